Context: an optimization exercise on an open-source flow, tuned for small area. The choices shown serve that exercise and are no tape-out recipe.
RTL that was checked went through simulation tests only; none was proved equivalent to the original.
The runs stand in the order in which they began. Some may have run side by side, so a run need not build on the results above it, and the first need not be the original design.
Some runs may be left out. An edit can pass the tests and still lose a function that they never use.
Function not checked in runs 3 and 6 to 9: the RTL went through the layout flow alone.
In runs 8 to 14 the design's own scripts or RTL, not TritonCTS, make the clock network.
The clock input has no modelled driver; a real chip could not lean on it and would need a root buffer or a full tree.
Power figures rest on the tool's default switching activity, not on a simulated workload.

## flow/config.mk

```make
export PLATFORM = sky130hd
export DESIGN_NAME = top
export DESIGN_NICKNAME = top
export VERILOG_FILES = /design/flow/design.v
export SDC_FILE = /design/flow/constraint.sdc
export NUM_CORES = 4
export LEC_CHECK = 0
export CAP_MARGIN = 20
export CORE_MARGIN = 2
export CORE_UTILIZATION = 40
export SLEW_MARGIN = 20
```

## flow/constraint.sdc

```tcl
create_clock -name core_clock -period 10.0 [get_ports {clk}]
set_input_delay 2.0000 -clock core_clock [delete_from_list [all_inputs] [get_ports {clk}]]
set_output_delay 2.0000 -clock core_clock [all_outputs]
set_load 0.01 [all_outputs]
```

## flow/design.v

```verilog
module decoder ( input wire [4:0] x, output reg [6:0] y );
    always @(*) begin
        case(x)
            'd0:     y = 'b1000000;         
            'd1:     y = 'b1111001;         
            'd2:     y = 'b0100100;         
            'd3:     y = 'b0110000;         
            'd4:     y = 'b0011001;         
            'd5:     y = 'b0010010;         
            'd6:     y = 'b0000010;         
            'd7:     y = 'b1111000;         
            'd8:     y = 'b0000000;         
            'd9:     y = 'b0010000;         
            'd10:    y = 'b0001000;         
            'd11:    y = 'b0000011;         
            'd12:    y = 'b1000110;         
            'd13:    y = 'b0100001;         
            'd14:    y = 'b0000110;         
            'd15:    y = 'b0001110;         
            'd16:    y = 'b0101111;         
            default: y = 'b1111111;
        endcase
    end
endmodule
`timescale 1ns / 1ps
module top
#(
    parameter speed = 1,
    parameter newclkc = 15,
    parameter std_score = 5,
    parameter error_str_count = 10000000
)
(
    input                   clk,
    input                   resetn,
    input       [15:0]      SW,
    input       [4:0]       BTN,
    output      [15:0]      LED,
    output                  DP,
    output      [7:0]       AN,
    output      [6:0]       C
    );
    localparam STATE_START_MENU = 'd0;
    localparam STATE_GAME = 'd1;
    localparam STATE_ERROR = 'd2;
    reg         [7:0]       cnt1;
    reg         [7:0]       cnt2;
    reg         [7:0]       score;
    reg                     isearlier;
    reg                     realisearlier;
    reg                     side;
    reg         [15:0]      tempLED;
    reg         [7:0]       tempAN;
    reg         [1:0]       switch_delay_btn1;
    reg         [1:0]       switch_delay_btn2;
    reg         [1:0]       delay_isearlier;
    reg         [1:0]       state;
    reg         [1:0]       nextstate;
    reg         [1:0]       flag_left;
    reg         [1:0]       flag_right;
    reg         [15:0]      flag_counter;
    reg         [15:0]      flag_counter1;
    reg [4:0] x;
    assign DP = 'b1;
    wire newClk;
    wire switch_start_press_btn1;
    wire switch_start_press_btn2;
    wire isearlier_w;
    assign isearlier_w = delay_isearlier[1] & !delay_isearlier[0];
    assign switch_start_press_btn1 = switch_delay_btn1[1] & !switch_delay_btn1[0];
    assign switch_start_press_btn2 = switch_delay_btn2[1] & !switch_delay_btn2[0];
    always @(posedge clk) begin
        if(!resetn) switch_delay_btn1 <= 'b0;
        else begin
            switch_delay_btn1[1] <= BTN[2];
            switch_delay_btn1[0] <= switch_delay_btn1[1];
        end
    end
    always @(posedge clk) begin
        if(!resetn) switch_delay_btn2 <= 'b0;
        else begin
            switch_delay_btn2[1] <= BTN[3];
            switch_delay_btn2[0] <= switch_delay_btn2[1];
        end
    end
    always @(posedge clk) begin
        if(!resetn) delay_isearlier <= 'b0;
        else begin
            delay_isearlier[1] <= isearlier;
            delay_isearlier[0] <= delay_isearlier[1];
        end
    end
    always @(posedge clk) begin
        state <= nextstate;
    end
    always @(posedge clk) begin
        if(!resetn) score <= std_score;
        else if(BTN[2] && state == STATE_START_MENU && switch_start_press_btn1 && score < 20) begin
            score <= score + 1;
        end
        else if(BTN[3] && score > 0 && state == STATE_START_MENU && switch_start_press_btn2) score <= score - 1;
        else if(BTN[4] && state == STATE_ERROR) score <= std_score;
    end
    always @(*) begin
        case(state)
            STATE_START_MENU: begin
                if(!resetn) nextstate = STATE_START_MENU;
                else if(BTN[1]) begin
                    if(score == 0) nextstate = STATE_ERROR;
                    else nextstate = STATE_GAME;
                end
                else nextstate = STATE_START_MENU;
            end
            STATE_GAME: begin
                if(!resetn) nextstate = STATE_START_MENU;
                else if(cnt1 == score || cnt2 == score) nextstate = STATE_START_MENU;
                else nextstate = STATE_GAME;
            end
            STATE_ERROR: begin
                if(!resetn) nextstate = STATE_START_MENU;
                else if(BTN[4]) begin
                    nextstate = STATE_START_MENU;
                end
                else nextstate = STATE_ERROR;
            end
            default: nextstate = STATE_START_MENU;
        endcase
    end
    reg [7:0] cnt1_n;
    reg [7:0] cnt2_n;
    always @(*) begin
        cnt1_n = cnt1;
        cnt2_n = cnt2;
        if(cnt1 == score || cnt2 == score) begin
            cnt1_n = 8'd0;
            cnt2_n = 8'd0;
        end
        if(state == STATE_GAME) begin
            if(tempLED == {1'b1, 15'b0} || flag_left == 1) cnt1_n = cnt1_n + 1'b1;
            if(tempLED == {15'b0, 1'b1} || flag_right == 1) cnt2_n = cnt2_n + 1'b1;
        end
    end
    always @(posedge clk) begin
        if(~resetn) begin
            cnt1 <= 8'd0;
            cnt2 <= 8'd0;
            flag_left <= 2'd0;
            flag_right <= 2'd0;
            flag_counter <= 16'd0;
            flag_counter1 <= 16'd0;
        end
        else if(newClk) begin
            cnt1 <= cnt1_n;
            cnt2 <= cnt2_n;
            if(state == STATE_GAME) begin
                if (SW[0]) flag_counter <= flag_counter +1'd1;
                if (flag_counter > 'd20) flag_right <=  1'd1;
                if (SW[0] == 0) begin
                    flag_right <= 0;
                    flag_counter <= 0;
                end
                if (SW[15]) flag_counter1 <= flag_counter1 +1'd1;
                if (flag_counter1 > 'd20) flag_left <=  1'd1;
                if (SW[15] == 0) begin
                    flag_left <= 0;
                    flag_counter1 <= 0;
                end
            end
        end
    end
    always @(posedge clk) begin
        if(!resetn) realisearlier <= 'b0;
        else begin
            if(isearlier_w) realisearlier <= 'b1;
            else if(tempLED == {1'b1, 15'b0} || tempLED == {15'b0, 1'b1}) realisearlier <= 'b0;
        end
    end
    always @(posedge clk) begin
        if(~resetn) isearlier <= 1'b0;
        else begin
            if(state == STATE_GAME) begin
                if((SW[0] && tempLED != 16'd2) || (SW[15] && tempLED != {1'b0, 1'b1, 14'b0})) isearlier <= 1'b1;
                if(tempLED == {1'b1, 15'b0} || tempLED == {15'b0, 1'b1}) isearlier <= 1'b0;
            end
        end
    end
    reg side_n;
    always @(*) begin
        side_n = side;
        if(tempLED == {14'b0, 1'b1, 1'b0} && SW[0] && !realisearlier) side_n = ~side_n;
        if(tempLED == {1'b0, 1'b1, 14'b0} && SW[15] && !realisearlier) side_n = ~side_n;
        if(tempLED == {15'b0, 1'b1} || tempLED == {1'b1, 15'b0}) side_n = ~side_n;
    end
    always @(posedge clk) begin
        if(~resetn) begin
            tempLED <= 'd32;
            side <= 'b0;
        end
        else if(newClk) begin
            if(state == STATE_GAME) begin
                side <= side_n;
                if(tempLED == {15'b0, 1'b1} || tempLED == {1'b1, 15'b0}) begin
                    tempLED <= {8'b0, 1'b1, 7'b0};
                end
                else begin
                    case(side_n)
                        'b0: tempLED <= {tempLED[14:0], tempLED[15]};  
                        'b1: tempLED <= {tempLED[0], tempLED[15:1]};
                    endcase
                end
            end
        end
    end
    reg [28:0] prescale_an;
    always @(posedge clk) begin
        if (~resetn) begin
            prescale_an <= 29'b0;
        end
        else if (prescale_an >= error_str_count) begin
            prescale_an <= 29'b0;
        end
        else prescale_an <= prescale_an + 1'b1;
    end
    reg [28:0] prescale;
    always @(posedge clk) begin
        if (~resetn) begin
            prescale <= 29'b0;
        end
        else if (prescale >= newclkc) begin
            prescale <= 29'b0;
        end
        else prescale <= prescale + speed;
    end
    reg [9:0] tic_an;
    always @(posedge clk) begin
        if(!resetn) begin
            tempAN <= 'b11111101;
            tic_an <= 10'd0;
        end
        else if(tic_an == 10'd1000) begin
            if(state == STATE_GAME) begin
                if(tempAN == 'b11111101) tempAN <= 8'b10111111;
                else tempAN <= {tempAN[6:0], tempAN[7]};  
                tic_an <= 10'd0;
            end
            else if(state == STATE_START_MENU) begin
                if(tempAN == 'b11111101) tempAN <= 8'b11110111;
                else tempAN <= {tempAN[6:0], tempAN[7]};
                tic_an <= 10'd0;
            end
            else if(state == STATE_ERROR) begin
                if(tempAN == 'b01111111) tempAN <= 8'b11110111;
                else tempAN <= {tempAN[6:0], tempAN[7]};
                tic_an <= 10'd0;
            end
        end
        else tic_an <= tic_an + 1'b1;
    end
    always @(posedge clk) begin
        if(state == STATE_GAME) begin
            case(tempAN)
                'b11111110: x <= cnt1 % 10;
                'b11111101: x <= cnt1 / 10;
                'b01111111: x <= cnt2 / 10;
                'b10111111: x <= cnt2 % 10;
            endcase
        end
        else if(state == STATE_START_MENU) begin
            case(tempAN)
                'b01111111: x <= 5'd5;   
                'b10111111: x <= 5'd12;  
                'b11011111: x <= 5'd0;  
                'b11101111: x <= 5'd16;  
                'b11110111: x <= 5'd14;  
                'b11111110: x <= score % 10;
                'b11111101: x <= score / 10;
            endcase
        end
        else if(state == STATE_ERROR) begin
            case(tempAN)
                'b01111111: x <= 5'd14;   
                'b10111111: x <= 5'd16;  
                'b11011111: x <= 5'd16;  
                'b11101111: x <= 5'd0;  
                'b11110111: x <= 5'd16;  
            endcase
        end
    end
    wire [4:0] wire_x = x;
    decoder dc(.x(wire_x), .y(C));
    assign AN = tempAN;
    assign newClk = (prescale >= newclkc);
    assign LED[15:0] = tempLED[15:0];
endmodule
```

## flow/run.sh

```bash
#!/bin/bash
# synth_recipe.tcl (not shown) runs the flow's synth.tcl, then flattens the netlist and writes it again
# the make line also repeats each setting of config.mk as NAME=value (left out here)
make -C /OpenROAD-flow-scripts/flow DESIGN_CONFIG=/design/flow/config.mk WORK_HOME=/design/flow/orfs CLKGATE_MAP_FILE= SYNTH_SCRIPT=/design/flow/synth_recipe.tcl finish
```

==> out/metrics.cfg, run 1 <==
[yosys]
synth_area_um2=9270
ys.flop_type=dfxtp_1
yosysWarnings=2
netlist_instances=1169
synth-simple-area-share_pct=27.5
synthTopCellsByArea=dfxtp_1, nand2_1, xor2_1
yosys.area.top_type=dfxtp_1
synthMuxAreaShare_pct=4.35
syn_avg_cell_area_um2=7.93
synth_top_family_by_area=simple AND/OR/NAND/NOR gates
ys_seq_area_share_pct=31.6
synth_edf_count=5
synthAdderAreaFrac_pct=3.38
synth_xor_xnor_area_share_pct=6.80
synth_compound_area_share_pct=21.4
synth_seq_cells=144
synth_top_area_share_pct=30.0
async_flop_share_pct=0
synth.distinct_cells=88

[place]
dpl.hpwl_um=15600
gp_congestion=0.845
portBuffers=38
place_inst=1452

[layout]
mostFrequentLayoutCell=dfxtp_1
post-route-util_pct=46.0
n_antenna_cell=0
layout.nets=1234
stdcell_count=1484
areaGrowthSynthToFinish_pct=12.7
drive_above_1_share_pct=7.17
final_cell_mix=dfxtp_1, nand2_1, nor2_1, o21ai_0, a21oi_1

[pwr]
ir_drop_uv=89.6
powerDensity_nw_per_um2=127
p_leak_nw=3.89

[status]
status=complete, no violations

[worst_setup_path]
path_delay_family=simple AND/OR/NAND/NOR gates
rr_worst_depth=24
rrSetupSlack_ps=2980
cp.required_ps=10330
timing.rr.start=tempAN[5]
cpMostUsedCell=ha_1
cp_slowest_cell=dfxtp_1
critPathKind=reg -> reg
worstPathMaxFanout=13
start_kind=flop
cp_cell_sequence=and4_1 -> and2_1 -> mux2_2 -> ha_1 -> or2_2 -> a221oi_1 -> nand3_1 -> and2_1 -> o21ai_0 -> a21boi_0 -> ha_1 -> and3_1 -> a311oi_1 -> o221ai_1 -> a2111oi_0 -> a311oi_1 -> nand3_1 -> o211ai_1 -> or2_2 -> o21ai_1 -> inv_1 -> ha_1 -> or4_1 -> o211a_1
r2r_end=C[6]
critical_path.endpoint_type=flop
cp_num_buf_inv=1
slowest_delay_ps=600
critical_path_arrival_ps=7350

[cts]
clock_path_buffers=2
clkTransAtPathRegs_ps=70
cts.htree.levels=4
numCtsBuffers=17
clock_latency_ps=440
hold_buffers=0
cts_num_sinks=144
cts_tree=done
cts_setup_buffers=0
cts-root-buf=clkbuf_16
ctsResizeCount=0

[floorplanning]
die_y_um=156
core_um2=22700
die-area_um2=24400
pin_count=55
row_count=55
initial_core_util_pct=40.8
die_w_um=156

[global_route]
grt_pass1_vias=7724
grt_use_total_pct=18.9
gr-total-overflow=0
grt_pass1_wl_um=38100
antenna_found_initial=0
grt_max_degree=67

[timing]
fmax_mhz=142
post-route-period-util_pct=70.2
setup-violations-final=0
maxSlewHeadroom_pct=28.5
slew_viol_final=0
finalSetupTns_ps=0
fin_worst_skew_ps=17.9
grt_setup_unrepaired=no
hold_viol=0
tightest_slew_ps=1060
min_period_ps=7020

[routing]
post_drt_wl_per_cell_um=15.0
drt_iter0_markers=521
antenna_left=0
avgViaCountPerCell=5.57
drt_wl_total_um=22200
vias=8262
first_pass_iters=5
drc=0

[worst_hold_path]
hp-start=delay_isearlier[1]
min_path_type=reg -> reg
min_to=delay_isearlier[0]
whs_path_depth=1

[run]
cap_violations=0

[cell usage after synthesis (12+ instances only)]
library cell,instances
o21ai_0,59
and3_1,14
nor4_1,23
a211oi_1,12
nor2_1,104
inv_1,33
or3_1,12
a21oi_1,56
clkbuf_1,56
nor2b_1,29
o211ai_1,16
nand4_1,29
dfxtp_1,139
ha_1,25
a31oi_1,13
nand2b_1,14
nor3_1,18
nand3_1,42
mux2i_1,31
xor2_1,52
nand2_1,127
xnor2_1,20
and2_1,42
[area by class of cell]
cell class                      count  area, µm²
Inverter                           35        131
Sequential cell                   144       2930
Clock inverter                     15        175
Clock buffer                       17        425
Multi-Input combinational cell    941       5990
Tap cell                          285        357
Timing Repair Buffer               47        440
Fill cell                        2205      12300
[layer usage]
metal | global-route usage [%] | wire length (µm) | up-vias
met3 | 3.49 | 877 | 22
met5 | 0 | 0 | -
met2 | 30.7 | 10400 | 147
met1 | 25.6 | 10700 | 3838
li1 | - | - | 4255
met4 | 5.85 | 279 | 0
[cells by family (layout without fill, tap and decap cells)]
kind of cell,count (synthesis),after routing
compound gates,281,281
xor+xnor,72,72
fa+ha+maj,25,25
buf+inv,108,114
flops,144,144
mux,39,39
other cells,2,26
simple gates,498,498
[how the worst max path moves through the flow]
stage	from	end	slack, ps	depth (start not counted)
after floorplan	tempAN[6]	C[6]	3640	29
after global placement	tempAN[5]	C[6]	3110	24
after detailed placement	tempAN[5]	C[6]	3020	24
after CTS	tempAN[5]	C[6]	2990	24
after global routing	tempAN[5]	C[6]	2430	24
final	tempAN[5]	C[6]	2980	24
[stage by stage]
stage                     setup WS, ps  power (mW)  hold WS, ps  cell area (µm²)
after floorplan                   3640       0.664          427             9360
final                             2980        1.33          450            10400
after detailed placement          3020       0.694          442             9850
after global placement            3110       0.692          434             9840
after global routing              2430        1.38          495            10400
after CTS                         2990        1.34          457            10400
[worst register-to-register path, cell delays in order (launching register included)]
cell       delay [ps]
dfxtp_1           600
and4_1            360
and2_1            360
mux2_2            400
ha_1              420
or2_2             320
a221oi_1          310
nand3_1           180
and2_1            280
o21ai_0           180
a21boi_0          150
ha_1              290
and3_1            170
a311oi_1          250
o221ai_1          160
a2111oi_0         590
a311oi_1          100
nand3_1           120
o211ai_1           90
or2_2             320
o21ai_1           230
inv_1             150
ha_1              250
or4_1             520
o211a_1           140
[state kept, by name, indices dropped and copies added (netlist names), 5 cells and up]
name and count:
C 7, cnt1 8, cnt2 8, flag_counter 16, flag_counter1 16, prescale 29
score 8, tempAN 8, tempLED 16, tic_an 10, x 5
[where the power goes]
part / switching, mW / internal, mW / total, mW
clock network: 0.305 / 0.340 / 0.645
registers: 0.0113 / 0.593 / 0.604
logic: 0.0436 / 0.0325 / 0.0762
total: 0.360 / 0.965 / 1.33
==> inputs of run 2 (changes only) <==
==> flow/design.v (replaced) <==
module decoder ( input wire [4:0] x, output wire [6:0] y );
    localparam [31:0] SEG0 = 32'hffff2812;
    localparam [31:0] SEG1 = 32'hffffd860;
    localparam [31:0] SEG2 = 32'hffffd004;
    localparam [31:0] SEG3 = 32'hffff8492;
    localparam [31:0] SEG4 = 32'hfffe02ba;
    localparam [31:0] SEG5 = 32'hffff208e;
    localparam [31:0] SEG6 = 32'hfffe1083;
    assign y = {SEG6[x], SEG5[x], SEG4[x], SEG3[x], SEG2[x], SEG1[x], SEG0[x]};
endmodule
`timescale 1ns / 1ps
module top
(
    input                   clk,
    input                   resetn,
    input       [15:0]      SW,
    input       [4:0]       BTN,
    output      [15:0]      LED,
    output                  DP,
    output      [7:0]       AN,
    output      [6:0]       C
    );
    reg         [1:0]       state;
    wire menu = ~state[0] & ~state[1];
    wire game = state[0];
    wire err  = state[1];
    reg         [1:0]       st;      
    reg         [3:0]       so;      
    reg         [4:0]       t1, t2;  
    reg         [3:0]       o1, o2;  
    reg                     isearlier;
    reg                     realisearlier;
    reg                     side;
    reg         [3:0]       pos;     
    reg         [2:0]       dig;     
    reg         [1:0]       sd1, sd2, dly;
    reg         [4:0]       fcr, fcl;    
    reg         [3:0]       prescale;
    reg         [9:0]       tic;
    reg         [4:0]       x;
    assign DP = 1'b1;
    wire newClk = &prescale;
    wire press1 = sd1[1] & ~sd1[0];
    wire press2 = sd2[1] & ~sd2[0];
    wire isearlier_w = dly[1] & ~dly[0];
    wire at0  = pos == 4'd0;
    wire at1  = pos == 4'd1;
    wire at14 = pos == 4'd14;
    wire at15 = pos == 4'd15;
    wire atend = at0 | at15;
    wire flag_right = fcr == 5'd22;
    wire flag_left  = fcl == 5'd22;
    wire eq1 = (t1 == {3'b0, st}) & (o1 == so);
    wire eq2 = (t2 == {3'b0, st}) & (o2 == so);
    wire eq  = eq1 | eq2;
    always @(posedge clk) begin
        if (!resetn) begin
            sd1 <= 2'b0; sd2 <= 2'b0; dly <= 2'b0;
        end else begin
            sd1 <= {BTN[2], sd1[1]};
            sd2 <= {BTN[3], sd2[1]};
            dly <= {isearlier, dly[1]};
        end
    end
    always @(posedge clk) begin
        if (!resetn) state <= 2'b00;
        else if (menu) begin
            if (BTN[1]) state <= (st == 2'd0 && so == 4'd0) ? 2'b10 : 2'b01;
        end
        else if (game) begin
            if (eq) state <= 2'b00;
        end
        else if (err) begin
            if (BTN[4]) state <= 2'b00;
        end
        else state <= 2'b00;
    end
    always @(posedge clk) begin
        if (!resetn) begin
            st <= 2'd0; so <= 4'd5;
        end
        else if (BTN[2] && menu && press1 && st != 2'd2) begin
            if (so == 4'd9) begin so <= 4'd0; st <= st + 1'b1; end
            else so <= so + 1'b1;
        end
        else if (BTN[3] && !(st == 2'd0 && so == 4'd0) && menu && press2) begin
            if (so == 4'd0) begin so <= 4'd9; st <= st - 1'b1; end
            else so <= so - 1'b1;
        end
        else if (BTN[4] && err) begin
            st <= 2'd0; so <= 4'd5;
        end
    end
    wire inc1 = game & (at15 | flag_left);
    wire inc2 = game & (at0 | flag_right);
    wire [4:0] bt1 = eq ? 5'd0 : t1;
    wire [3:0] bo1 = eq ? 4'd0 : o1;
    wire [4:0] bt2 = eq ? 5'd0 : t2;
    wire [3:0] bo2 = eq ? 4'd0 : o2;
    always @(posedge clk) begin
        if (!resetn) begin
            t1 <= 5'd0; o1 <= 4'd0; t2 <= 5'd0; o2 <= 4'd0;
            fcr <= 5'd0; fcl <= 5'd0;
        end
        else if (newClk) begin
            if (inc1) begin
                if (bt1 == 5'd25 && bo1 == 4'd5) begin t1 <= 5'd0; o1 <= 4'd0; end
                else if (bo1 == 4'd9) begin t1 <= bt1 + 1'b1; o1 <= 4'd0; end
                else begin t1 <= bt1; o1 <= bo1 + 1'b1; end
            end
            else begin t1 <= bt1; o1 <= bo1; end
            if (inc2) begin
                if (bt2 == 5'd25 && bo2 == 4'd5) begin t2 <= 5'd0; o2 <= 4'd0; end
                else if (bo2 == 4'd9) begin t2 <= bt2 + 1'b1; o2 <= 4'd0; end
                else begin t2 <= bt2; o2 <= bo2 + 1'b1; end
            end
            else begin t2 <= bt2; o2 <= bo2; end
            if (game) begin
                if (!SW[0]) fcr <= 5'd0;
                else if (!flag_right) fcr <= fcr + 1'b1;
                if (!SW[15]) fcl <= 5'd0;
                else if (!flag_left) fcl <= fcl + 1'b1;
            end
        end
    end
    always @(posedge clk) begin
        if (!resetn) realisearlier <= 1'b0;
        else if (isearlier_w) realisearlier <= 1'b1;
        else if (atend) realisearlier <= 1'b0;
    end
    always @(posedge clk) begin
        if (!resetn) isearlier <= 1'b0;
        else if (game) begin
            if (atend) isearlier <= 1'b0;
            else if ((SW[0] && !at1) || (SW[15] && !at14)) isearlier <= 1'b1;
        end
    end
    wire side_n = side ^ (atend | (!realisearlier & ((at1 & SW[0]) | (at14 & SW[15]))));
    always @(posedge clk) begin
        if (!resetn) begin
            pos <= 4'd5; side <= 1'b0;
        end
        else if (newClk && game) begin
            side <= side_n;
            if (atend) pos <= 4'd7;
            else if (side_n) pos <= pos - 1'b1;
            else pos <= pos + 1'b1;
        end
    end
    always @(posedge clk) begin
        if (!resetn) prescale <= 4'd0;
        else prescale <= prescale + 1'b1;
    end
    always @(posedge clk) begin
        if (!resetn) begin
            dig <= 3'd1; tic <= 10'd0;
        end
        else if (tic == 10'd1000) begin
            tic <= 10'd0;
            if (game & dig == 3'd1) dig <= 3'd6;
            else if (menu & dig == 3'd1) dig <= 3'd3;
            else if (err & dig == 3'd7) dig <= 3'd3;
            else dig <= dig + 1'b1;
        end
        else tic <= tic + 1'b1;
    end
    always @(posedge clk) begin
        if (game) begin
            case (dig)
                3'd0: x <= {1'b0, o1};
                3'd1: x <= t1;
                3'd7: x <= t2;
                3'd6: x <= {1'b0, o2};
                default: ;
            endcase
        end
        else if (menu) begin
            case (dig)
                3'd7: x <= 5'd5;
                3'd6: x <= 5'd12;
                3'd5: x <= 5'd0;
                3'd4: x <= 5'd16;
                3'd3: x <= 5'd14;
                3'd0: x <= {1'b0, so};
                3'd1: x <= {3'b0, st};
                default: ;
            endcase
        end
        else if (err) begin
            case (dig)
                3'd7: x <= 5'd14;
                3'd6: x <= 5'd16;
                3'd5: x <= 5'd16;
                3'd4: x <= 5'd0;
                3'd3: x <= 5'd16;
                default: ;
            endcase
        end
    end
    decoder dc(.x(x), .y(C));
    genvar i;
    generate
        for (i = 0; i < 16; i = i + 1) begin : g_led
            assign LED[i] = pos == i;
        end
        for (i = 0; i < 8; i = i + 1) begin : g_an
            assign AN[i] = dig != i;
        end
    endgenerate
endmodule
==> run 2 against run 1 <==
Final area shrank 46%; total power down 47%; die area is 46% lower; area after synthesis is 47% lower; critical path type is now reg -> out; largest cell class unchanged; largest power group unchanged.
==> out/metrics.cfg, run 2 <==
[worst_setup_path]
cpMostUsedCell=inv_1
cp_cell_sequence=inv_1 -> ha_1 -> nor2b_1 -> inv_1 -> clkdlybuf4s50_1
timing.rr.start=so[0]
critPathKind=reg -> out
path_delay_family=buffers and inverters
rrSetupSlack_ps=6820
critical_path_arrival_ps=2350
worstPathMaxFanout=9
cp.required_ps=8000
cp_num_buf_inv=3
r2r_end=t2[0]
cp.depth=5
endpoint=AN[1]
start_kind=flop
critical_path.endpoint_type=primary output
cp_slowest_cell=nor2b_1
rr_worst_depth=11
slowest_delay_ps=550
setup.worst_path.start=dig[1]

[floorplanning]
initial_core_util_pct=40.9
core_um2=12000
die_w_um=115
pin_count=55
die_y_um=115
row_count=40
die-area_um2=13200

[yosys]
synthTopCellsByArea=dfxtp_1, ha_1, nand2_1
synthMuxAreaShare_pct=1.94
synth_top_family_by_area=simple AND/OR/NAND/NOR gates
ys_seq_area_share_pct=30.0
yosysWarnings=1
syn_avg_cell_area_um2=8.01
netlist_instances=613
ys.flop_type=dfxtp_1
synth-simple-area-share_pct=28.0
synth_top_area_share_pct=26.9
synth_edf_count=5
synth_xor_xnor_area_share_pct=5.71
synth_compound_area_share_pct=19.5
synth_seq_cells=71
synth_top_cells_by_count=dfxtp_1, nand2_1, nor2_1, a21oi_1
yosys.area.top_type=dfxtp_1
async_flop_share_pct=0
synthAdderAreaFrac_pct=7.90
synth_most_common_cell=dfxtp_1
synth_area_um2=4910
synth.distinct_cells=81

[cts]
ctsResizeCount=0
cts_tree=done
cts_num_sinks=71
hold_buffers=0
clkTransAtPathRegs_ps=60
cts_setup_buffers=0
numCtsBuffers=9
clock_path_buffers=2
cts.htree.levels=3
clock_latency_ps=340
cts-root-buf=clkbuf_16

[global_route]
gr-total-overflow=0
grt_use_met2_pct=32.3
grt-busiest-layer=met2
grt_util_met3_pct=4.32
grt_max_degree=35
grtUsageMet1_pct=24.8
grt_pass1_wl_um=20600
antenna_found_initial=0
grt_pass1_vias=4327
grt_use_total_pct=19.5

[place]
placed_area_um2=5290
gp_congestion=0.863
portBuffers=38
dpl.hpwl_um=8640

[layout]
design_area_um2=5610
mostFrequentLayoutCell=dfxtp_1
post-route-util_pct=46.7
areaGrowthSynthToFinish_pct=14.4
drive_above_1_share_pct=5.91
final_cell_mix=dfxtp_1, nand2_1, nor2_1, clkdlybuf4s50_1, a21oi_1
largest-register=tic
largest_reg_flops=10
n_antenna_cell=0
layout.nets=675

[timing]
whs_ps=450
tightest_slew_ps=919
setup-violations-final=0
post-route-period-util_pct=43.5
finalSetupTns_ps=0
slew_viol_final=0
maxSlewHeadroom_pct=38.6
grt_setup_unrepaired=no
min_period_ps=4350
fmax_mhz=230
fin_worst_skew_ps=5.68
hold_viol=0

[worst_hold_path]
min_path_type=reg -> reg

[routing]
first_pass_iters=6
drt_wl_total_um=12200
antenna_left=0
avgViaCountPerCell=5.78
drt_iter0_markers=321
drc=0
post_drt_wl_per_cell_um=15.8
vias=4471

[pwr]
p_leak_nw=2.04
ir_drop_uv=57.3
powerDensity_nw_per_um2=126

[run]
cap_violations=0

[status]
status=complete, no violations

## run 2: layout make-up
cell class | count | area, µm²
fill | 1170 | 6400
multi-input combinational | 464 | 3100
sequential | 71 | 1470
timing repair buffer | 42 | 430
clock buffer | 13 | 262
tap | 147 | 184
inverter | 33 | 129
clock inverter | 3 | 40.0
## run 2: per-stage QoR
step	setup slack (ps)	instances	total power, mW
final	5650	773	0.706
after global routing	5500	773	0.737
after CTS	5670	772	0.715
after detailed placement	5490	756	0.382
after global placement	5560	756	0.380
after floorplan	6590	613	0.357
## run 2: kinds of logic (layout without fill, tap and decap cells)
family / after synthesis / after routing
AND/OR/NAND/NOR: 256 / 256
XOR/XNOR: 32 / 32
multiplexers: 9 / 9
other: 1 / 1
adder cells (fa/ha/maj): 31 / 31
buffers and inverters: 78 / 91
AO/OA/AOI/OAI: 135 / 135
flip-flops: 71 / 71
## run 2: how the worst min path moves through the flow
stage | slack (ps) | depth (start not counted) | from | end
CTS | 450 | 1 | prescale[0] | prescale[0]
global placement | 430 | 1 | prescale[0] | prescale[0]
detailed placement | 440 | 1 | dly[1] | dly[0]
floorplan | 420 | 1 | prescale[0] | prescale[0]
finish | 450 | 1 | prescale[0] | prescale[0]
global route | 490 | 1 | isearlier | dly[1]
## run 2: worst reg2reg max path: stages, from the launching register on
cell and delay [ps]:
dfxtp_1 700, xnor2_1 140, nand3_1 170, o22a_1 160, buf_4 310, and2_1 220, ha_1 140, nor4bb_1 230
and4b_1 270, o21ai_0 230, o211a_1 290, a31o_1 210
## run 2: metal layers
metal / routed length (µm) / vias up
li1: - / 2202
met1: 5560 / 2123
met2: 5740 / 127
met3: 643 / 19
met4: 231 / 0
met5: 0 / -
## run 2: where the power goes
group	internal (mW)	switching, mW
clock	0.208	0.121
sequential	0.294	0.0134
combinational	0.0332	0.0359
==> inputs of run 3 (changes only) <==
--- a/flow/design.v
+++ b/flow/design.v
@@ -50,4 +50,6 @@
     wire atend = at0 | at15;
-    wire flag_right = fcr == 5'd22;
-    wire flag_left  = fcl == 5'd22;
+    wire flag_right = fcr[4] & fcr[3] & fcr[1];
+    wire flag_left  = fcl[4] & fcl[3] & fcl[1];
+    wire [4:0] fcr_step = {fcr[3:0], ~(fcr[4] ^ fcr[1])};
+    wire [4:0] fcl_step = {fcl[3:0], ~(fcl[4] ^ fcl[1])};
     wire eq1 = (t1 == {3'b0, st}) & (o1 == so);
@@ -102,3 +104,3 @@
             t1 <= 5'd0; o1 <= 4'd0; t2 <= 5'd0; o2 <= 4'd0;
-            fcr <= 5'd0; fcl <= 5'd0;
+            fcr <= 5'd8; fcl <= 5'd8;
         end
@@ -118,6 +120,6 @@
             if (game) begin
-                if (!SW[0]) fcr <= 5'd0;
-                else if (!flag_right) fcr <= fcr + 1'b1;
-                if (!SW[15]) fcl <= 5'd0;
-                else if (!flag_left) fcl <= fcl + 1'b1;
+                if (!SW[0]) fcr <= 5'd8;
+                else if (!flag_right) fcr <= fcr_step;
+                if (!SW[15]) fcl <= 5'd8;
+                else if (!flag_left) fcl <= fcl_step;
             end
@@ -153,8 +155,10 @@
     end
-    always @(posedge clk) begin
-        if (!resetn) begin
-            dig <= 3'd1; tic <= 10'd0;
-        end
-        else if (tic == 10'd1000) begin
-            tic <= 10'd0;
+    localparam [9:0] TIC0 = 10'd178;
+    wire tic_end = tic[9] & tic[8] & tic[7] & tic[6] & tic[4] & tic[3] & tic[1] & tic[0];
+    always @(posedge clk) begin
+        if (!resetn) begin
+            dig <= 3'd1; tic <= TIC0;
+        end
+        else if (tic_end) begin
+            tic <= TIC0;
             if (game & dig == 3'd1) dig <= 3'd6;
@@ -164,3 +168,3 @@
         end
-        else tic <= tic + 1'b1;
+        else tic <= {tic[8:0], ~(tic[9] ^ tic[2])};
     end
==> run 3 against run 2 <==
Maximum frequency decreased by 2.9%; die area shrank 6.6%; setup slack got worse by 130 ps; critical endpoint is now C[3]; largest cell class unchanged; largest power group unchanged.
==> out/metrics.cfg, run 3 <==
[status]
status=complete, no violations

[cts]
ctsResizeCount=0
cts_tree=done
clock_latency_ps=340
cts_num_sinks=71
cts.htree.levels=3
numCtsBuffers=9
cts_setup_buffers=0
cts-root-buf=clkbuf_16
clock_path_buffers=2
hold_buffers=0
clkTransAtPathRegs_ps=60

[layout]
multi_input_area_um2=2790
n_antenna_cell=0
layout.nets=626
post-route-util_pct=47.0
mostFrequentLayoutCell=dfxtp_1
seq_area_um2=1470
largest_reg_flops=10
final_cell_mix=dfxtp_1, nand2_1, nor2_1, clkdlybuf4s50_1, inv_1
drive_above_1_share_pct=6.20
areaGrowthSynthToFinish_pct=15.9
fillerInstances=1094
largest-register=tic

[global_route]
grt_pass1_vias=3850
grt-busiest-layer=met2
grt_pass1_wl_um=19300
grtUsageMet1_pct=25.7
grt_use_met2_pct=30.0
gr-total-overflow=0
antenna_found_initial=0
grt_use_total_pct=19.2
grt_max_degree=44
grt_util_met3_pct=4.59

[yosys]
yosysWarnings=1
ys_seq_area_share_pct=32.2
ys.flop_type=dfxtp_1
synth_top_cells_by_count=dfxtp_1, nand2_1, nor2_1, clkbuf_1, inv_1
synth_area_um2=4570
synth_seq_cells=71
syn_avg_cell_area_um2=8.11
synth_most_common_cell=dfxtp_1
synthTopCellsByArea=dfxtp_1, ha_1, nand2_1
yosys.area.top_type=dfxtp_1
synth_top_area_share_pct=28.9
async_flop_share_pct=0
netlist_instances=564
synth.distinct_cells=69
synth_edf_count=5

[pwr]
clkPwrFrac_pct=50.2
p_seq_share_pct=43.7
ir_drop_uv=145
swShare_pct=23.5
p_leak_nw=1.98
powerDensity_nw_per_um2=132
power.internal_uw=534
switching_power_uw=164
combPwrFrac_pct=6.2
p_total_uw=698

[floorplanning]
core_um2=11300
die_w_um=111
die_y_um=111
die-area_um2=12300
pin_count=55
initial_core_util_pct=40.6
row_count=39

[worst_setup_path]
worstPathMaxFanout=6
start_kind=flop
critical_path.endpoint_type=primary output
cp.required_ps=8000
critPathKind=reg -> out
critical_path_arrival_ps=2480

[routing]
drc=0
drt_wl_total_um=11500
vias=4098
antenna_left=0
first_pass_iters=5
drt_iter0_markers=341
avgViaCountPerCell=5.66
post_drt_wl_per_cell_um=15.9

[timing]
finalSetupTns_ps=0
tightest_slew_ps=779
setup-violations-final=0
min_period_ps=4480
maxSlewHeadroom_pct=47.7
slew_viol_final=0
fmax_mhz=223
fin_worst_skew_ps=9.75
post-route-period-util_pct=44.8
grt_setup_unrepaired=no
hold_viol=0

[place]
gp_congestion=0.891
portBuffers=38
dpl.hpwl_um=8090

[run]
cap_violations=0

[worst_hold_path]
min_path_type=reg -> reg

## run 3: layer usage
layer / wire, µm / vias to the layer above
li1: - / 2051
met1: 5510 / 1921
met2: 5180 / 108
met3: 600 / 18
met4: 218 / 0
met5: 0 / -
## run 3: final timing paths
path / start / end / slack [ps] / cells past startpoint
setup / recovery: x[1] / C[3] / 5520 / 6
hold / removal: tic[6] / tic[7] / 440 / 1
setup reg to reg: so[2] / t2[1] / 6440 / 12
hold reg to reg: tic[6] / tic[7] / 440 / 1
## run 3: area by class of cell
| cell class | count | share of cell area (%) |
|---|---|---|
| tap | 143 | 3.38 |
| clock buffer | 10 | 4.32 |
| clock inverter | 6 | 1.75 |
| inverter | 33 | 2.43 |
| sequential | 71 | 27.8 |
| timing repair buffer | 42 | 7.74 |
| multi-input combinational | 419 | 52.6 |
## run 3: metrics by stage
stage                     std cells  hold WS, ps  setup WS, ps  cell area [µm²]
after CTS                       724          442          5510             5300
final                           724          438          5520             5300
after detailed placement        708          435          5860             4980
after floorplan                 564          411          6460             4570
after global routing            724          467          5410             5300
after global placement          708          428          5920             4980
## run 3: kinds of logic (layout without fill, tap and decap cells)
family	after synthesis	in the layout	share of synthesized area, %
AO/OA/AOI/OAI	129	129	19.9
XOR/XNOR	20	20	3.83
adder cells (fa/ha/maj)	27	27	7.39
buffers and inverters	74	91	6.87
flip-flops	71	71	32.2
multiplexers	14	14	3.34
other	1	1	0.0820
AND/OR/NAND/NOR	228	228	26.4
## run 3: power groups by stage
stage / Sequential, mW / Clock [mW] / Combinational, mW
floorplan: 0.303 / 0 / 0.0332
global placement: 0.310 / 0 / 0.0423
detailed placement: 0.311 / 0 / 0.0429
CTS: 0.304 / 0.358 / 0.0431
global route: 0.306 / 0.369 / 0.0477
finish: 0.305 / 0.350 / 0.0429
## run 3: worst max-delay path, stage by stage, from the launching register on
cell	delay (ps)
edfxtp_1	470
inv_1	120
ha_1	310
inv_1	50
mux4_2	440
or2_2	280
clkdlybuf4s50_1	480
==> inputs of run 4 (changes only) <==
==> flow/design.v (replaced) <==
module decoder ( input wire [4:0] x, output wire [6:0] y );
    assign y[0] = ((~x[0] & ~x[1] & x[2] & ~x[3]) | (x[4]) | (x[0] & x[1] & ~x[2] & x[3]) | (x[0] & ~x[1] & ~x[2] & ~x[3]) | (x[0] & ~x[1] & x[2] & x[3]));
    assign y[1] = ((x[0] & ~x[1] & x[2] & ~x[3]) | (x[0] & x[1] & x[3]) | (x[4]) | (~x[0] & x[1] & x[2]) | (~x[0] & x[2] & x[3]));
    assign y[2] = ((~x[0] & x[2] & x[3]) | (x[4]) | (~x[0] & x[1] & ~x[2] & ~x[3]) | (x[1] & x[2] & x[3]));
    assign y[3] = ((~x[0] & ~x[1] & x[2] & ~x[3]) | (~x[0] & x[1] & ~x[2] & x[3]) | (x[4]) | (x[0] & ~x[1] & ~x[2] & ~x[3]) | (x[0] & x[1] & x[2]));
    assign y[4] = ((x[3] & x[4]) | (x[0] & ~x[1] & ~x[2]) | (~x[1] & x[2] & ~x[3]) | (x[0] & ~x[3]) | (x[1] & x[4]));
    assign y[5] = ((x[0] & ~x[2] & ~x[3]) | (x[4]) | (x[1] & ~x[2] & ~x[3]) | (x[0] & x[1] & ~x[3]) | (x[0] & ~x[1] & x[2] & x[3]));
    assign y[6] = ((~x[1] & ~x[2] & ~x[3] & ~x[4]) | (x[2] & x[4]) | (x[3] & x[4]) | (~x[0] & ~x[1] & x[2] & x[3]) | (x[0] & x[1] & x[2] & ~x[3]) | (x[1] & x[4]) | (x[0] & x[4]));
endmodule
`timescale 1ns / 1ps
module top
(
    input                   clk,
    input                   resetn,
    input       [15:0]      SW,
    input       [4:0]       BTN,
    output      [15:0]      LED,
    output                  DP,
    output      [7:0]       AN,
    output      [6:0]       C
    );
    wire rst = ~resetn;
    reg                     game, err;
    wire menu = ~game & ~err;
    reg         [1:0]       st;
    reg         [3:0]       so;
    reg         [4:0]       t1, t2;
    reg         [3:0]       o1, o2;
    reg                     isearlier, realisearlier, side;
    reg         [3:0]       pos;     
    reg         [2:0]       dig;     
    reg         [1:0]       sd1, sd2, dly;
    reg         [4:0]       fcr, fcl;
    reg         [3:0]       prescale;
    reg         [9:0]       tic;
    reg         [4:0]       x;
    assign DP = 1'b1;
    wire newClk = &prescale;
    always @(posedge clk) begin
        prescale[0] <= ~rst & ~prescale[0];
        prescale[1] <= ~rst & (prescale[1] ^ prescale[0]);
        prescale[2] <= ~rst & (prescale[2] ^ (prescale[1] & prescale[0]));
        prescale[3] <= ~rst & (prescale[3] ^ (prescale[2] & prescale[1] & prescale[0]));
    end
    wire press1 = sd1[1] & ~sd1[0];
    wire press2 = sd2[1] & ~sd2[0];
    always @(posedge clk) begin
        sd1[1] <= ~rst & BTN[2];
        sd1[0] <= sd1[1];
        sd2[1] <= ~rst & BTN[3];
        sd2[0] <= sd2[1];
    end
    wire s20 = st[1];                        
    wire s0  = ~st[1] & ~st[0] & ~so[3] & ~so[2] & ~so[1] & ~so[0];
    wire up  = BTN[2] & menu & press1 & ~s20;
    wire dn  = ~up & BTN[3] & menu & press2 & ~s0;
    wire ld5 = rst | (~up & ~dn & BTN[4] & err);
    wire so9 = so[3] & so[0];
    wire soz = ~so[3] & ~so[2] & ~so[1] & ~so[0];
    wire [3:0] so_up = so9 ? 4'd0 : {so[3] ^ (so[2] & so[1] & so[0]), so[2] ^ (so[1] & so[0]), so[1] ^ so[0], ~so[0]};
    wire [3:0] so_dn = soz ? 4'd9 : {so[3] & (so[2] | so[1] | so[0]), so[2] ^ (~so[1] & ~so[0]), so[1] ^ ~so[0], ~so[0]};
    always @(posedge clk) begin
        if (ld5) begin
            st <= 2'd0; so <= 4'd5;
        end else begin
            if (up) begin
                so <= so_up;
                if (so9) st <= {st[0], ~st[0]};
            end else if (dn) begin
                so <= so_dn;
                if (soz) st <= {1'b0, st[1]};
            end
        end
    end
    wire eq1 = ~t1[4] & ~t1[3] & ~t1[2] & (t1[1:0] == st) & (o1 == so);
    wire eq2 = ~t2[4] & ~t2[3] & ~t2[2] & (t2[1:0] == st) & (o2 == so);
    wire eq  = eq1 | eq2;
    always @(posedge clk) begin
        game <= ~rst & ((menu & BTN[1] & ~s0) | (game & ~eq));
        err  <= ~rst & ((menu & BTN[1] & s0) | (err & ~BTN[4]));
    end
    wire at0  = pos == 4'd0;
    wire at1  = pos == 4'd1;
    wire at14 = pos == 4'd14;
    wire at15 = pos == 4'd15;
    wire atend = at0 | at15;
    wire step = newClk & game;
    wire side_n = side ^ (atend | (~realisearlier & ((at1 & SW[0]) | (at14 & SW[15]))));
    wire [3:0] g = pos ^ {4{side_n}};
    wire [3:0] pos_mv = {pos[3] ^ (g[2] & g[1] & g[0]), pos[2] ^ (g[1] & g[0]), pos[1] ^ g[0], ~pos[0]};
    always @(posedge clk) begin
        if (rst) begin
            pos <= 4'd5; side <= 1'b0;
        end else if (step) begin
            side <= side_n;
            pos <= atend ? 4'd7 : pos_mv;
        end
    end
    wire isearlier_w = dly[1] & ~dly[0];
    always @(posedge clk) begin
        dly[1] <= ~rst & isearlier;
        dly[0] <= dly[1];
        realisearlier <= ~rst & (isearlier_w | (realisearlier & ~atend));
        isearlier <= ~rst & (game ? ~atend & (isearlier | (SW[0] & ~at1) | (SW[15] & ~at14)) : isearlier);
    end
    wire flag_right = fcr[4] & fcr[3] & fcr[1];
    wire flag_left  = fcl[4] & fcl[3] & fcl[1];
    always @(posedge clk) begin
        if (rst | (step & ~SW[0])) fcr <= 5'd8;
        else if (step & ~flag_right) fcr <= {fcr[3:0], ~(fcr[4] ^ fcr[1])};
        if (rst | (step & ~SW[15])) fcl <= 5'd8;
        else if (step & ~flag_left) fcl <= {fcl[3:0], ~(fcl[4] ^ fcl[1])};
    end
    wire inc1 = step & (at15 | flag_left);
    wire inc2 = step & (at0 | flag_right);
    wire eqE = newClk & eq;
    wire c1 = inc1 & o1[0];
    wire w1 = inc1 & t1[4] & t1[3] & t1[0] & o1[2] & ~o1[1] & o1[0];    
    wire clr1 = rst | eqE | w1;
    wire ti1 = inc1 & o1[3] & o1[0];
    always @(posedge clk) begin
        o1[0] <= ~rst & (eqE ? inc1 : (o1[0] ^ inc1) & ~w1);
        o1[1] <= ~clr1 & (o1[1] ^ (c1 & ~o1[3]));
        o1[2] <= ~clr1 & (o1[2] ^ (c1 & o1[1]));
        o1[3] <= ~clr1 & (o1[3] ? ~c1 : (c1 & o1[1] & o1[2]));
        t1[0] <= ~clr1 & (t1[0] ^ ti1);
        t1[1] <= ~clr1 & (t1[1] ^ (ti1 & t1[0]));
        t1[2] <= ~clr1 & (t1[2] ^ (ti1 & t1[0] & t1[1]));
        t1[3] <= ~clr1 & (t1[3] ^ (ti1 & t1[0] & t1[1] & t1[2]));
        t1[4] <= ~clr1 & (t1[4] ^ (ti1 & t1[0] & t1[1] & t1[2] & t1[3]));
    end
    wire c2 = inc2 & o2[0];
    wire w2 = inc2 & t2[4] & t2[3] & t2[0] & o2[2] & ~o2[1] & o2[0];
    wire clr2 = rst | eqE | w2;
    wire ti2 = inc2 & o2[3] & o2[0];
    always @(posedge clk) begin
        o2[0] <= ~rst & (eqE ? inc2 : (o2[0] ^ inc2) & ~w2);
        o2[1] <= ~clr2 & (o2[1] ^ (c2 & ~o2[3]));
        o2[2] <= ~clr2 & (o2[2] ^ (c2 & o2[1]));
        o2[3] <= ~clr2 & (o2[3] ? ~c2 : (c2 & o2[1] & o2[2]));
        t2[0] <= ~clr2 & (t2[0] ^ ti2);
        t2[1] <= ~clr2 & (t2[1] ^ (ti2 & t2[0]));
        t2[2] <= ~clr2 & (t2[2] ^ (ti2 & t2[0] & t2[1]));
        t2[3] <= ~clr2 & (t2[3] ^ (ti2 & t2[0] & t2[1] & t2[2]));
        t2[4] <= ~clr2 & (t2[4] ^ (ti2 & t2[0] & t2[1] & t2[2] & t2[3]));
    end
    wire tic_end = tic[9] & tic[8] & tic[7] & tic[6] & tic[4] & tic[3] & tic[1] & tic[0];
    always @(posedge clk) begin
        if (rst | tic_end) tic <= 10'd178;
        else tic <= {tic[8:0], ~(tic[9] ^ tic[2])};
    end
    wire d1 = dig == 3'd1;
    wire d7 = dig == 3'd7;
    wire [2:0] dig_inc = {dig[2] ^ (dig[1] & dig[0]), dig[1] ^ dig[0], ~dig[0]};
    always @(posedge clk) begin
        if (rst) dig <= 3'd1;
        else if (tic_end) begin
            if (game & d1) dig <= 3'd6;
            else if ((menu & d1) | (err & d7)) dig <= 3'd3;
            else dig <= dig_inc;
        end
    end
    wire sd0 = dig == 3'd0;
    wire sd6 = dig == 3'd6;
    wire [4:0] dval = ({5{game & sd0}} & {1'b0, o1}) |
                      ({5{game & d1}}  & t1) |
                      ({5{game & d7}}  & t2) |
                      ({5{game & sd6}} & {1'b0, o2}) |
                      ({5{menu & sd0}} & {1'b0, so}) |
                      ({5{menu & d1}}  & {3'b0, st});
    wire [4:0] lval = err ? (d7 ? 5'd14 : (dig == 3'd4) ? 5'd0 : 5'd16) :
                      d7 ? 5'd5 : sd6 ? 5'd12 : (dig == 3'd5) ? 5'd0 : (dig == 3'd4) ? 5'd16 : 5'd14;
    wire hold = game ? ~(sd0 | d1 | d7 | sd6) :
                menu ? (dig == 3'd2) :
                       (dig == 3'd0) | d1 | (dig == 3'd2);
    wire letter = ~game & (dig[2] | (dig[1] & dig[0]));
    always @(posedge clk) begin
        if (!hold) x <= letter ? lval : dval;
    end
    decoder dc(.x(x), .y(C));
    genvar i;
    generate
        for (i = 0; i < 16; i = i + 1) begin : g_led
            assign LED[i] = pos == i;
        end
        for (i = 0; i < 8; i = i + 1) begin : g_an
            assign AN[i] = dig != i;
        end
    endgenerate
endmodule
==> flow/flow/run.sh (new file) <==
#!/bin/bash
# Standard ORFS layout with smaller port buffers and a lighter clock tree:
# ports get sky130_fd_sc_hd__buf_1 buffers, the clock tree is built from
# clkbuf_4/clkbuf_8 cells without dummy loads. Tool output goes to
# standard.log and to ORFS's own logs under orfs/logs.
export BUFFER_PORTS_ARGS="-buffer_cell sky130_fd_sc_hd__buf_1"
export CTS_ARGS="-sink_clustering_enable -repair_clock_nets -buf_list {sky130_fd_sc_hd__clkbuf_4 sky130_fd_sc_hd__clkbuf_8} -dont_use_dummy_load"
bash standard.sh > standard.log 2>&1
==> flow/standard.sh (new file) <==
#!/bin/bash
# synth_recipe.tcl (not shown) runs the flow's synth.tcl, then flattens the netlist and writes it again
# the make line also repeats each setting of config.mk as NAME=value (left out here)
make -C /OpenROAD-flow-scripts/flow DESIGN_CONFIG=/design/flow/config.mk WORK_HOME=/design/flow/orfs CLKGATE_MAP_FILE= SYNTH_SCRIPT=/design/flow/synth_recipe.tcl "${@:-finish}"
removed: flow/run.sh
==> run 4 against run 3 <==
First-iteration DRC count decreased by 33%; still clean; highest routed layer unchanged; critical path type unchanged; combinational power increased by 15%; die area decreased by 12%; total power decreased by 24%; non-clock buffer count decreased by 3; global-route usage decreased by 2.1 points; utilization decreased by 3.1 points; maximum frequency increased by 10%; largest cell class unchanged.
==> out/metrics.cfg, run 4 <==
[layout]
largest-register=tic
n_antenna_cell=0
drive_above_1_share_pct=4.02
layout.nets=545
multi_input_area_um2=2290
post-route-util_pct=43.9
seq_area_um2=1470
mostFrequentLayoutCell=dfxtp_1
final_cell_mix=dfxtp_1, nor2_1, buf_1, nand2_1
fillerInstances=1007
design_area_um2=4290
stdcell_count=631
largest_reg_flops=10
areaGrowthSynthToFinish_pct=6.86

[worst_setup_path]
critical_path_arrival_ps=2060
rr_worst_depth=11
rrSetupSlack_ps=6830
start_kind=flop
r2r_end=t1[4]
critical_path.endpoint_type=primary output
critPathKind=reg -> out
timing.rr.start=game
worstPathMaxFanout=11
setup.worst_path.start=dig[0]
cp.required_ps=8000

[pwr]
powerDensity_nw_per_um2=124
p_total_uw=532
ir_drop_uv=74.0
p_leak_nw=1.62

[routing]
drc=0
first_pass_iters=6
drt_wl_total_um=9020
drt_iter0_markers=227
vias=3449
avgViaCountPerCell=5.47
post_drt_wl_per_cell_um=14.3
antenna_left=0

[floorplanning]
die-area_um2=10800
core_um2=9770
row_count=36
die_w_um=104
initial_core_util_pct=41.1
die_y_um=104
pin_count=55

[yosys]
netlist_instances=483
synth_top_area_share_pct=32.9
synth.distinct_cells=63
ys_seq_area_share_pct=36.7
synthTopCellsByArea=dfxtp_1, ha_1, xnor2_1
synth_edf_count=5
synth_most_common_cell=dfxtp_1
async_flop_share_pct=0
synth_top_cells_by_count=dfxtp_1, nor2_1, nand2_1, and2_1, xnor2_1
yosys.area.top_type=dfxtp_1
synth_seq_cells=71
ys.flop_type=dfxtp_1
synth_area_um2=4010
yosysWarnings=1
syn_avg_cell_area_um2=8.31

[timing]
grt_setup_unrepaired=no
fmax_mhz=246
post-route-period-util_pct=40.6
hold_viol=0
finalSetupTns_ps=0
maxSlewHeadroom_pct=43.3
whs_ps=349
fin_worst_skew_ps=31.0
worst_slack_ps=5940
min_period_ps=4060
tightest_slew_ps=849
setup-violations-final=0
slew_viol_final=0

[global_route]
gr-total-overflow=0
grt_pass1_vias=3202
grt_max_degree=36
grt_pass1_wl_um=15300
grt_use_total_pct=17.2
antenna_found_initial=0

[cts]
clock_latency_ps=350
cts_num_sinks=71
clkTransAtPathRegs_ps=70
cts.htree.levels=3
cts_setup_buffers=0
cts_tree=done
ctsResizeCount=0
numCtsBuffers=9
clock_path_buffers=2
hold_buffers=0
cts-root-buf=clkbuf_8

[worst_hold_path]
whs_path_depth=0
min_path_type=reg -> reg
min_to=sd1[0]
hp-start=sd1[1]

[place]
placed_area_um2=4160
place_inst=622
dpl.hpwl_um=6420
gp_congestion=0.927
dpl_worst_slack_ps=6340
portBuffers=38

[run]
cap_violations=0

[status]
status=complete, no violations

==> run 4: worst max path at each step <==
stage,endpoint,depth (start not counted)
after floorplan,pos[3],6
after global placement,AN[1],4
after detailed placement,AN[1],4
after CTS,AN[1],4
after global routing,AN[1],4
final,AN[1],4
==> run 4: worst max-delay path, cell delays in order, from the launching register on <==
cell     delay, ps
dfxtp_1        410
ha_1           340
nor2b_1        730
inv_1           80
buf_1          160
==> run 4: cell families after synthesis <==
group	count (synthesis)	synth area share, %
and+or+nand+nor	203	26.3
AOI/OAI and AO/OA	100	17.1
DFF	71	36.7
buffers and inverters	56	6.27
xor gates and xnor gates	26	5.68
adders and majority gates	22	6.86
muxes	4	0.998
other	1	0.0935
==> run 4: report_power, final <==
part	internal, mW	switching (mW)
combinational	0.0204	0.0291
sequential	0.296	0.0127
clock	0.0803	0.0941
==> run 4: cell type report <==
class	count	area share, %
inverter	23	2.01
tap	133	3.88
sequential	71	34.3
timing repair buffer	39	3.50
multi-input combinational	356	53.4
clock buffer	9	2.89
==> run 4: routing by layer <==
layer,vias to the layer above,track usage (%),part of all wire [%],wire length (µm)
met2,103,28.6,47,4230
met1,1607,22.2,46,4170
met5,-,0,0,0
li1,1717,-,-,-
met4,0,7.05,2.3,203
met3,22,2.69,4.5,410
==> inputs of run 5 (changes only) <==
==> flow/flow/run.sh (replaced) <==
#!/bin/bash
# Own layout flow: the standard ORFS flow (standard.sh) with three changes.
#  1. Synthesis is synth_recipe.tcl unchanged except that Yosys's abc pass maps
#     the combinational logic with flow/abc_area.script (area-oriented) instead
#     of ORFS's delay-oriented script. Registers are not touched by abc.
#  2. Port buffers are sky130_fd_sc_hd__buf_1.
#  3. The clock tree uses clkbuf_4/clkbuf_8 cells and no dummy loads.
# make's output goes to standard.log; ORFS keeps each step's log under orfs/logs.
set -euo pipefail
HERE=$(pwd)
cat > "$HERE/area_synth.tcl" <<EOS
proc abc {args} {
  set i [lsearch -exact \$args -script]
  if {\$i >= 0} { lset args [expr {\$i + 1}] $HERE/flow/abc_area.script }
  set j [lsearch -exact \$args -D]
  if {\$j >= 0} { set args [lreplace \$args \$j [expr {\$j + 1}]] }
  yosys abc {*}\$args
}
source $HERE/synth_recipe.tcl
EOS
export BUFFER_PORTS_ARGS="-buffer_cell sky130_fd_sc_hd__buf_1"
export CTS_ARGS="-sink_clustering_enable -repair_clock_nets -buf_list {sky130_fd_sc_hd__clkbuf_4 sky130_fd_sc_hd__clkbuf_8} -dont_use_dummy_load"
bash standard.sh SYNTH_SCRIPT="$HERE/area_synth.tcl" finish > standard.log 2>&1
==> flow/flow/abc_area.script (new file) <==
strash
balance -l
resub -K 6 -l
rewrite -l
resub -K 6 -N 2 -l
refactor -l
resub -K 8 -l
balance -l
resub -K 8 -N 2 -l
rewrite -l
resub -K 10 -l
rewrite -z -l
resub -K 10 -N 2 -l
balance -l
resub -K 12 -l
refactor -z -l
resub -K 12 -N 2 -l
rewrite -z -l
balance -l
balance -l
resub -K 6 -l
rewrite -l
resub -K 6 -N 2 -l
refactor -l
resub -K 8 -l
balance -l
resub -K 8 -N 2 -l
rewrite -l
resub -K 10 -l
rewrite -z -l
resub -K 10 -N 2 -l
balance -l
resub -K 12 -l
refactor -z -l
resub -K 12 -N 2 -l
rewrite -z -l
balance -l
dch -f
amap
topo
==> run 5 against run 4 <==
Total power decreased by 6.7%; flip-flop and latch count stayed put; non-clock buffer count is 1 higher; synthesized cell count is 4.3% lower; clock skew fell by 0.83 ps; clock power about the same; first-iteration DRC count decreased by 55%; register-to-register slack better by 120 ps; combinational power down 46%; maximum frequency grew 5.7%; critical path depth up 1; critical endpoint is now C[6].
==> out/metrics.cfg, run 5 <==
[floorplanning]
die_w_um=99.1
die-area_um2=9820
core_um2=8760
pin_count=55
initial_core_util_pct=41.3
row_count=34
die_y_um=99.1

[timing]
tightest_slew_ps=688
fin_worst_skew_ps=30.2
grt_setup_unrepaired=no
setup-violations-final=0
min_period_ps=3840
slew_viol_final=0
fmax_mhz=260
maxSlewHeadroom_pct=53.5
worst_slack_ps=6160
post-route-period-util_pct=38.4
hold_viol=0
whs_ps=355
finalSetupTns_ps=0

[worst_hold_path]
min_path_type=reg -> reg
whs_path_depth=0

[place]
gp_congestion=0.867
dpl_worst_slack_ps=6060
portBuffers=38
place_inst=605
dpl.hpwl_um=6200
placed_area_um2=3870

[yosys]
ys.flop_type=dfxtp_1
synthTopCellsByArea=dfxtp_1, nor2_1, ha_1
synth_edf_count=5
yosysWarnings=1
syn_avg_cell_area_um2=7.83
yosys.area.top_type=dfxtp_1
synth_most_common_cell=nor2_1
ys_seq_area_share_pct=40.7
synth_seq_cells=71
synth.distinct_cells=39
async_flop_share_pct=0
synth_area_um2=3620
synth_top_area_share_pct=36.5
netlist_instances=462
synth_top_cells_by_count=nor2_1, clkinv_1, dfxtp_1, nand2_1, o21ai_0

[status]
status=complete, no violations

[global_route]
grt_pass1_vias=3047
grtUsageMet1_pct=21.7
gr-total-overflow=0
grt_use_total_pct=17.3
grt_pass1_wl_um=13800
grt_use_met2_pct=28.7
grt_util_met3_pct=4.99
grt_max_degree=19
antenna_found_initial=0
grt-busiest-layer=met2

[worst_setup_path]
critical_path_arrival_ps=1840
worstPathMaxFanout=9
cp_num_buf_inv=2
endpoint=C[6]
cp_cell_sequence=clkinv_1 -> o22ai_1 -> o21ai_0 -> a221o_1 -> buf_1
critPathKind=reg -> out
timing.rr.start=prescale[0]
r2r_end=t2[4]
rrSetupSlack_ps=6950
rr_worst_depth=11
path_delay_family=compound AO/OA/AOI/OAI gates
cp.required_ps=8000
start_kind=flop
slowest_delay_ps=500
critical_path.endpoint_type=primary output
setup.worst_path.start=x[2]
cp_slowest_cell=edfxtp_1
cp.depth=5

[routing]
antenna_left=0
first_pass_iters=5
post_drt_wl_per_cell_um=13.4
avgViaCountPerCell=5.40
drt_iter0_markers=102
drt_wl_total_um=8220
vias=3313
drc=0

[cts]
cts_setup_buffers=0
numCtsBuffers=9
clock_path_buffers=2
hold_buffers=0
cts_tree=done
cts_num_sinks=71
clock_latency_ps=350
cts-root-buf=clkbuf_8
clkTransAtPathRegs_ps=60
ctsResizeCount=0
cts.htree.levels=3

[pwr]
ir_drop_uv=75.4
p_leak_nw=1.52
powerDensity_nw_per_um2=124
p_total_uw=497

[layout]
largest-register=tic
areaGrowthSynthToFinish_pct=10.5
layout.nets=553
final_cell_mix=nor2_1, clkinv_1, dfxtp_1, buf_1, nand2_1
fillerInstances=886
post-route-util_pct=45.6
stdcell_count=614
mostFrequentLayoutCell=nor2_1
largest_reg_flops=10
n_antenna_cell=0
drive_above_1_share_pct=2.17
design_area_um2=4000

[run]
cap_violations=0

[run 5: cell families (layout without fill, tap and decap cells)]
family,after synthesis,after routing,share of synthesized area (%)
DFF,71,71,40.7
adders and majority gates,22,22,7.61
buffers and inverters,73,117,8.09
other,1,1,0.104
AOI/OAI and AO/OA,103,103,19.5
and+or+nand+nor,192,192,24.0
[run 5: report_power, final]
group	leakage [nW]	total [mW]	switching, mW	internal [mW]
clock network	0.0647	0.172	0.0914	0.0802
registers	0.600	0.298	0.00568	0.293
logic	0.855	0.0266	0.0166	0.0101
total	1.52	0.497	0.114	0.383
[run 5: layout make-up]
| type | count | area, µm² | area share, % |
|---|---|---|---|
| Timing Repair Buffer | 40 | 158 | 3.94 |
| Clock buffer | 9 | 124 | 3.10 |
| Multi-Input combinational cell | 318 | 1850 | 46.4 |
| Tap cell | 108 | 135 | 3.38 |
| Inverter | 68 | 255 | 6.39 |
| Sequential cell | 71 | 1470 | 36.8 |
[run 5: worst min-delay path by stage]
| stage | end | from | slack [ps] |
|---|---|---|---|
| 2_1_floorplan | sd1[0] | sd1[1] | 330 |
| 3_3_place_gp | sd1[0] | sd1[1] | 340 |
| 3_5_place_dp | dly[0] | dly[1] | 340 |
| 4_1_cts | dly[0] | dly[1] | 360 |
| 5_1_grt | sd2[0] | sd2[1] | 370 |
| 6_report | sd1[0] | sd1[1] | 350 |
[run 5: routing by layer]
layer / vias up / wire (µm)
li1: 1702 / -
met1: 1517 / 3840
met2: 86 / 3810
met3: 8 / 461
met4: 0 / 102
met5: - / 0
[run 5: worst register-to-register path, cell delays in order, from the launching register on]
cell      delay (ps)
dfxtp_1          330
ha_1             200
and2_0           190
nand3_1          350
clkinv_1         430
o21ai_0          350
nor3_1           110
ha_1             200
ha_1             190
ha_1             180
ha_1             180
a211oi_1         230
==> inputs of run 6 (changes only) <==
--- a/flow/design.v
+++ b/flow/design.v
@@ -24,4 +24,3 @@
     wire menu = ~game & ~err;
-    reg         [1:0]       st;
-    reg         [3:0]       so;
+    reg         [4:0]       score;
     reg         [4:0]       t1, t2;
@@ -52,4 +51,4 @@
     end
-    wire s20 = st[1];                        
-    wire s0  = ~st[1] & ~st[0] & ~so[3] & ~so[2] & ~so[1] & ~so[0];
+    wire s20 = score[4] & score[2];          
+    wire s0  = ~|score;
     wire up  = BTN[2] & menu & press1 & ~s20;
@@ -57,19 +56,17 @@
     wire ld5 = rst | (~up & ~dn & BTN[4] & err);
-    wire so9 = so[3] & so[0];
-    wire soz = ~so[3] & ~so[2] & ~so[1] & ~so[0];
-    wire [3:0] so_up = so9 ? 4'd0 : {so[3] ^ (so[2] & so[1] & so[0]), so[2] ^ (so[1] & so[0]), so[1] ^ so[0], ~so[0]};
-    wire [3:0] so_dn = soz ? 4'd9 : {so[3] & (so[2] | so[1] | so[0]), so[2] ^ (~so[1] & ~so[0]), so[1] ^ ~so[0], ~so[0]};
+    wire [4:0] sg = score ^ {5{dn}};
+    wire       mv = up | dn;
+    wire [4:0] sc_t = {mv & sg[3] & sg[2] & sg[1] & sg[0], mv & sg[2] & sg[1] & sg[0],
+                       mv & sg[1] & sg[0], mv & sg[0], mv};
     always @(posedge clk) begin
-        if (ld5) begin
-            st <= 2'd0; so <= 4'd5;
-        end else begin
-            if (up) begin
-                so <= so_up;
-                if (so9) st <= {st[0], ~st[0]};
-            end else if (dn) begin
-                so <= so_dn;
-                if (soz) st <= {1'b0, st[1]};
-            end
-        end
+        score[0] <= ld5 | (score[0] ^ sc_t[0]);
+        score[1] <= ~ld5 & (score[1] ^ sc_t[1]);
+        score[2] <= ld5 | (score[2] ^ sc_t[2]);
+        score[3] <= ~ld5 & (score[3] ^ sc_t[3]);
+        score[4] <= ~ld5 & (score[4] ^ sc_t[4]);
     end
+    wire ge10 = score[4] | (score[3] & (score[2] | score[1]));
+    wire [1:0] st = {s20, ge10 & ~s20};
+    localparam [47:0] HALF_MOD5 = 48'h000023444688;
+    wire [3:0] so = {HALF_MOD5[score[4:1] * 3 +: 3], score[0]};
     wire eq1 = ~t1[4] & ~t1[3] & ~t1[2] & (t1[1:0] == st) & (o1 == so);
@@ -81,6 +78,6 @@
     end
-    wire at0  = pos == 4'd0;
-    wire at1  = pos == 4'd1;
-    wire at14 = pos == 4'd14;
-    wire at15 = pos == 4'd15;
+    wire at0  = LED[0];
+    wire at1  = LED[1];
+    wire at14 = LED[14];
+    wire at15 = LED[15];
     wire atend = at0 | at15;
--- a/flow/flow/run.sh
+++ b/flow/flow/run.sh
@@ -1,3 +1,3 @@
 #!/bin/bash
-# Own layout flow: the standard ORFS flow (standard.sh) with three changes.
+# Own layout flow: the standard ORFS flow (standard.sh) with four changes.
 #  1. Synthesis is synth_recipe.tcl unchanged except that Yosys's abc pass maps
@@ -6,3 +6,4 @@
 #  2. Port buffers are sky130_fd_sc_hd__buf_1.
-#  3. The clock tree uses clkbuf_4/clkbuf_8 cells and no dummy loads.
+#  3. TritonCTS runs as usual, then flow/clock_tree.tcl (POST_CTS hook)
+#     replaces its tree with four clkbuf_8 buffers fed by the clock port.
 # make's output goes to standard.log; ORFS keeps each step's log under orfs/logs.
@@ -22,2 +23,5 @@
 export CTS_ARGS="-sink_clustering_enable -repair_clock_nets -buf_list {sky130_fd_sc_hd__clkbuf_4 sky130_fd_sc_hd__clkbuf_8} -dont_use_dummy_load"
+export POST_CTS_TCL="$HERE/flow/clock_tree.tcl"
+export FLAT_CTS_BUF=sky130_fd_sc_hd__clkbuf_8
+export FLAT_CTS_NET=clk
 bash standard.sh SYNTH_SCRIPT="$HERE/area_synth.tcl" finish > standard.log 2>&1
==> flow/flow/clock_tree.tcl (new file) <==
# POST_CTS hook: replace the clock tree TritonCTS built with a flat one.
# The flip-flops are split into four groups of neighbours (two columns by
# x, then two rows by y within each column); each group is driven by one
# clock buffer placed at the group's centre, and the clock port drives the
# four buffers. Every register's clock passes through exactly one buffer.
set block [ord::get_db_block]
set db [ord::get_db]
set buf_master [$db findMaster $::env(FLAT_CTS_BUF)]
set clk_net [$block findNet $::env(FLAT_CTS_NET)]

# walk the tree TritonCTS made: collect its buffers and the clock sinks
set tree_bufs {}
set sinks {}
proc walk {net} {
  global tree_bufs sinks
  foreach it [$net getITerms] {
    if {[$it isOutputSignal]} { continue }
    set inst [$it getInst]
    set mname [[$inst getMaster] getName]
    if {[string match "*clkbuf*" $mname]} {
      lappend tree_bufs $inst
      foreach o [$inst getITerms] {
        if {[$o isOutputSignal] && [$o getNet] ne "NULL"} { walk [$o getNet] }
      }
    } else {
      lappend sinks $it
    }
  }
}
walk $clk_net
puts "flat clock tree: removing [llength $tree_bufs] TritonCTS buffers, [llength $sinks] sinks"
foreach inst $tree_bufs {
  set onet "NULL"
  foreach o [$inst getITerms] {
    if {[$o isOutputSignal]} { set onet [$o getNet] }
    $o disconnect
  }
  odb::dbInst_destroy $inst
  if {$onet ne "NULL" && $onet ne $clk_net} { odb::dbNet_destroy $onet }
}

proc by_x {a b} {
  set ax [lindex [[$a getInst] getLocation] 0]; set bx [lindex [[$b getInst] getLocation] 0]
  expr {$ax < $bx ? -1 : ($ax > $bx ? 1 : 0)}
}
proc by_y {a b} {
  set ay [lindex [[$a getInst] getLocation] 1]; set by [lindex [[$b getInst] getLocation] 1]
  expr {$ay < $by ? -1 : ($ay > $by ? 1 : 0)}
}
set sorted [lsort -command by_x $sinks]
set n [llength $sorted]
set half [expr {($n + 1) / 2}]
set groups {}
foreach col [list [lrange $sorted 0 [expr {$half - 1}]] [lrange $sorted $half end]] {
  set col [lsort -command by_y $col]
  set m [llength $col]
  set h [expr {($m + 1) / 2}]
  lappend groups [lrange $col 0 [expr {$h - 1}]] [lrange $col $h end]
}
set g 0
foreach grp $groups {
  if {[llength $grp] == 0} { continue }
  set inst [odb::dbInst_create $block $buf_master "flat_clkbuf_$g"]
  set net [odb::dbNet_create $block "flat_clknet_$g"]
  $net setSigType CLOCK
  set sx 0; set sy 0
  foreach it $grp {
    $it disconnect
    $it connect $net
    set loc [[$it getInst] getLocation]
    incr sx [lindex $loc 0]; incr sy [lindex $loc 1]
  }
  $inst setLocation [expr {$sx / [llength $grp]}] [expr {$sy / [llength $grp]}]
  $inst setPlacementStatus PLACED
  foreach it [$inst getITerms] {
    if {[$it isInputSignal]} { $it connect $clk_net }
    if {[$it isOutputSignal]} { $it connect $net }
  }
  puts "flat clock tree: flat_clkbuf_$g drives [llength $grp] sinks"
  incr g
}
detailed_placement
check_placement -verbose
estimate_parasitics -placement
report_clock_skew
==> run 6 against run 5 <==
Area after synthesis shrank 0.97%; final area shrank 1.1%; utilization shrank 0.27 points; total power is 3.5% higher; critical path type unchanged; largest cell class unchanged; largest power group unchanged; highest routed layer unchanged.
==> out/metrics.cfg, run 6 <==
[status]
status=complete, no violations

[timing]
slew_viol_final=0
fin_worst_skew_ps=28.7
worst_slack_ps=6140
whs_ps=332
min_period_ps=3860
maxSlewHeadroom_pct=52.0
finalSetupTns_ps=0
fmax_mhz=259
hold_viol=0
tightest_slew_ps=702
post-route-period-util_pct=38.6
setup-violations-final=0
grt_setup_unrepaired=no

[run]
cap_violations=0

[floorplanning]
initial_core_util_pct=41.1
core_um2=8720
die_y_um=98.6
row_count=34
die-area_um2=9730
die_w_um=98.6
pin_count=55

[pwr]
powerDensity_nw_per_um2=130
p_leak_nw=1.48
ir_drop_uv=57.9

[layout]
multi_input_area_um2=1830
fillerInstances=882
layout.nets=552
drive_above_1_share_pct=1.97
areaGrowthSynthToFinish_pct=10.4
largest-register=tic
seq_area_um2=1450
mostFrequentLayoutCell=nor2_1
final_cell_mix=nor2_1, clkinv_1, dfxtp_1, buf_1, o21ai_0
stdcell_count=615
largest_reg_flops=10
n_antenna_cell=0

[worst_setup_path]
critical_path_arrival_ps=1860
slowest_delay_ps=510
path_delay_family=compound AO/OA/AOI/OAI gates
cp_num_buf_inv=2
rr_worst_depth=12
r2r_end=t2[0]
timing.rr.start=score[1]
critical_path.endpoint_type=primary output
start_kind=flop
critPathKind=reg -> out
rrSetupSlack_ps=6870
cp_slowest_cell=edfxtp_1
cp_cell_sequence=clkinv_1 -> o22ai_1 -> o21ai_0 -> a221o_1 -> buf_1
cp.required_ps=8000
worstPathMaxFanout=9

[routing]
avgViaCountPerCell=5.33
drt_wl_total_um=8080
post_drt_wl_per_cell_um=13.1
antenna_left=0
drc=0
drt_iter0_markers=240
first_pass_iters=4
vias=3276

[cts]
cts_tree=done
cts_num_sinks=70
clock_latency_ps=350
clkTransAtPathRegs_ps=80

[place]
gp_congestion=0.959
place_inst=606
portBuffers=38
dpl_worst_slack_ps=6000
dpl.hpwl_um=6190

[yosys]
syn_avg_cell_area_um2=7.72
synth.distinct_cells=38
ys_seq_area_share_pct=40.5
synthTopCellsByArea=dfxtp_1, nor2_1, clkinv_1
synth_most_common_cell=nor2_1
async_flop_share_pct=0
yosysWarnings=1
synth_area_um2=3580
yosys.area.top_type=dfxtp_1
synth_edf_count=5
synth_seq_cells=70
synth_top_cells_by_count=nor2_1, clkinv_1, dfxtp_1, o21ai_0, nand2_1
synth_top_area_share_pct=36.3
ys.flop_type=dfxtp_1
netlist_instances=464

[worst_hold_path]
min_path_type=reg -> reg
hp-start=sd2[1]
whs_path_depth=0
min_to=sd2[0]

[global_route]
grt_pass1_wl_um=13500
gr-total-overflow=0
antenna_found_initial=0
grt_max_degree=19
grt_use_total_pct=17.2
grt_pass1_vias=2947

## run 6: cell types whose count changed in the layout (fill, tap and decap cells not counted), sizes merged, moves of 2 or more
cell	delta
a21oi	+7
a221oi	-5
a311oi	+2
clkinv	+3
ha	-2
nand3	-2
nor2	+2
nor3	-2
o21ai	+7
o221a	+2
o22ai	-6
## run 6: routing by layer
metal	wire [µm]	track usage [%]	up-vias
met4	188	8.96	0
met3	356	3.19	17
li1	-	-	1710
met5	0	0	-
met2	3540	26.5	68
met1	3990	23.0	1481
## run 6: logic make-up after synthesis
family                     Yosys count  synth area share, %
AOI/OAI and AO/OA                  108                 20.3
adders and majority gates           20                 6.99
other                                1                0.105
buffers and inverters               76                 8.49
and+or+nand+nor                    189                 23.6
DFF                                 70                 40.5
## run 6: layout make-up, clock buffers not listed
cell class / instances / share of cell area, %
Multi-Input combinational cell: 318 / 46.2
Timing Repair Buffer: 39 / 3.80
Inverter: 71 / 6.74
Tap cell: 108 / 3.42
Sequential cell: 70 / 36.7
## run 6: through the flow
stage / instance area [µm²] / util, % / total power, mW
after global routing: 3950 / 45.3 / 0.538
after detailed placement: 3830 / 43.9 / 0.349
after floorplan: 3580 / - / 0.336
after global placement: 3830 / 43.9 / 0.349
final: 3950 / 45.3 / 0.514
## run 6: where the power goes
part	internal [mW]	total, mW	switching [mW]
Sequential	0.291	0.297	0.00634
Combinational	0.0166	0.0464	0.0298
Clock	0.0801	0.171	0.0908
## run 6: how the worst max path moves through the flow
stage / slack (ps) / cells past startpoint / end / start
after global routing: 5930 / 5 / C[6] / x[2]
final: 6140 / 5 / C[6] / x[2]
after global placement: 6020 / 13 / score[4] / BTN[2]
after floorplan: 6360 / 12 / score[4] / BTN[2]
after detailed placement: 6000 / 4 / tic[0] / resetn
## run 6: worst reg2reg max path, delay by kind of cell, from the launching register on
kind / cells / cell delay, ps
buffers and inverters: 2 / 320
AND/OR/NAND/NOR: 4 / 1020
AO/OA/AOI/OAI: 6 / 1280
flip-flops: 1 / 350
==> inputs of run 7 (changes only) <==
--- a/flow/flow/run.sh
+++ b/flow/flow/run.sh
@@ -7,3 +7,3 @@
 #  3. TritonCTS runs as usual, then flow/clock_tree.tcl (POST_CTS hook)
-#     replaces its tree with four clkbuf_8 buffers fed by the clock port.
+#     replaces its tree with four clkbuf_16 buffers fed by the clock port.
 # make's output goes to standard.log; ORFS keeps each step's log under orfs/logs.
@@ -24,3 +24,3 @@
 export POST_CTS_TCL="$HERE/flow/clock_tree.tcl"
-export FLAT_CTS_BUF=sky130_fd_sc_hd__clkbuf_8
+export FLAT_CTS_BUF=sky130_fd_sc_hd__clkbuf_16
 export FLAT_CTS_NET=clk
==> run 7 against run 6 <==
Critical path depth stayed put; utilization stayed put; sequential share of layout area stayed put; highest routed layer unchanged; via count stayed put; cell count stayed put; register-to-register slack hardly changed; critical endpoint unchanged; combinational power hardly changed; wire length stayed put; clock skew stayed put; synthesized cell count stayed put.
==> out/metrics.cfg, run 7 <==
[status]
status=complete, no violations

[timing]
finalSetupTns_ps=0
fin_worst_skew_ps=28.7
maxSlewHeadroom_pct=52.0
fmax_mhz=259
post-route-period-util_pct=38.6
whs_ps=332
hold_viol=0
tightest_slew_ps=702
slew_viol_final=0
worst_slack_ps=6140
grt_setup_unrepaired=no
setup-violations-final=0
min_period_ps=3860

[yosys]
synth_compound_area_share_pct=20.3
synth.distinct_cells=38
synthMuxAreaShare_pct=0
netlist_instances=464
syn_avg_cell_area_um2=7.72
synth_most_common_cell=nor2_1
ys.flop_type=dfxtp_1
synth_seq_cells=70
synth_top_area_share_pct=36.3
synth_xor_xnor_area_share_pct=0
synth-simple-area-share_pct=23.6
yosysWarnings=1
ys_seq_area_share_pct=40.5
synthAdderAreaFrac_pct=6.99
synthTopCellsByArea=dfxtp_1, nor2_1, clkinv_1
synth_edf_count=5
async_flop_share_pct=0
synth_top_family_by_area=simple AND/OR/NAND/NOR gates
yosys.area.top_type=dfxtp_1
synth_area_um2=3580
synth_top_cells_by_count=nor2_1, clkinv_1, dfxtp_1, o21ai_0, nand2_1

[routing]
avgViaCountPerCell=5.33
antenna_left=0
post_drt_wl_per_cell_um=13.1
drt_wl_total_um=8080
drc=0
vias=3276
drt_iter0_markers=240
first_pass_iters=4

[pwr]
p_leak_nw=1.48
powerDensity_nw_per_um2=130
ir_drop_uv=57.9
p_total_uw=514

[place]
portBuffers=38
gp_congestion=0.959
dpl.hpwl_um=6190
dpl_worst_slack_ps=6000

[global_route]
grt_pass1_vias=2947
gr-total-overflow=0
antenna_found_initial=0
grt_pass1_wl_um=13500
grt_max_degree=19
grt_use_total_pct=17.2

[floorplanning]
die-area_um2=9730
core_um2=8720
die_y_um=98.6
row_count=34
die_w_um=98.6
initial_core_util_pct=41.1
pin_count=55

[layout]
largest_reg_flops=10
final_cell_mix=nor2_1, clkinv_1, dfxtp_1, buf_1, o21ai_0
largest-register=tic
areaGrowthSynthToFinish_pct=10.4
drive_above_1_share_pct=1.97
mostFrequentLayoutCell=nor2_1
n_antenna_cell=0
layout.nets=552

[cts]
clock_latency_ps=350
clkTransAtPathRegs_ps=80
cts_tree=done
cts_num_sinks=70

[worst_setup_path]
critical_path_arrival_ps=1860
cp_cell_sequence=clkinv_1 -> o22ai_1 -> o21ai_0 -> a221o_1 -> buf_1
slowest_delay_ps=510
setup.worst_path.start=x[2]
critPathKind=reg -> out
critical_path.endpoint_type=primary output
cp.required_ps=8000
timing.rr.start=score[1]
start_kind=flop
worstPathMaxFanout=9
cp_slowest_cell=edfxtp_1
path_delay_family=compound AO/OA/AOI/OAI gates
cp_num_buf_inv=2

[worst_hold_path]
hp-start=sd2[1]
min_path_type=reg -> reg

[run]
cap_violations=0

## run 7: worst reg2reg max path, stage by stage (launching register included)
cell	delay (ps)
dfxtp_1	350
nor3_1	300
clkinv_1	130
o22ai_1	210
clkinv_1	190
a211oi_1	280
o221ai_1	140
a2111oi_0	280
o221ai_1	170
o21ai_0	200
nand3_1	280
nand3_1	350
nor2b_1	90
## run 7: path summary, 6_finish.rpt
check	to	slack (ps)	depth (start not counted)
worst max-delay path	C[6]	6140	5
worst min-delay path	sd2[0]	330	0
worst max register to register	t2[0]	6870	12
worst min register to register	sd2[0]	330	0
## run 7: power breakdown
| group | leakage [nW] | internal (mW) | switching (mW) | total (mW) |
|---|---|---|---|---|
| Clock | 0.0647 | 0.0801 | 0.0908 | 0.171 |
| Combinational | 0.829 | 0.0166 | 0.0298 | 0.0464 |
| Sequential | 0.591 | 0.291 | 0.00634 | 0.297 |
| Total | 1.48 | 0.387 | 0.127 | 0.514 |
## run 7: layer usage
| layer | wire length, µm | part of all wire (%) | global-route usage (%) |
|---|---|---|---|
| met1 | 3990 | 49 | 23.0 |
| met2 | 3540 | 44 | 26.5 |
| met3 | 356 | 4.4 | 3.19 |
| met4 | 188 | 2.3 | 8.96 |
| met5 | 0 | 0 | 0 |
## run 7: area by class of cell, clock buffers not listed
type / instances / area [µm²]
Fill cell: 882 / 4770
Tap cell: 108 / 135
Inverter: 71 / 267
Timing Repair Buffer: 39 / 150
Multi-Input combinational cell: 318 / 1830
Sequential cell: 70 / 1450
## run 7: cell families after synthesis
family                   Yosys count
flip-flops                        70
other                              1
buffers and inverters             76
AO/OA/AOI/OAI                    108
AND/OR/NAND/NOR                  189
adder cells (fa/ha/maj)           20
## run 7: through the flow
stage               util [%]  std cells  area [µm²]
floorplan                  -        464        3580
global placement        43.9        606        3830
detailed placement      43.9        606        3830
global route            45.3        615        3950
finish                  45.3        615        3950
==> inputs of run 8 (changes only) <==
--- a/flow/flow/run.sh
+++ b/flow/flow/run.sh
@@ -7,3 +7,3 @@
 #  3. TritonCTS runs as usual, then flow/clock_tree.tcl (POST_CTS hook)
-#     replaces its tree with four clkbuf_16 buffers fed by the clock port.
+#     replaces its tree with four clkbuf_8 buffers fed by the clock port.
 # make's output goes to standard.log; ORFS keeps each step's log under orfs/logs.
@@ -24,3 +24,3 @@
 export POST_CTS_TCL="$HERE/flow/clock_tree.tcl"
-export FLAT_CTS_BUF=sky130_fd_sc_hd__clkbuf_16
+export FLAT_CTS_BUF=sky130_fd_sc_hd__clkbuf_8
 export FLAT_CTS_NET=clk
--- a/flow/flow/clock_tree.tcl
+++ b/flow/flow/clock_tree.tcl
@@ -11,6 +11,5 @@
 # walk the tree TritonCTS made: collect its buffers and the clock sinks
-set tree_bufs {}
-set sinks {}
-proc walk {net} {
-  global tree_bufs sinks
+set ::flat_tree_bufs {}
+set ::flat_sinks {}
+proc flat_walk {net} {
   foreach it [$net getITerms] {
@@ -20,8 +19,8 @@
     if {[string match "*clkbuf*" $mname]} {
-      lappend tree_bufs $inst
+      lappend ::flat_tree_bufs $inst
       foreach o [$inst getITerms] {
-        if {[$o isOutputSignal] && [$o getNet] ne "NULL"} { walk [$o getNet] }
+        if {[$o isOutputSignal] && [$o getNet] ne "NULL"} { flat_walk [$o getNet] }
       }
     } else {
-      lappend sinks $it
+      lappend ::flat_sinks $it
     }
@@ -29,3 +28,5 @@
 }
-walk $clk_net
+flat_walk $clk_net
+set tree_bufs $::flat_tree_bufs
+set sinks $::flat_sinks
 puts "flat clock tree: removing [llength $tree_bufs] TritonCTS buffers, [llength $sinks] sinks"
@@ -41,3 +42,3 @@
 
-proc by_x {a b} {
+proc flat_by_x {a b} {
   set ax [lindex [[$a getInst] getLocation] 0]; set bx [lindex [[$b getInst] getLocation] 0]
@@ -45,3 +46,3 @@
 }
-proc by_y {a b} {
+proc flat_by_y {a b} {
   set ay [lindex [[$a getInst] getLocation] 1]; set by [lindex [[$b getInst] getLocation] 1]
@@ -49,3 +50,3 @@
 }
-set sorted [lsort -command by_x $sinks]
+set sorted [lsort -command flat_by_x $sinks]
 set n [llength $sorted]
@@ -54,3 +55,3 @@
 foreach col [list [lrange $sorted 0 [expr {$half - 1}]] [lrange $sorted $half end]] {
-  set col [lsort -command by_y $col]
+  set col [lsort -command flat_by_y $col]
   set m [llength $col]
==> run 8 against run 7 <==
First-iteration DRC count shrank 17%; area after synthesis is the same; critical path depth decreased by 1; register-to-register slack hardly changed; final area decreased by 1.7%; die area unchanged; via count shrank 0.79%; maximum frequency grew 0.93%; clock skew decreased by 23 ps; largest power group unchanged.
==> out/metrics.cfg, run 8 <==
[status]
status=complete, no violations

[yosys]
synth_area_um2=3580
synthTopCellsByArea=dfxtp_1, nor2_1, clkinv_1
netlist_instances=464
synth_top_cells_by_count=nor2_1, clkinv_1, dfxtp_1, o21ai_0, nand2_1
syn_avg_cell_area_um2=7.72
synth_edf_count=5
synth.distinct_cells=38
synth_most_common_cell=nor2_1
yosys.area.top_type=dfxtp_1
synth_seq_cells=70
synth_top_area_share_pct=36.3
yosysWarnings=1
async_flop_share_pct=0
ys.flop_type=dfxtp_1
ys_seq_area_share_pct=40.5

[layout]
final_cell_mix=nor2_1, clkinv_1, dfxtp_1, buf_1, o21ai_0
largest_reg_flops=10
largest-register=tic
mostFrequentLayoutCell=nor2_1
n_antenna_cell=0
stdcell_count=610
fillerInstances=884
areaGrowthSynthToFinish_pct=8.45
drive_above_1_share_pct=0.996
layout.nets=547

[worst_setup_path]
critPathKind=in -> reg
cp.required_ps=10080
worstPathMaxFanout=18
path_delay_family=buffers and inverters
critical_path.endpoint_type=flop
slowest_delay_ps=670
cp_num_buf_inv=2
critical_path_arrival_ps=3900
cp_slowest_cell=clkinv_1
cp_cell_sequence=buf_1 -> clkinv_1 -> or2_0 -> a221oi_1
start_kind=input port

[timing]
setup-violations-final=0
post-route-period-util_pct=38.3
fmax_mhz=261
finalSetupTns_ps=0
min_period_ps=3830
maxSlewHeadroom_pct=52.2
grt_setup_unrepaired=no
fin_worst_skew_ps=6.10
hold_viol=0
tightest_slew_ps=699
slew_viol_final=0

[pwr]
powerDensity_nw_per_um2=115
power.internal_uw=344
p_leak_nw=1.45
switching_power_uw=104
p_seq_share_pct=66.2
swShare_pct=23.1
clkPwrFrac_pct=23.4
ir_drop_uv=54.5
combPwrFrac_pct=10.4

[routing]
antenna_left=0
first_pass_iters=4
avgViaCountPerCell=5.33
post_drt_wl_per_cell_um=13.1
drc=0
vias=3250
drt_iter0_markers=200
drt_wl_total_um=8010

[floorplanning]
die_w_um=98.6
die_y_um=98.6
row_count=34
die-area_um2=9730
initial_core_util_pct=41.1
pin_count=55
core_um2=8720

[global_route]
grt_util_met3_pct=3.83
grt_pass1_wl_um=13300
grt_max_degree=19
grtUsageMet1_pct=22.7
antenna_found_initial=0
grt-busiest-layer=met2
grt_pass1_vias=2878
grt_use_total_pct=16.7
gr-total-overflow=0
grt_use_met2_pct=26.6

[run]
cap_violations=0

[cts]
cts_num_sinks=70
clkTransAtPathRegs_ps=100
clock_latency_ps=160

[worst_hold_path]
min_path_type=reg -> reg

[place]
place_inst=606
gp_congestion=0.959
portBuffers=38
dpl.hpwl_um=6190

==> run 8: cell count changes in the layout (fill, tap and decap cells not counted) <==
| cell | change |
|---|---|
| clkbuf_8 | -5 |
==> run 8: power by group through the flow <==
| stage | Sequential, mW | Combinational (mW) | Clock, mW |
|---|---|---|---|
| finish | 0.297 | 0.0464 | 0.105 |
| global route | 0.298 | 0.0525 | 0.120 |
| detailed placement | 0.303 | 0.0463 | 0 |
| global placement | 0.303 | 0.0460 | 0 |
| floorplan | 0.301 | 0.0347 | 0 |
==> run 8: per-layer routing <==
| metal | part of all wire (%) | up-vias | wire, µm |
|---|---|---|---|
| met5 | 0 | - | 0 |
| met4 | 2.1 | 0 | 168 |
| met3 | 4.6 | 13 | 368 |
| met2 | 44 | 64 | 3530 |
| met1 | 49 | 1468 | 3950 |
| li1 | - | 1705 | - |
==> run 8: worst paths after layout <==
| check | from | cells after the start | slack (ps) | to |
|---|---|---|---|---|
| max | resetn | 4 | 6170 | tic[0] |
| min | dly[1] | 0 | 360 | dly[0] |
| max reg2reg | score[1] | 12 | 6880 | t2[0] |
| min reg2reg | dly[1] | 0 | 360 | dly[0] |
==> run 8: area by class of cell <==
class / instances / area, µm² / area share, %
well taps: 108 / 135 / 3.48
multi-input cells: 318 / 1830 / 47.0
flip-flops and latches: 70 / 1450 / 37.4
repair buffers: 39 / 150 / 3.86
plain buffers: 4 / 55.1 / 1.42
inverters: 71 / 267 / 6.86
==> run 8: cell families after synthesis <==
family	Yosys count	share of synthesized area (%)
fa+ha+maj	20	6.99
other cells	1	0.105
flops	70	40.5
simple gates	189	23.6
compound gates	108	20.3
buf+inv	76	8.49
==> run 8: per-stage QoR <==
step / utilization, % / power [mW] / worst slack [ps] / instance area, µm² / hold slack (ps)
2_1_floorplan: - / 0.336 / 6360 / 3580 / 331
3_3_place_gp: 43.9 / 0.349 / 6020 / 3830 / 335
3_5_place_dp: 43.9 / 0.349 / 6000 / 3830 / 340
5_1_grt: 44.5 / 0.471 / 5880 / 3880 / 362
6_report: 44.5 / 0.448 / 6170 / 3880 / 359
==> inputs of run 9 (changes only) <==
--- a/flow/flow/run.sh
+++ b/flow/flow/run.sh
@@ -7,3 +7,3 @@
 #  3. TritonCTS runs as usual, then flow/clock_tree.tcl (POST_CTS hook)
-#     replaces its tree with four clkbuf_8 buffers fed by the clock port.
+#     replaces its tree with four clkbuf_16 buffers fed by the clock port.
 # make's output goes to standard.log; ORFS keeps each step's log under orfs/logs.
@@ -24,3 +24,3 @@
 export POST_CTS_TCL="$HERE/flow/clock_tree.tcl"
-export FLAT_CTS_BUF=sky130_fd_sc_hd__clkbuf_8
+export FLAT_CTS_BUF=sky130_fd_sc_hd__clkbuf_16
 export FLAT_CTS_NET=clk
==> run 9 against run 8 <==
Total power grew 8.1%; setup slack lost 2.5 ps; hold slack lost 4.4 ps; maximum frequency is essentially flat; area after synthesis is the same; utilization grew 0.52 points; synthesized cell count is the same; sequential share of layout area shrank 0.43 points; via count shrank 0.28%.
==> out/metrics.cfg, run 9 <==
[cts]
clock_latency_ps=140
clkTransAtPathRegs_ps=70
cts_num_sinks=70

[routing]
drc=0
first_pass_iters=4
avgViaCountPerCell=5.31
drt_wl_total_um=8020
antenna_left=0
vias=3241
post_drt_wl_per_cell_um=13.1
drt_iter0_markers=181

[global_route]
grt_pass1_wl_um=13400
gr-total-overflow=0
grt_max_degree=19
grt_pass1_vias=2873
antenna_found_initial=0
grt_use_total_pct=16.7

[timing]
tightest_slew_ps=631
maxSlewHeadroom_pct=56.8
fin_worst_skew_ps=4.20
setup-violations-final=0
worst_slack_ps=6170
slew_viol_final=0
grt_setup_unrepaired=no
post-route-period-util_pct=38.3
hold_viol=0
min_period_ps=3830
fmax_mhz=261
finalSetupTns_ps=0
whs_ps=354

[yosys]
syn_avg_cell_area_um2=7.72
synth_top_area_share_pct=36.3
async_flop_share_pct=0
ys_seq_area_share_pct=40.5
synth_area_um2=3580
synth_most_common_cell=nor2_1
synth_top_cells_by_count=nor2_1, clkinv_1, dfxtp_1, o21ai_0, nand2_1
yosysWarnings=1
netlist_instances=464
synth_seq_cells=70
yosys.area.top_type=dfxtp_1
synth_edf_count=5
synthTopCellsByArea=dfxtp_1, nor2_1, clkinv_1
ys.flop_type=dfxtp_1
synth.distinct_cells=38

[layout]
post-route-util_pct=45.1
seq_area_um2=1450
multi_input_area_um2=1830
fillerInstances=886
areaGrowthSynthToFinish_pct=9.71
stdcell_count=610
largest-register=tic
final_cell_mix=nor2_1, clkinv_1, dfxtp_1, buf_1, o21ai_0
mostFrequentLayoutCell=nor2_1
largest_reg_flops=10
drive_above_1_share_pct=0.996
layout.nets=547
n_antenna_cell=0
design_area_um2=3930

[floorplanning]
die_w_um=98.6
die_y_um=98.6
die-area_um2=9730
core_um2=8720
initial_core_util_pct=41.1
pin_count=55
row_count=34

[place]
dpl_worst_slack_ps=6000
gp_congestion=0.959
place_inst=606
placed_area_um2=3830
dpl.hpwl_um=6190
portBuffers=38

[worst_setup_path]
start_kind=input port
rrSetupSlack_ps=6890
cp.required_ps=10030
critical_path_arrival_ps=3860
worstPathMaxFanout=3
critPathKind=in -> reg
critical_path.endpoint_type=flop

[pwr]
powerDensity_nw_per_um2=123
ir_drop_uv=65.4
p_leak_nw=1.47
p_total_uw=484

[worst_hold_path]
min_path_type=reg -> reg

[status]
status=complete, no violations

[run]
cap_violations=0

==> run 9: final timing paths <==
kind,depth (start not counted),to,startpoint
max reg2reg,12,t2[0],score[1]
min reg2reg,0,dly[0],dly[1]
min,0,dly[0],dly[1]
max,12,score[4],BTN[3]
==> run 9: metal layers <==
metal	GRT usage, %	up-vias	share of wire (%)
li1	-	1700	-
met4	6.43	0	2.4
met5	0	-	0
met2	26.8	74	44
met1	22.8	1451	49
met3	2.62	16	4.7
==> run 9: power by group <==
group / total [mW] / switching [mW] / leakage [nW] / internal, mW
combinational: 0.0464 / 0.0298 / 0.829 / 0.0166
sequential: 0.296 / 0.00634 / 0.591 / 0.290
clock: 0.141 / 0.0689 / 0.0493 / 0.0722
total: 0.484 / 0.105 / 1.47 / 0.379
==> run 9: logic make-up (layout without fill, tap and decap cells) <==
family	Yosys count	count (layout)	synth area share, %
AOI/OAI and AO/OA	108	108	20.3
adders and majority gates	20	20	6.99
buffers and inverters	76	114	8.49
DFF	70	70	40.5
other	1	1	0.105
and+or+nand+nor	189	189	23.6
==> run 9: worst max-delay path: stages <==
cell and delay (ps):
buf_1 110, nand4_1 100, nor4_1 440, clkinv_1 150, nor2_1 150, clkinv_1 110
o22ai_1 200, o221ai_1 200, nor2_1 120, a21oi_1 60, a21oi_1 150, nor2_1 50
==> run 9: final cells by class <==
type / instances / share of cell area (%)
Buffer: 4 / 2.55
Inverter: 71 / 6.78
Multi-Input combinational cell: 318 / 46.5
Sequential cell: 70 / 36.9
Tap cell: 108 / 3.44
Timing Repair Buffer: 39 / 3.82
==> inputs of run 10 (changes only) <==
--- a/flow/design.v
+++ b/flow/design.v
@@ -150,10 +150,10 @@
     wire d7 = dig == 3'd7;
-    wire [2:0] dig_inc = {dig[2] ^ (dig[1] & dig[0]), dig[1] ^ dig[0], ~dig[0]};
+    wire [2:0] dig_t = (game & d1) ? 3'b111 :
+                       (menu & d1) ? 3'b010 :
+                       (err & d7)  ? 3'b100 :
+                       {dig[1] & dig[0], dig[0], 1'b1};
     always @(posedge clk) begin
-        if (rst) dig <= 3'd1;
-        else if (tic_end) begin
-            if (game & d1) dig <= 3'd6;
-            else if ((menu & d1) | (err & d7)) dig <= 3'd3;
-            else dig <= dig_inc;
-        end
+        dig[0] <= rst | (dig[0] ^ (tic_end & dig_t[0]));
+        dig[1] <= ~rst & (dig[1] ^ (tic_end & dig_t[1]));
+        dig[2] <= ~rst & (dig[2] ^ (tic_end & dig_t[2]));
     end
@@ -161,8 +161,5 @@
     wire sd6 = dig == 3'd6;
-    wire [4:0] dval = ({5{game & sd0}} & {1'b0, o1}) |
-                      ({5{game & d1}}  & t1) |
-                      ({5{game & d7}}  & t2) |
-                      ({5{game & sd6}} & {1'b0, o2}) |
-                      ({5{menu & sd0}} & {1'b0, so}) |
-                      ({5{menu & d1}}  & {3'b0, st});
+    wire [4:0] pt = dig[2] ? t2 : game ? t1 : {3'b0, st};
+    wire [3:0] po = dig[2] ? o2 : game ? o1 : so;
+    wire [4:0] dval = dig[0] ? pt : {1'b0, po};
     wire [4:0] lval = err ? (d7 ? 5'd14 : (dig == 3'd4) ? 5'd0 : 5'd16) :
--- a/flow/flow/run.sh
+++ b/flow/flow/run.sh
@@ -7,3 +7,3 @@
 #  3. TritonCTS runs as usual, then flow/clock_tree.tcl (POST_CTS hook)
-#     replaces its tree with four clkbuf_16 buffers fed by the clock port.
+#     replaces its tree with four clkbuf_8 buffers fed by the clock port.
 # make's output goes to standard.log; ORFS keeps each step's log under orfs/logs.
@@ -24,3 +24,3 @@
 export POST_CTS_TCL="$HERE/flow/clock_tree.tcl"
-export FLAT_CTS_BUF=sky130_fd_sc_hd__clkbuf_16
+export FLAT_CTS_BUF=sky130_fd_sc_hd__clkbuf_8
 export FLAT_CTS_NET=clk
--- a/flow/flow/abc_area.script
+++ b/flow/flow/abc_area.script
@@ -37,4 +37,4 @@
 balance -l
-dch -f
-amap
+dch
+amap -F 4 -A 8
 topo
==> run 10 against run 9 <==
Clock power decreased by 24%; synthesized cell count fell by 4.3%; area after synthesis is 1.6% lower; via count shrank 0.71%; critical path depth fell by 8; flip-flop and latch count unchanged.
==> out/metrics.cfg, run 10 <==
[status]
status=complete, no violations

[yosys]
synth_seq_cells=70
netlist_instances=444
synth.distinct_cells=39
ys.flop_type=dfxtp_1
synth_most_common_cell=nor2_1
ys_seq_area_share_pct=41.2
synthTopCellsByArea=dfxtp_1, nor2_1, clkinv_1
async_flop_share_pct=0
yosysWarnings=1
yosys.area.top_type=dfxtp_1
synth_edf_count=5
synth_top_cells_by_count=nor2_1, clkinv_1, dfxtp_1, o21ai_0
syn_avg_cell_area_um2=7.94
synth_area_um2=3520
synth_top_area_share_pct=36.9

[timing]
slew_viol_final=0
maxSlewHeadroom_pct=55.1
setup-violations-final=0
post-route-period-util_pct=38.5
tightest_slew_ps=669
grt_setup_unrepaired=no
hold_viol=0
fin_worst_skew_ps=5.10
worst_slack_ps=6150
fmax_mhz=260
finalSetupTns_ps=0
min_period_ps=3850

[floorplanning]
die_y_um=97.9
core_um2=8640
die-area_um2=9580
pin_count=55
initial_core_util_pct=40.8
die_w_um=97.9
row_count=34

[pwr]
powerDensity_nw_per_um2=125
switching_power_uw=123
combPwrFrac_pct=14.4
p_total_uw=478
swShare_pct=25.7
p_leak_nw=1.40
ir_drop_uv=85.1
power.internal_uw=355
p_seq_share_pct=63.1
clkPwrFrac_pct=22.5

[layout]
seq_area_um2=1450
layout.nets=523
final_cell_mix=nor2_1, clkinv_1, dfxtp_1, buf_1, o21ai_0
drive_above_1_share_pct=1.04
largest-register=tic
multi_input_area_um2=1780
n_antenna_cell=0
areaGrowthSynthToFinish_pct=8.59
design_area_um2=3830
largest_reg_flops=10
stdcell_count=590
mostFrequentLayoutCell=nor2_1
fillerInstances=907

[worst_setup_path]
cp_slowest_cell=dfxtp_1
cp.required_ps=8000
critical_path_arrival_ps=1850
critical_path.endpoint_type=primary output
cp.depth=4
cp_num_buf_inv=2
rr_worst_depth=13
worstPathMaxFanout=14
path_delay_family=buffers and inverters
start_kind=flop
critPathKind=reg -> out
cp_cell_sequence=clkinv_1 -> nor2_1 -> nand2_1 -> buf_1
slowest_delay_ps=520

[global_route]
gr-total-overflow=0
grt_pass1_wl_um=13800
grt_use_total_pct=17.3
grt_pass1_vias=2961
grt_max_degree=23
antenna_found_initial=0

[worst_hold_path]
min_path_type=reg -> reg
whs_path_depth=0

[routing]
antenna_left=0
drt_wl_total_um=8310
drc=0
drt_iter0_markers=193
vias=3218
first_pass_iters=7
post_drt_wl_per_cell_um=14.1
avgViaCountPerCell=5.45

[place]
dpl.hpwl_um=6390
gp_congestion=0.944
dpl_worst_slack_ps=5970
placed_area_um2=3770
place_inst=586
portBuffers=38

[run]
cap_violations=0

[cts]
clock_latency_ps=160
clkTransAtPathRegs_ps=110
cts_num_sinks=70

run 10: changes by cell type after synthesis, sizes merged, moves of 4 or more:
cell	change
nor2	-9
o21ai	-4
nor3	-4
ha	-4
nand2	-10
a221oi	+10
run 10: power groups by stage:
stage                     Clock, mW  Combinational, mW  Sequential [mW]
after floorplan                   0             0.0513            0.305
after global placement            0             0.0673            0.307
after detailed placement          0             0.0686            0.308
after global routing          0.125             0.0776            0.303
final                         0.107             0.0688            0.301
run 10: path summary, 6_finish.rpt:
kind / startpoint / end / slack (ps)
max: dig[0] / AN[7] / 6150
min: dly[1] / dly[0] / 360
min reg2reg: dly[1] / dly[0] / 360
max reg2reg: score[2] / t2[4] / 6820
run 10: per-layer routing:
layer	vias up	part of all wire, %	track usage (%)
met2	66	46	29.0
met1	1471	48	22.9
met3	14	3.7	2.00
met5	-	0	0
met4	0	2.3	6.62
li1	1667	-	-
run 10: cells by family (layout without fill, tap and decap cells):
kind of cell	count (synthesis)	count (layout)	share of synthesized area [%]
flops	70	70	41.2
fa+ha+maj	16	16	5.68
simple gates	169	169	22.0
other cells	1	1	0.106
buf+inv	73	111	8.31
compound gates	115	115	22.7
run 10: worst reg2reg max path: stages, from the launching register on:
cell and delay (ps):
dfxtp_1 400, clkinv_1 190, nor2_1 370, clkinv_1 180, o21ai_0 240, clkinv_1 260, a22oi_1 240, o2111ai_1 140
o22ai_1 450, nand4_1 190, nand2_1 130, nor2_1 80, clkinv_1 150, a211oi_1 60
run 10: cell type report:
cell class	instances	area share [%]
tap	108	3.53
multi-input combinational	301	46.5
timing repair buffer	39	3.92
buffer	4	1.44
inverter	68	6.67
sequential	70	37.9
run 10: through the flow:
stage	util, %	hold slack (ps)
floorplan	-	331
global placement	43.7	336
detailed placement	43.7	345
global route	44.3	367
finish	44.3	360
==> inputs of run 11 (changes only) <==
--- a/flow/design.v
+++ b/flow/design.v
@@ -102,9 +102,13 @@
     end
-    wire flag_right = fcr[4] & fcr[3] & fcr[1];
-    wire flag_left  = fcl[4] & fcl[3] & fcl[1];
+    wire flag_right = ~fcr[4] & fcr[3] & ~fcr[1] & fcr[0];
+    wire flag_left  = ~fcl[4] & fcl[3] & ~fcl[1] & fcl[0];
+    wire ar = step & ~flag_right;
+    wire al = step & ~flag_left;
+    wire cr = rst | (step & ~SW[0]);
+    wire cl = rst | (step & ~SW[15]);
+    wire [4:0] fcr_n = ar ? {fcr[3:0], ~(fcr[4] ^ fcr[2])} : fcr;
+    wire [4:0] fcl_n = al ? {fcl[3:0], ~(fcl[4] ^ fcl[2])} : fcl;
     always @(posedge clk) begin
-        if (rst | (step & ~SW[0])) fcr <= 5'd8;
-        else if (step & ~flag_right) fcr <= {fcr[3:0], ~(fcr[4] ^ fcr[1])};
-        if (rst | (step & ~SW[15])) fcl <= 5'd8;
-        else if (step & ~flag_left) fcl <= {fcl[3:0], ~(fcl[4] ^ fcl[1])};
+        fcr <= {5{~cr}} & fcr_n;
+        fcl <= {5{~cl}} & fcl_n;
     end
==> run 11 against run 10 <==
Highest routed layer unchanged; still clean; sequential power up 1%; combinational power up 15%; clock power about the same; largest power group unchanged; critical path type is now in -> reg; wire length down 6.5%.
==> out/metrics.cfg, run 11 <==
[run]
cap_violations=0

[yosys]
synthAdderAreaFrac_pct=4.71
synth_compound_area_share_pct=22.8
synth-simple-area-share_pct=22.8
synth_area_um2=3450
yosysWarnings=1
synthMuxAreaShare_pct=0
netlist_instances=441
ys_seq_area_share_pct=42.0
synth_seq_cells=70
synthTopCellsByArea=dfxtp_1, nor2_1, clkinv_1
yosys.area.top_type=dfxtp_1
ys.flop_type=dfxtp_1
syn_avg_cell_area_um2=7.83
synth_edf_count=5
synth.distinct_cells=36
synth_xor_xnor_area_share_pct=0
synth_top_family_by_area=compound AO/OA/AOI/OAI gates
synth_top_area_share_pct=37.7
async_flop_share_pct=0
synth_most_common_cell=nor2_1
synth_top_cells_by_count=nor2_1, dfxtp_1, clkinv_1, nand2_1, o21ai_0

[global_route]
antenna_found_initial=0
grt_max_degree=19
grt_pass1_vias=2881
grt_use_total_pct=16.4
gr-total-overflow=0
grt_pass1_wl_um=13000

[status]
status=complete, no violations

[floorplanning]
die-area_um2=9390
core_um2=8300
pin_count=55
die_y_um=96.9
row_count=33
initial_core_util_pct=41.6
die_w_um=96.9

[routing]
drc=0
drt_wl_total_um=7770
drt_iter0_markers=143
post_drt_wl_per_cell_um=13.3
antenna_left=0
avgViaCountPerCell=5.45
first_pass_iters=7
vias=3182

[worst_setup_path]
critical_path.endpoint_type=flop
critical_path_arrival_ps=4200
worstPathMaxFanout=3
rrSetupSlack_ps=6460
critPathKind=in -> reg
cp.required_ps=10110
start_kind=input port

[place]
dpl_worst_slack_ps=5740
portBuffers=38
dpl.hpwl_um=5960
gp_congestion=0.876

[layout]
areaGrowthSynthToFinish_pct=8.66
final_cell_mix=nor2_1, dfxtp_1, clkinv_1, buf_1, nand2_1
mostFrequentLayoutCell=nor2_1
n_antenna_cell=0
drive_above_1_share_pct=1.04
largest_reg_flops=10
fillerInstances=871
layout.nets=517
largest-register=tic

[cts]
clock_latency_ps=160
clkTransAtPathRegs_ps=110
cts_num_sinks=70

[timing]
slew_viol_final=0
worst_slack_ps=5910
fmax_mhz=244
post-route-period-util_pct=40.9
min_period_ps=4090
grt_setup_unrepaired=no
finalSetupTns_ps=0
tightest_slew_ps=811
hold_viol=0
maxSlewHeadroom_pct=45.7
setup-violations-final=0
fin_worst_skew_ps=8.00

[worst_hold_path]
min_path_type=reg -> reg

[pwr]
powerDensity_nw_per_um2=131
p_leak_nw=1.36
ir_drop_uv=65.2

## run 11: cell types whose count changed in the layout (fill, tap and decap cells not counted), sizes merged, moves of 3 or more
cell	previous run	this run
a22oi	3	8
clkinv	68	59
ha	16	13
o221a	4	1
nand3	8	4
a21oi	18	23
a221oi	11	5
nand2	21	30
o22ai	13	16
nor3	10	13
## run 11: worst max-delay path, cell delays in order
cell	delay [ps]
buf_1	100
a221oi_1	280
nor2_1	80
o21ai_0	390
clkinv_1	190
o22ai_1	170
o21ai_0	170
a21oi_1	210
clkinv_1	110
a221oi_1	260
o21ai_0	120
a21oi_1	120
## run 11: power by group
| group | internal (mW) | switching [mW] | total, mW |
|---|---|---|---|
| Combinational | 0.0294 | 0.0495 | 0.0789 |
| Clock | 0.0373 | 0.0699 | 0.107 |
| Sequential | 0.294 | 0.0112 | 0.305 |
## run 11: final timing paths
path	start	to	depth (start not counted)
hold / removal	dly[1]	dly[0]	0
hold reg to reg	dly[1]	dly[0]	0
setup / recovery	SW[0]	pos[3]	12
setup reg to reg	game	pos[3]	10
## run 11: cells by family (layout without fill, tap and decap cells)
kind of cell	count (synthesis)	after routing
compound gates	118	118
fa+ha+maj	13	13
buf+inv	64	102
flops	70	70
other cells	1	1
simple gates	175	175
## run 11: metal layers
layer	track usage, %	wire length [µm]	vias to the layer above
met2	27.6	3620	64
met3	2.53	284	5
met1	21.6	3790	1464
met5	0	0	-
li1	-	-	1649
met4	5.31	80	0
## run 11: stage by stage
stage	hold slack, ps	area [µm²]	power (mW)	util [%]	std cells
floorplan	331	3450	0.368	-	441
global placement	338	3700	0.389	44.6	580
detailed placement	340	3700	0.390	44.6	580
global route	364	3750	0.518	45.2	584
finish	361	3750	0.491	45.2	584
## run 11: cell type report
type                            count  area, µm²  share of cell area (%)
Buffer                              4       55.1                    1.47
Inverter                           59        221                    5.90
Multi-Input combinational cell    307       1740                    46.4
Sequential cell                    70       1450                    38.7
Tap cell                          105        131                    3.50
Timing Repair Buffer               39        150                    4.00
==> inputs of run 12 (changes only) <==
--- a/flow/design.v
+++ b/flow/design.v
@@ -125,3 +125,3 @@
         o1[2] <= ~clr1 & (o1[2] ^ (c1 & o1[1]));
-        o1[3] <= ~clr1 & (o1[3] ? ~c1 : (c1 & o1[1] & o1[2]));
+        o1[3] <= ~clr1 & (o1[3] ^ (c1 & (o1[3] | (o1[1] & o1[2]))));
         t1[0] <= ~clr1 & (t1[0] ^ ti1);
@@ -140,3 +140,3 @@
         o2[2] <= ~clr2 & (o2[2] ^ (c2 & o2[1]));
-        o2[3] <= ~clr2 & (o2[3] ? ~c2 : (c2 & o2[1] & o2[2]));
+        o2[3] <= ~clr2 & (o2[3] ^ (c2 & (o2[3] | (o2[1] & o2[2]))));
         t2[0] <= ~clr2 & (t2[0] ^ ti2);
--- a/flow/flow/abc_area.script
+++ b/flow/flow/abc_area.script
@@ -39,2 +39,23 @@
 amap -F 4 -A 8
+strash
+balance -l
+resub -K 6 -l
+rewrite -l
+resub -K 6 -N 2 -l
+refactor -l
+resub -K 8 -l
+balance -l
+resub -K 8 -N 2 -l
+rewrite -l
+resub -K 10 -l
+rewrite -z -l
+resub -K 10 -N 2 -l
+balance -l
+resub -K 12 -l
+refactor -z -l
+resub -K 12 -N 2 -l
+rewrite -z -l
+balance -l
+dch
+amap -F 4 -A 8
 topo
==> run 12 against run 11 <==
Still clean on timing, DRC and antenna; clock skew is 0.81 ps lower; flip-flop and latch count stayed put; combinational power is 4.8% lower; utilization is 0.12 points lower; die area is 1.3% lower; highest routed layer unchanged.
==> out/metrics.cfg, run 12 <==
[layout]
areaGrowthSynthToFinish_pct=8.74
largest-register=tic
drive_above_1_share_pct=1.06
design_area_um2=3700
mostFrequentLayoutCell=nor2_1
fillerInstances=820
n_antenna_cell=0
stdcell_count=577
largest_reg_flops=10
layout.nets=508
final_cell_mix=nor2_1, dfxtp_1, clkinv_1, buf_1, o21ai_0

[worst_setup_path]
start_kind=input port
timing.rr.start=score[2]
critPathKind=in -> reg
setup.worst_path.start=SW[15]
rr_worst_depth=11
critical_path_arrival_ps=4040
rrSetupSlack_ps=6620
endpoint=pos[3]
cp.required_ps=10060
r2r_end=o2[2]
critical_path.endpoint_type=flop
worstPathMaxFanout=3

[yosys]
yosysWarnings=1
synth_seq_cells=70
yosys.area.top_type=dfxtp_1
synth_most_common_cell=nor2_1
synth_area_um2=3410
synth_top_cells_by_count=nor2_1, dfxtp_1, clkinv_1, o21ai_0, nand2_1
synth_top_area_share_pct=38.2
async_flop_share_pct=0
netlist_instances=435
ys_seq_area_share_pct=42.6
syn_avg_cell_area_um2=7.83
ys.flop_type=dfxtp_1
synth.distinct_cells=32
synth_edf_count=5
synthTopCellsByArea=dfxtp_1, nor2_1, clkinv_1

[global_route]
gr-total-overflow=0
antenna_found_initial=0
grt_pass1_vias=2814
grt_pass1_wl_um=12900
grt_max_degree=23
grt_use_total_pct=17.5

[routing]
drc=0
drt_iter0_markers=125
vias=3156
antenna_left=0
first_pass_iters=4
post_drt_wl_per_cell_um=13.2
avgViaCountPerCell=5.47
drt_wl_total_um=7590

[floorplanning]
pin_count=55
die_w_um=96.3
die-area_um2=9270
row_count=33
initial_core_util_pct=41.5
die_y_um=96.3
core_um2=8220

[timing]
finalSetupTns_ps=0
fin_worst_skew_ps=7.19
tightest_slew_ps=688
post-route-period-util_pct=39.8
grt_setup_unrepaired=no
worst_slack_ps=6020
min_period_ps=3980
slew_viol_final=0
setup-violations-final=0
fmax_mhz=251
hold_viol=0
maxSlewHeadroom_pct=53.6

[worst_hold_path]
min_path_type=reg -> reg

[place]
placed_area_um2=3640
place_inst=573
dpl.hpwl_um=5940
gp_congestion=0.833
portBuffers=38
dpl_worst_slack_ps=5880

[cts]
cts_num_sinks=70
clkTransAtPathRegs_ps=110
clock_latency_ps=160

[pwr]
ir_drop_uv=57.7
p_leak_nw=1.28
p_total_uw=489
powerDensity_nw_per_um2=132

[status]
status=complete, no violations

[run]
cap_violations=0

==> run 12: cell type report <==
type / count / area, µm² / area share, %
Buffer: 4 / 55.1 / 1.49
Inverter: 60 / 225 / 6.08
Multi-Input combinational cell: 300 / 1700 / 45.9
Sequential cell: 70 / 1450 / 39.2
Tap cell: 105 / 131 / 3.55
Timing Repair Buffer: 38 / 143 / 3.85
==> run 12: logic make-up (layout without fill, tap and decap cells) <==
family / count (synthesis) / in the layout / synth area share, %
buffers and inverters: 65 / 102 / 7.71
adder cells (fa/ha/maj): 11 / 11 / 4.04
AND/OR/NAND/NOR: 165 / 165 / 21.9
AO/OA/AOI/OAI: 123 / 123 / 23.6
flip-flops: 70 / 70 / 42.6
other: 1 / 1 / 0.110
==> run 12: worst min-delay path by stage <==
| stage | slack [ps] | end | depth (start not counted) | from |
|---|---|---|---|---|
| floorplan | 330 | dly[0] | 0 | dly[1] |
| finish | 360 | sd2[0] | 0 | sd2[1] |
| detailed placement | 340 | dly[0] | 0 | dly[1] |
| global placement | 340 | sd1[0] | 0 | sd1[1] |
| global route | 380 | dly[0] | 0 | dly[1] |
==> run 12: metal layers <==
layer  track usage (%)  up-vias  part of all wire (%)
met5                 0        -                     0
met4              5.75        0                   1.7
met3              2.74       10                   4.2
met2              29.5       65                    47
met1              22.8     1444                    47
li1                  -     1637                     -
==> run 12: power by group <==
| part | leakage [nW] | total (mW) | switching (mW) | internal (mW) |
|---|---|---|---|---|
| logic | 0.667 | 0.0751 | 0.0478 | 0.0273 |
| registers | 0.586 | 0.308 | 0.0133 | 0.294 |
| clock network | 0.0288 | 0.107 | 0.0693 | 0.0373 |
| total | 1.28 | 0.489 | 0.130 | 0.359 |
==> run 12: critical path: stages <==
cell	delay, ps
buf_1	100
a221oi_1	270
nor2_1	80
o21ai_0	370
clkinv_1	210
o22ai_1	170
o21ai_0	190
a21oi_1	260
o221ai_1	180
o21ai_0	160
a21oi_1	50
==> run 12: per-stage QoR <==
stage,hold WS [ps],util (%)
global placement,335,44.3
finish,361,45.1
global route,376,45.1
floorplan,331,-
detailed placement,341,44.3
==> inputs of run 13 (changes only) <==
--- a/flow/flow/run.sh
+++ b/flow/flow/run.sh
@@ -1,6 +1,7 @@
 #!/bin/bash
-# Own layout flow: the standard ORFS flow (standard.sh) with four changes.
+# Own layout flow: the standard ORFS flow (standard.sh) with three changes.
 #  1. Synthesis is synth_recipe.tcl unchanged except that Yosys's abc pass maps
 #     the combinational logic with flow/abc_area.script (area-oriented) instead
-#     of ORFS's delay-oriented script. Registers are not touched by abc.
+#     of ORFS's delay-oriented script, and ADDER_MAP_FILE is left empty so that
+#     half adders are not extracted ahead of abc. Registers are not touched.
 #  2. Port buffers are sky130_fd_sc_hd__buf_1.
@@ -26,2 +27,2 @@
 export FLAT_CTS_NET=clk
-bash standard.sh SYNTH_SCRIPT="$HERE/area_synth.tcl" finish > standard.log 2>&1
+bash standard.sh SYNTH_SCRIPT="$HERE/area_synth.tcl" ADDER_MAP_FILE= finish > standard.log 2>&1
==> run 13 against run 12 <==
Still clean; sequential power about the same; first-iteration DRC count increased by 51%; cell count is 1.4% higher; combinational power up 5.1%; setup slack better by 31 ps; synthesized cell count rose by 1.8%; final area decreased by 2.3%; die area decreased by 2.6%; largest power group unchanged.
==> out/metrics.cfg, run 13 <==
[status]
status=complete, no violations

[worst_setup_path]
worstPathMaxFanout=21
cp.required_ps=10090
cp_cell_sequence=buf_1 -> clkinv_1 -> nor2_1 -> o21ai_0 -> a211oi_1
path_delay_family=buffers and inverters
critical_path.endpoint_type=flop
start_kind=input port
cp_num_buf_inv=2
slowest_delay_ps=610
critical_path_arrival_ps=4030
cp_slowest_cell=clkinv_1
critPathKind=in -> reg

[yosys]
synth_area_um2=3310
synthTopCellsByArea=dfxtp_1, nor2_1, clkinv_1
ys_seq_area_share_pct=43.8
synth_top_cells_by_count=nor2_1, dfxtp_1, clkinv_1, nand2_1, o21ai_0
synth_top_area_share_pct=39.3
synth_seq_cells=70
synth.distinct_cells=33
ys.flop_type=dfxtp_1
synth_most_common_cell=nor2_1
synth_edf_count=5
async_flop_share_pct=0
yosysWarnings=1
netlist_instances=443
syn_avg_cell_area_um2=7.48
yosys.area.top_type=dfxtp_1

[timing]
finalSetupTns_ps=0
post-route-period-util_pct=39.5
fin_worst_skew_ps=8.14
tightest_slew_ps=830
slew_viol_final=0
grt_setup_unrepaired=no
min_period_ps=3950
fmax_mhz=253
whs_ps=364
maxSlewHeadroom_pct=44.1
setup-violations-final=0
hold_viol=0

[global_route]
grt_max_degree=22
grt_pass1_vias=2751
grt_use_total_pct=17.7
gr-total-overflow=0
antenna_found_initial=0
grt_pass1_wl_um=12700

[routing]
post_drt_wl_per_cell_um=13.1
antenna_left=0
drt_wl_total_um=7660
drc=0
avgViaCountPerCell=5.45
first_pass_iters=5
vias=3189
drt_iter0_markers=189

[floorplanning]
core_um2=8130
die-area_um2=9030
row_count=33
pin_count=55
initial_core_util_pct=40.7
die_y_um=95.0
die_w_um=95.0

[cts]
clkTransAtPathRegs_ps=110
cts_num_sinks=70
clock_latency_ps=170

[place]
gp_congestion=0.850
place_inst=581
dpl.hpwl_um=5920
portBuffers=38

[layout]
final_cell_mix=nor2_1, dfxtp_1, clkinv_1, buf_1
mostFrequentLayoutCell=nor2_1
areaGrowthSynthToFinish_pct=9.21
layout.nets=505
post-route-util_pct=44.5
drive_above_1_share_pct=1.25
largest_reg_flops=10
n_antenna_cell=0
largest-register=tic
stdcell_count=585

[pwr]
ir_drop_uv=69.2
p_leak_nw=1.15
powerDensity_nw_per_um2=137

[worst_hold_path]
min_path_type=reg -> reg

[run]
cap_violations=0

-- run 13: layout make-up --
cell class                 count  area (µm²)
buffer                         4        55.1
sequential                    70        1450
inverter                      61         229
timing repair buffer          38         143
multi-input combinational    307        1610
fill                         835        4510
tap                          105         131
-- run 13: layer usage --
metal	wire, µm	GRT usage [%]
met2	3410	29.1
met4	116	4.35
met1	3750	23.9
met5	0	0
met3	378	3.72
-- run 13: through the flow --
step | area (µm²) | power, mW | setup slack, ps
final | 3620 | 0.495 | 6050
after global placement | 3550 | 0.388 | 5920
after global routing | 3620 | 0.519 | 5760
after detailed placement | 3560 | 0.390 | 5820
after floorplan | 3310 | 0.367 | 6320
-- run 13: power breakdown --
group          internal (mW)  switching, mW  leakage, nW
Combinational         0.0277         0.0512        0.535
Clock                 0.0374         0.0725       0.0288
Sequential             0.294         0.0122        0.586
-- run 13: kinds of logic (layout without fill, tap and decap cells) --
kind of cell / count (synthesis) / count (layout) / share of synthesized area [%]
flops: 70 / 70 / 43.8
simple gates: 173 / 173 / 21.9
buf+inv: 66 / 103 / 8.04
other cells: 1 / 1 / 0.113
compound gates: 133 / 133 / 26.1
-- run 13: final timing paths --
check,start,endpoint,slack (ps),cells past startpoint
setup / recovery,resetn,t2[3],6050,5
hold / removal,sd1[1],sd1[0],360,0
setup reg to reg,game,t2[4],6290,12
hold reg to reg,sd1[1],sd1[0],360,0
==> inputs of run 14 (changes only) <==
--- a/flow/design.v
+++ b/flow/design.v
@@ -86,10 +86,12 @@
     wire [3:0] g = pos ^ {4{side_n}};
-    wire [3:0] pos_mv = {pos[3] ^ (g[2] & g[1] & g[0]), pos[2] ^ (g[1] & g[0]), pos[1] ^ g[0], ~pos[0]};
+    wire [3:0] pos_t = {step & (at15 | (~at0 & g[2] & g[1] & g[0])),
+                        step & (at0 | (~at15 & g[1] & g[0])),
+                        step & (at0 | (~at15 & g[0])),
+                        step & ~at15};
     always @(posedge clk) begin
-        if (rst) begin
-            pos <= 4'd5; side <= 1'b0;
-        end else if (step) begin
-            side <= side_n;
-            pos <= atend ? 4'd7 : pos_mv;
-        end
+        pos[0] <= rst | (pos[0] ^ pos_t[0]);
+        pos[1] <= ~rst & (pos[1] ^ pos_t[1]);
+        pos[2] <= rst | (pos[2] ^ pos_t[2]);
+        pos[3] <= ~rst & (pos[3] ^ pos_t[3]);
+        side <= ~rst & (side ^ (step & (side ^ side_n)));
     end
==> run 14 against run 13 <==
Cell count shrank 0.17%; sequential share of layout area down 0.055 points; global-route usage grew 0.30 points; critical path depth increased by 6; setup slack improved by 13 ps.
==> out/metrics.cfg, run 14 <==
[worst_hold_path]
hp-start=sd2[1]
min_path_type=reg -> reg

[timing]
tightest_slew_ps=807
hold_viol=0
post-route-period-util_pct=39.3
maxSlewHeadroom_pct=46.0
slew_viol_final=0
fin_worst_skew_ps=3.93
grt_setup_unrepaired=no
whs_ps=356
min_period_ps=3930
fmax_mhz=254
finalSetupTns_ps=0
setup-violations-final=0

[layout]
fillerInstances=836
multi_input_area_um2=1630
stdcell_count=584
layout.nets=504
final_cell_mix=nor2_1, dfxtp_1, clkinv_1, buf_1, nand2_1
drive_above_1_share_pct=1.46
areaGrowthSynthToFinish_pct=9.44
mostFrequentLayoutCell=nor2_1
largest_reg_flops=10
seq_area_um2=1450
n_antenna_cell=0
largest-register=tic

[yosys]
synth_top_area_share_pct=39.3
synthTopCellsByArea=dfxtp_1, nor2_1, clkinv_1
synth_edf_count=5
synth_area_um2=3310
synth.distinct_cells=31
synth_top_cells_by_count=nor2_1, dfxtp_1, clkinv_1, nand2_1, o21ai_0
netlist_instances=441
ys.flop_type=dfxtp_1
synth_seq_cells=70
yosys.area.top_type=dfxtp_1
synth_most_common_cell=nor2_1
async_flop_share_pct=0
ys_seq_area_share_pct=43.8
yosysWarnings=1
syn_avg_cell_area_um2=7.51

[worst_setup_path]
cp_num_buf_inv=2
start_kind=input port
critical_path_arrival_ps=3980
setup.worst_path.start=SW[15]
cp_cell_sequence=buf_1 -> a221oi_1 -> nor2_1 -> o21ai_0 -> clkinv_1 -> a22oi_1 -> nor2_1 -> o21ai_0 -> nor2_1 -> a21oi_1 -> o21ai_0
worstPathMaxFanout=4
critPathKind=in -> reg
timing.rr.start=game
cp_slowest_cell=o21ai_0
slowest_delay_ps=370
path_delay_family=compound AO/OA/AOI/OAI gates
critical_path.endpoint_type=flop
cp.required_ps=10050

[global_route]
grt_pass1_wl_um=13100
gr-total-overflow=0
grt_util_met3_pct=2.87
grt_use_total_pct=18.0
grt_pass1_vias=2813
grt-busiest-layer=met2
grt_use_met2_pct=27.5
antenna_found_initial=0
grt_max_degree=22
grtUsageMet1_pct=25.8

[cts]
clock_latency_ps=160
clkTransAtPathRegs_ps=110
cts_num_sinks=70

[place]
portBuffers=38
dpl.hpwl_um=5750
gp_congestion=0.904
place_inst=580

[routing]
avgViaCountPerCell=5.39
drt_iter0_markers=228
vias=3146
drt_wl_total_um=7630
first_pass_iters=5
antenna_left=0
drc=0
post_drt_wl_per_cell_um=13.1

[pwr]
powerDensity_nw_per_um2=136
p_total_uw=495
ir_drop_uv=90.3
p_leak_nw=1.16

[floorplanning]
die_w_um=95.0
initial_core_util_pct=40.7
die_y_um=95.0
row_count=33
pin_count=55
core_um2=8130
die-area_um2=9020

[run]
cap_violations=0

[status]
status=complete, no violations

run 14: final cells by class:
class	instances	share of cell area, %
Tap cell	105	3.62
Buffer	4	1.52
Multi-Input combinational cell	310	44.9
Inverter	56	5.80
Timing Repair Buffer	39	4.14
Sequential cell	70	40.0
run 14: routing by layer:
metal	share of wire, %	up-vias
li1	-	1656
met1	51	1408
met2	43	73
met3	4.9	9
met4	1.5	0
met5	0	-
run 14: kinds of logic after synthesis:
logic type	after synthesis	synth area share (%)
other	1	0.113
DFF	70	43.8
and+or+nand+nor	180	22.9
buffers and inverters	61	7.48
AOI/OAI and AO/OA	129	25.7
run 14: final timing paths:
check                           endpoint  slack (ps)  cells past startpoint
worst max-delay path              pos[2]        6070                     11
worst min register to register    sd2[0]         360                      0
worst min-delay path              sd2[0]         360                      0
worst max register to register     t2[4]        6260                     12
run 14: through the flow:
stage | util [%] | area, µm² | setup slack [ps]
after floorplan | - | 3310 | 6310
after global placement | 43.7 | 3560 | 5920
after detailed placement | 43.8 | 3560 | 5880
after global routing | 44.6 | 3620 | 5660
final | 44.6 | 3620 | 6070
run 14: power by group:
group / switching, mW / internal, mW
clock: 0.0697 / 0.0373
combinational: 0.0513 / 0.0295
sequential: 0.0127 / 0.294

==> port drivers added, routing unchanged <==
No port has a modelled driver above. Below, the same layouts with a new extraction and two added sets of constraints.
Step 1 assumes that a clkbuf_16 drives the clock port and a buf_2 every other input.
Step 2 moves the port delays by t, midway between the first and last clock arrival at a register: inputs arrive t later, outputs are due t later. That takes back most of the time a late clock gives input paths.
a / b / c = ideal ports / drivers / drivers and shift; a / b = the first two.
run | t (ns) | setup WS [ns] | clock arrival spread, ns | worst slew at a driven data input, ns
run 1 | 0.474 | 2.981 / 2.981 / 2.981 | 0.021 / 0.021 | 0.04
run 2 | 0.379 | 5.650 / 5.608 / 5.784 | 0.006 / 0.006 | 0.03
run 3 | 0.379 | 5.517 / 5.478 / 5.857 | 0.010 / 0.010 | 0.03
run 4 | 0.370 | 5.936 / 5.903 / 6.273 | 0.031 / 0.031 | 0.03
run 5 | 0.370 | 6.156 / 6.124 / 5.984 | 0.030 / 0.031 | 0.03
run 6 | 0.365 | 6.137 / 6.108 / 6.008 | 0.029 / 0.029 | 0.03
run 7 | 0.365 | 6.137 / 6.108 / 6.008 | 0.029 / 0.029 | 0.03
run 8 | 0.217 | 6.173 / 6.209 / 5.992 | 0.006 / 0.006 | 0.03
run 9 | 0.218 | 6.170 / 6.226 / 6.008 | 0.005 / 0.005 | 0.03
run 10 | 0.223 | 6.153 / 6.089 / 6.010 | 0.006 / 0.005 | 0.03
run 11 | 0.220 | 5.905 / 5.945 / 5.725 | 0.008 / 0.008 | 0.04
run 12 | 0.220 | 6.023 / 6.062 / 5.842 | 0.007 / 0.007 | 0.03
run 13 | 0.224 | 6.054 / 6.095 / 5.871 | 0.010 / 0.010 | 0.03
run 14 | 0.220 | 6.067 / 6.108 / 5.888 | 0.004 / 0.004 | 0.03
After both steps setup and hold are still met in every run listed. The setup slack of run 13, which loses most, moves by +0.041 ns with the drivers and by -0.183 ns with both steps.
